From an optimization exercise on the open Yosys and OpenROAD flow, aimed at small area; shortcuts taken in it are not production practice. RTL that was checked went through simulation tests only; none was proved equivalent to the original. Runs are listed by start time; runs that overlapped did not see each other's results, and the first one shown may already differ from the original design. Not every run is shown, and edits may drop behaviour that the tests do not exercise. For runs 1, 8 and 9, only the layout was checked, not whether the RTL still works. Power and IR drop assume default switching activity.

### flow/design.v
module FIFO_sync
(
    input wire       clk,
    input wire       rst,
    input wire       wr_en,      
    input wire [7:0] din,        
    input wire       rd_en,      
    output reg       valid,      
    output reg [7:0] dout,       
    output reg       empty,      
    output reg       full        
    );
reg [7:0] FIFO[15:0] ;   
reg [3:0] wr_ptr;        
reg [3:0] rd_ptr;        
reg [4:0] count;         
reg [7:0] dout_reg;
reg       valid_reg;
wire wr_fire = wr_en && !full;     
wire rd_fire = rd_en && !empty;    
wire [4:0] count_next = count + {4'd0, wr_fire} - {4'd0, rd_fire};
always @(posedge clk or posedge rst)
begin
    if (rst)
    begin
        wr_ptr<=0;
    end
    else if (wr_fire)
    begin
        wr_ptr<=wr_ptr+1;
    end
end
always @(posedge clk or posedge rst)
begin
    if (rst)
    begin
        rd_ptr<=0;
    end
    else if (rd_fire)
    begin
        rd_ptr<=rd_ptr+1;
    end
end
always @(posedge clk or posedge rst)
begin
    if (rst)
    begin
        count<=0;
    end
    else
        count<=count_next;
end
always @(posedge clk or posedge rst)
begin
    if (rst)
    begin
        empty<=1;
    end
    else
        empty<=(count_next==5'd0);
end
always @(posedge clk or posedge rst)
begin
    if (rst)
    begin
        full<=0;
    end
    else
        full<=(count_next==5'd16);
end
integer i;
always @(posedge clk or posedge rst)
begin
    if (rst)
    begin
        for (i=0;i<=15;i=i+1)
        begin
            FIFO[i]<=0;
        end
    end
    else if (wr_fire)
    begin
        FIFO[wr_ptr]<=din;
    end
end
always @(posedge clk or posedge rst)
begin
    if (rst)
    begin
        dout_reg<=0;
    end
    else if (rd_fire)
    begin
        dout_reg<=FIFO[rd_ptr];
    end
end
always @(posedge clk or posedge rst)
begin
    if (rst)
    begin
        valid_reg<=0;
        valid<=0;
    end
    else
    begin
        valid_reg<=rd_fire;
        valid<=valid_reg;
    end
end
always @(posedge clk or posedge rst)
begin
    if (rst)
    begin
        dout<=0;
    end
    else
        dout<=dout_reg;
end
endmodule
### flow/config.mk
export PLATFORM = sky130hd
export DESIGN_NAME = FIFO_sync
export DESIGN_NICKNAME = FIFO_sync
export VERILOG_FILES = /design/flow/design.v
export SDC_FILE = /design/flow/constraint.sdc
export NUM_CORES = 4
export LEC_CHECK = 0
export CAP_MARGIN = 20
export CORE_MARGIN = 2
export CORE_UTILIZATION = 40
export SLEW_MARGIN = 20
### flow/run.sh
#!/bin/bash
# synth_recipe.tcl (not shown) runs the flow's synth.tcl, then flattens the netlist and writes it again
# the make line also repeats each setting of config.mk as NAME=value (left out here)
make -C /OpenROAD-flow-scripts/flow DESIGN_CONFIG=/design/flow/config.mk WORK_HOME=/design/flow/orfs CLKGATE_MAP_FILE= SYNTH_SCRIPT=/design/flow/synth_recipe.tcl finish
### flow/constraint.sdc
create_clock -name core_clock -period 4.0 [get_ports {clk}]
set_input_delay 0.8000 -clock core_clock [delete_from_list [all_inputs] [get_ports {clk}]]
set_output_delay 0.8000 -clock core_clock [all_outputs]
set_load 0.01 [all_outputs]
==> metrics.yaml, run 1 <==
cts:
  clock_sinks: 161
  insertion_delay_ns: 0.43
  postCtsSetupRepairBufs: 0
  hold_buffers: 0
  cts_resized: 0
  cts_buffer_depth: 2
  htree_levels: 4
  root_buffer: "clkbuf_16"
  clkSlewWorstSetupHoldPaths_ns: 0.06
  cts_tree: "yes"
  cts_buffers: 17
synthesis:
  async_reset_ff_share_pct: 100
  yosys.area.top_type: "dfrtp_1"
  ys_ff_latch: 161
  synth_top_cell_area_share_pct: 54.9
  synth_edf_count: 0
  synth_ff_type: "dfrtp_1"
  seq_area_frac_synth_pct: 55.2
  syn_avg_cell_area_um2: 13.2
  synthTopCellsByCount: "dfrtp_1 (160), mux2_2 (108), a22oi_1 (20), clkbuf_1 (20), nand2_1 (20)"
  synth_most_common_cell: "dfrtp_1"
  syn-cell-area_um2: 7300
  synthTopCellsByArea: "dfrtp_1 (55%), mux2_2 (17%), mux2_4 (3.3%)"
  synth-warning-count: 2
  postSynthCellCount: 555
  syn_nets: 581
  ys_types: 50
place:
  io_buffers: 22
  finalWeightedCongestion: 0.777
  hpwl_um: 10800
  place_area_um2: 7760
  dp_cells: 784
timing:
  timing.fmax_mhz: 331
  hold_viol_final: 0
  drv_slew: 0
  fin_tns_setup_ns: 0
  hold_slack_ns: 0.347
  maxSlewHeadroom_pct: 25.7
  setup_viol: 0
  skew_ns: 0.00675
  period_minus_slack_ns: 3.02
  worst_pin_slew_ns: 1.11
  rsz0062_at_grt: "false"
  period_share_pct: 75.5
global_routing:
  grt_overflow: 0
  antenna_found_initial: 0
  first_global_vias: 4635
  grt_use_total_pct: 18.1
  grt_max_degree: 68
  grt_pass1_wl_um: 26900
route:
  routedWlPerCell_um: 20.4
  dr.pass1.iters: 6
  antenna_left: 0
  wirelength_um: 16700
  viasPerCell: 5.61
  drc_errors: 0
  drt_iter0_drc: 376
  vias: 4574
final_layout:
  area_growth_pct: 13.9
  drive_gt1_share_pct: 32.0
  multiInputGateArea_um2: 3070
  fin_cells: 816
  fillers: 1595
  final-seq-area_um2: 4030
  stdcell_area_um2: 8310
  utilization_pct: 46.4
  largest_reg_flops: 128
  antennaDiodeCount: 0
  nNetsFinal: 600
run_status:
  outcome: "no timing/DRC/antenna violations"
pwr:
  power_density_nw_per_um2: 845
  ir_drop_v: 0.000428
  leakagePower_nw: 3.63
die:
  die_width_um: 139
  start_util_pct: 40.8
  die_h_um: 139
  die_area_um2: 19300
  core_area_um2: 17900
  rows: 49
  ioPinCount: 23
setup_path:
  crit_fanout: 7
  crit_type: "input port to register"
  crit_path_end_kind: "register"
  required_ns: 4.34
  cp-start-kind: "input port"
  crit_arrival_ns: 3.36
min_path:
  min-delay-path-class: "register to register"
run:
  maxCapViolCount: 0
-- report_power, final --
| group | total (mW) | switching (mW) | internal, mW |
|---|---|---|---|
| logic | 2.60 | 1.31 | 1.29 |
| clock network | 1.51 | 0.662 | 0.851 |
| registers | 2.91 | 0.488 | 2.42 |
| total | 7.02 | 2.45 | 4.56 |
-- area by class of cell --
type / instances / area share (%)
clock buffer: 18 / 5.16
multi-input combinational: 347 / 36.9
clock inverter: 14 / 1.42
sequential: 161 / 48.5
inverter: 13 / 0.663
tap: 229 / 3.45
timing repair buffer: 34 / 3.88
-- final timing paths --
path                                       start                       to  slack (ns)  cells past startpoint
min                          valid_reg$_DFF_PP0_          valid$_DFF_PP0_        0.35                      0
max                                        wr_en           full$_DFF_PP0_        0.98                     11
max reg2reg                rd_ptr[3]$_DFFE_PP0P_  dout_reg[7]$_DFFE_PP0P_        1.30                      5
max in group asynchronous                    rst  FIFO[12][4]$_DFFE_PP0P_        2.38                      3
min in group asynchronous                    rst   FIFO[3][5]$_DFFE_PP0P_        0.76                      2
min reg2reg                  valid_reg$_DFF_PP0_          valid$_DFF_PP0_        0.35                      0
-- metal layers --
metal,track usage (%),vias to the layer above,wire length (um)
met4,5.69,0,234
met5,0,-,0
li1,-,2078,-
met3,4.28,19,528
met2,27.8,78,7760
met1,25.4,2399,8150
-- placed cells by master, fill, tap and decap left out, types with 5 or more instances in the layout --
cell             netlist  layout
dfrtp_1              160     160
xnor2_1                9       9
nand3b_1               5       5
mux2_4                16      16
ha_1                  13      13
a222oi_1               5       5
a21oi_1               17      17
nor2_1                 8       8
mux2i_1                7       7
clkbuf_16              0      17
nand4b_1               7       7
buf_4                  1      11
mux2_1                 6       6
nor4_1                 5       5
nor3_1                 8       8
a22oi_1               20      20
clkinv_2               0       6
inv_1                 11      10
a221oi_1               7       7
mux2_2               108     108
o21ai_0               16      16
nand3_1               15      15
nand2_1               20      20
nand2_2                8       8
o22ai_1                6       6
a211oi_1              11      11
clkdlybuf4s50_1        0      22
-- metrics by stage --
stage	power (mW)	setup slack, ns
after CTS	7.05	1.00
after detailed placement	5.53	0.535
after global placement	5.40	0.608
after floorplan	4.75	0.908
after global routing	7.46	0.798
final	7.02	0.981
-- worst max-delay path, stage by stage --
cell,delay (ns)
clkdlybuf4s50_1,0.45
nor2b_2,0.32
inv_4,0.09
ha_1,0.29
inv_1,0.04
ha_1,0.20
fa_1,0.43
a21o_1,0.18
a21oi_1,0.18
xnor2_1,0.17
nor3b_1,0.22
-- kinds of logic (layout without fill, tap and decap cells) --
group	count (synthesis)	after routing	synth area share, %
flops	161	161	55.2
buf+inv	47	79	2.74
fa+ha+maj	14	14	2.50
simple gates	95	95	7.85
compound gates	90	90	8.33
xor+xnor	10	10	1.20
mux	138	138	22.1
==> inputs of run 2 (changes only) <==
==> flow/design.v (replaced) <==
module FIFO_sync
(
    input wire       clk,
    input wire       rst,
    input wire       wr_en,      
    input wire [7:0] din,        
    input wire       rd_en,      
    output reg       valid,      
    output reg [7:0] dout,       
    output wire      empty,      
    output wire      full        
    );
reg [7:0] mem[15:0];
reg [4:0] count;         
reg       valid_reg;
assign empty = (count == 5'd0);
assign full  = count[4];
wire wr_fire = wr_en && !full;     
wire rd_fire = rd_en && !empty;    
always @(posedge clk or posedge rst)
begin
    if (rst)
        count <= 5'd0;
    else
        count <= count + {4'd0, wr_fire} - {4'd0, rd_fire};
end
integer i;
always @(posedge clk)
begin
    if (wr_fire)
    begin
        mem[0] <= din;
        for (i = 1; i <= 15; i = i + 1)
            mem[i] <= mem[i-1];
    end
end
always @(posedge clk or posedge rst)
begin
    if (rst)
    begin
        valid_reg <= 1'b0;
        valid     <= 1'b0;
    end
    else
    begin
        valid_reg <= rd_fire;
        valid     <= valid_reg;
    end
end
always @(posedge clk)
    dout <= mem[count[3:0]];
endmodule
==> run 2 against run 1 <==
Maximum frequency increased by 5.1%. Flip-flop and latch count down 18. Global-route usage decreased by 2.7 points. First-iteration DRC count is 43% lower. Register-to-register slack better by 0.09 ns. Via count is 35% lower. Final cell count decreased by 33%. Combinational power is 38% lower. Clock power down 4%. Design area down 23%. Critical path depth fell by 7. Area after synthesis shrank 25%. Critical path type is now register to primary output. Critical endpoint is now empty. Largest power group unchanged.
==> metrics.yaml, run 2 <==
setup_path:
  crit_fanout: 3
  critical_path.top_delay_family: "buffers and inverters"
  cpPeakStageDelay_ns: 0.63
  crit_arrival_ns: 2.07
  cp-start-kind: "register"
  path_buf_inv: 2
  crit_path_end_kind: "primary output"
  reg2reg_slack_ns: 1.39
  required_ns: 3.20
  cpMaxStageDelayCell: "clkdlybuf4s50_1"
  worstPathCellList: "inv_1, ha_1, nor4b_1, clkdlybuf4s50_1"
  crit_type: "register to primary output"
route:
  viasPerCell: 5.43
  routedWlPerCell_um: 19.0
  drc_errors: 0
  wirelength_um: 10300
  vias: 2960
  dr.pass1.iters: 5
  drt_iter0_drc: 213
  antenna_left: 0
pwr:
  p_clk_share_pct: 27.0
  leakagePower_nw: 2.14
  p_sw_mw: 1.71
  internal_power_mw: 3.64
  sequentialPowerShare_pct: 42.8
  ir_drop_v: 0.000371
  power_frac_comb_pct: 30.1
  swShare_pct: 32.0
  power_density_nw_per_um2: 835
cts:
  cts_resized: 0
  clock_sinks: 143
  root_buffer: "clkbuf_16"
  cts_tree: "yes"
  cts_buffers: 17
  hold_buffers: 0
  cts_buffer_depth: 2
  htree_levels: 4
  postCtsSetupRepairBufs: 0
  clkSlewWorstSetupHoldPaths_ns: 0.06
  insertion_delay_ns: 0.42
timing:
  drv_slew: 0
  rsz0062_at_grt: "false"
  period_minus_slack_ns: 2.87
  timing.fmax_mhz: 348
  worst_pin_slew_ns: 0.910
  skew_ns: 0.0112
  maxSlewHeadroom_pct: 39.3
  setup_viol: 0
  period_share_pct: 71.8
  fin_tns_setup_ns: 0
  hold_viol_final: 0
  hold_slack_ns: 0.363
run:
  maxCapViolCount: 0
run_status:
  outcome: "no timing/DRC/antenna violations"
global_routing:
  first_global_vias: 3015
  grt_overflow: 0
  grt_use_total_pct: 15.4
  grt_max_degree: 62
  antenna_found_initial: 0
  grt_pass1_wl_um: 16500
final_layout:
  regMostFlops: "mem"
  drive_gt1_share_pct: 10.3
  nNetsFinal: 377
  final_cell_mix: "edfxtp_1 (128), a22oi_1 (34), clkdlybuf4s50_1 (22)"
  layout_commonest_cell: "edfxtp_1"
  fillers: 1174
  final-seq-area_um2: 4180
  multiInputGateArea_um2: 1130
  antennaDiodeCount: 0
  largest_reg_flops: 128
  largest_registers: "mem (128), dout (8), count (5)"
  area_growth_pct: 16.6
synthesis:
  synth_most_common_cell: "edfxtp_1"
  syn_avg_cell_area_um2: 16.7
  ys_types: 44
  postSynthCellCount: 330
  synth_top_cell_area_share_pct: 69.9
  synth_ff_type: "edfxtp_1"
  synthTopCellsByCount: "edfxtp_1 (128), a22oi_1 (34), a21oi_1 (17)"
  seq_area_frac_synth_pct: 76.0
  async_reset_ff_share_pct: 4.90
  synth_edf_count: 128
  syn-cell-area_um2: 5500
  syn_nets: 351
  synthTopCellsByArea: "edfxtp_1 (70%), a22oi_1 (4.6%), dfrtp_1 (3.2%)"
  ys_ff_latch: 143
  synth-warning-count: 2
  yosys.area.top_type: "edfxtp_1"
die:
  rows: 42
  die_h_um: 121
  die_area_um2: 14700
  ioPinCount: 23
  core_area_um2: 13300
  die_width_um: 121
  start_util_pct: 41.2
min_path:
  min-delay-path-class: "register to register"
place:
  hpwl_um: 5990
  finalWeightedCongestion: 0.769
  io_buffers: 22
run 2: cell types whose count changed after synthesis, sizes merged, moves of 7 or more:
cell	before	now
dfxtp	0	8
xnor2	9	2
nor3	9	1
buf	14	21
mux2	130	0
nand2	32	15
a32o	0	7
a22oi	20	34
nand3	15	0
nand4b	7	0
o21ai	16	3
edfxtp	0	128
dfrtp	160	7
clkbuf	20	2
run 2: routing by layer:
| metal | routed length (um) | global-route usage (%) |
|---|---|---|
| met5 | 0 | 0 |
| met4 | 107 | 6.03 |
| met3 | 631 | 5.40 |
| met2 | 4950 | 22.6 |
| met1 | 4650 | 20.9 |
run 2: cell type report:
type                    count  area share (%)
clock buffers              25            7.58
well taps                 176            3.44
clock inverters             7           0.957
repair buffers             30            4.57
inverters                  10           0.625
multi-input cells         154            17.6
flip-flops and latches    143            65.2
run 2: power groups by stage:
| stage | registers [mW] | clock network [mW] | logic [mW] |
|---|---|---|---|
| final | 2.29 | 1.45 | 1.61 |
| after floorplan | 2.32 | 0 | 1.16 |
| after global routing | 2.34 | 1.54 | 1.79 |
| after detailed placement | 2.32 | 0 | 1.63 |
| after global placement | 2.31 | 0 | 1.60 |
| after CTS | 2.29 | 1.48 | 1.64 |
run 2: worst paths after layout:
kind | startpoint | end | cells after the start
worst max register to register | count[2]$_DFF_PP0_ | count[4]$_DFF_PP0_ | 13
min in group asynchronous | rst | valid_reg$_DFF_PP0_ | 2
worst min-delay path | valid_reg$_DFF_PP0_ | valid$_DFF_PP0_ | 0
max in group asynchronous | rst | count[0]$_DFF_PP0_ | 2
worst min register to register | valid_reg$_DFF_PP0_ | valid$_DFF_PP0_ | 0
worst max-delay path | count[2]$_DFF_PP0_ | empty | 4
run 2: cell families after synthesis:
logic type / count (synthesis) / synth area share [%]
multiplexers: 1 / 0.182
AO/OA/AOI/OAI: 100 / 14.1
buffers and inverters: 33 / 3.42
flip-flops: 143 / 76.0
AND/OR/NAND/NOR: 40 / 3.39
adder cells (fa/ha/maj): 9 / 2.19
XOR/XNOR: 4 / 0.638
run 2: worst register-to-register path, delay by kind of cell, from the launching register on:
kind | cells | cell delay, ns
adder cells (fa/ha/maj) | 4 | 1.03
buffers and inverters | 4 | 0.29
AO/OA/AOI/OAI | 2 | 0.20
AND/OR/NAND/NOR | 2 | 0.47
flip-flops | 1 | 0.40
XOR/XNOR | 1 | 0.13
run 2: stage by stage:
| stage | utilization (%) | instance area (um2) | power, mW | worst slack [ns] | cells |
|---|---|---|---|---|---|
| after floorplan | - | 5500 | 3.48 | 0.163 | 330 |
| final | 48.0 | 6410 | 5.35 | 1.13 | 545 |
| after global routing | 48.0 | 6410 | 5.67 | 0.942 | 545 |
| after CTS | 48.0 | 6410 | 5.42 | 1.09 | 545 |
| after global placement | 43.9 | 5860 | 3.91 | 1.18 | 513 |
| after detailed placement | 43.9 | 5860 | 3.95 | 1.12 | 513 |
==> inputs of run 3 (changes only) <==
--- a/flow/design.v
+++ b/flow/design.v
@@ -13,7 +13,23 @@
 reg [7:0] mem[15:0];
 reg [4:0] count;         
 reg       valid_reg;
-assign empty = (count == 5'd0);
+wire [3:0] lo_n, hi_n;
+wire [15:0] rsel;
+fifo_or2    u_l0 (.a(count[0]), .b(count[1]), .y(lo_n[0]));
+fifo_nand2b u_l1 (.a_n(count[1]), .b(count[0]), .y(lo_n[1]));
+fifo_nand2b u_l2 (.a_n(count[0]), .b(count[1]), .y(lo_n[2]));
+fifo_nand2  u_l3 (.a(count[0]), .b(count[1]), .y(lo_n[3]));
+fifo_or2    u_h0 (.a(count[2]), .b(count[3]), .y(hi_n[0]));
+fifo_nand2b u_h1 (.a_n(count[3]), .b(count[2]), .y(hi_n[1]));
+fifo_nand2b u_h2 (.a_n(count[2]), .b(count[3]), .y(hi_n[2]));
+fifo_nand2  u_h3 (.a(count[2]), .b(count[3]), .y(hi_n[3]));
+genvar k, b;
+generate
+    for (k = 0; k < 16; k = k + 1) begin : g_sel
+        fifo_nor2 u_sel (.a(lo_n[k % 4]), .b(hi_n[k / 4]), .y(rsel[k]));
+    end
+endgenerate
+assign empty = ~(lo_n[0] | hi_n[0] | count[4]);
 assign full  = count[4];
 wire wr_fire = wr_en && !full;     
 wire rd_fire = rd_en && !empty;    
@@ -47,6 +63,44 @@
         valid     <= valid_reg;
     end
 end
+wire [7:0] rdata;
+generate
+    for (b = 0; b < 8; b = b + 1) begin : g_rd
+        wire [4:0] y;
+        wire       y5, t;
+        for (k = 0; k < 5; k = k + 1) begin : g_ao
+            fifo_a222oi u_ao (
+                .a1(mem[3*k][b]),   .b1(rsel[3*k]),
+                .a2(mem[3*k+1][b]), .b2(rsel[3*k+1]),
+                .a3(mem[3*k+2][b]), .b3(rsel[3*k+2]),
+                .y(y[k]));
+        end
+        fifo_nand2 u_n15 (.a(mem[15][b]), .b(rsel[15]), .y(y5));
+        fifo_and3  u_a3  (.a(y[3]), .b(y[4]), .c(y5), .y(t));
+        fifo_nand4 u_n4  (.a(y[0]), .b(y[1]), .c(y[2]), .d(t), .y(rdata[b]));
+    end
+endgenerate
 always @(posedge clk)
-    dout <= mem[count[3:0]];
+    dout <= rdata;
 endmodule
+module fifo_a222oi (input wire a1, b1, a2, b2, a3, b3, output wire y);
+    assign y = ~((a1 & b1) | (a2 & b2) | (a3 & b3));
+endmodule
+module fifo_nand2 (input wire a, b, output wire y);
+    assign y = ~(a & b);
+endmodule
+module fifo_nand2b (input wire a_n, b, output wire y);
+    assign y = ~(~a_n & b);
+endmodule
+module fifo_or2 (input wire a, b, output wire y);
+    assign y = a | b;
+endmodule
+module fifo_nor2 (input wire a, b, output wire y);
+    assign y = ~(a | b);
+endmodule
+module fifo_and3 (input wire a, b, c, output wire y);
+    assign y = a & b & c;
+endmodule
+module fifo_nand4 (input wire a, b, c, d, output wire y);
+    assign y = ~(a & b & c & d);
+endmodule
--- a/flow/config.mk
+++ b/flow/config.mk
@@ -9,3 +9,5 @@
 export CORE_MARGIN = 2
 export CORE_UTILIZATION = 40
 export SLEW_MARGIN = 20
+export SYNTH_HIERARCHICAL = 1
+export SYNTH_MINIMUM_KEEP_SIZE = 0
==> run 3 against run 2 <==
Still clean on timing, DRC and antenna. Critical path type unchanged. Hold slack improved by 0.012 ns. Maximum frequency rose by 2.3%. Critical endpoint unchanged. Total power down 7.2%. Wire length down 19%.
==> metrics.yaml, run 3 <==
die:
  ioPinCount: 23
  die_width_um: 116
  die_area_um2: 13500
  rows: 40
  core_area_um2: 12100
  start_util_pct: 41.5
  die_h_um: 116
synthesis:
  ys_ff_latch: 143
  syn-cell-area_um2: 5020
  seq_area_frac_synth_pct: 83.2
  syn_avg_cell_area_um2: 19.4
  syn_nets: 277
  synthTopCellsByArea: "edfxtp_1 (77%), a222oi_1 (8.0%), dfrtp_1 (3.5%)"
  async_reset_ff_share_pct: 4.90
  synth_ff_type: "edfxtp_1"
  yosys.area.top_type: "edfxtp_1"
  synthTopCellsByCount: "edfxtp_1 (128), a222oi_1 (40), nor2_1 (18)"
  postSynthCellCount: 259
  ys_types: 19
  synth_most_common_cell: "edfxtp_1"
  synth_top_cell_area_share_pct: 76.5
  synth_edf_count: 128
  synth-warning-count: 9
timing:
  period_minus_slack_ns: 2.81
  worst_pin_slew_ns: 0.660
  maxSlewHeadroom_pct: 56.0
  period_share_pct: 70.2
  rsz0062_at_grt: "false"
  skew_ns: 0.00676
  setup_viol: 0
  drv_slew: 0
  hold_viol_final: 0
  timing.fmax_mhz: 356
  worst_slack_ns: 1.19
place:
  dp_slack_ns: 1.14
  finalWeightedCongestion: 0.750
  io_buffers: 22
  hpwl_um: 5210
final_layout:
  nNetsFinal: 319
  largest_registers: "mem (128), dout (8), count (5)"
  regMostFlops: "mem"
  drive_gt1_share_pct: 11.5
  largest_reg_flops: 128
  layout_commonest_cell: "edfxtp_1"
  final_cell_mix: "edfxtp_1 (128), a222oi_1 (40), clkdlybuf4s50_1 (22)"
  antennaDiodeCount: 0
  area_growth_pct: 22.0
pwr:
  power_density_nw_per_um2: 811
  p_total_mw: 4.97
  leakagePower_nw: 2.05
  ir_drop_v: 0.000358
global_routing:
  grt_use_total_pct: 13.5
  first_global_vias: 2482
  grt_max_degree: 129
  grt_overflow: 0
  antenna_found_initial: 0
  grt_pass1_wl_um: 13300
run_status:
  outcome: "no timing/DRC/antenna violations"
setup_path:
  crit_fanout: 7
  crit_arrival_ns: 2.01
  crit_type: "register to primary output"
  cp-start-kind: "register"
  required_ns: 3.20
  crit_path_end_kind: "primary output"
route:
  vias: 2623
  drt_iter0_drc: 386
  drc_errors: 0
  dr.pass1.iters: 5
  antenna_left: 0
  routedWlPerCell_um: 17.4
  wirelength_um: 8380
  viasPerCell: 5.44
cts:
  cts_buffer_depth: 2
  root_buffer: "clkbuf_16"
  clock_sinks: 143
  cts_buffers: 17
  postCtsSetupRepairBufs: 0
  hold_buffers: 0
  clkSlewWorstSetupHoldPaths_ns: 0.05
  insertion_delay_ns: 0.41
  cts_tree: "yes"
  htree_levels: 4
  cts_resized: 0
run:
  maxCapViolCount: 0
min_path:
  min-delay-path-class: "register to register"
[run 3: layer usage]
metal / up-vias / global-route usage [%] / wire length [um] / part of all wire (%)
li1: 1193 / - / - / -
met3: 10 / 4.65 / 502 / 6.0
met5: - / 0 / 0 / 0
met2: 91 / 20.0 / 3950 / 47
met4: 0 / 5.79 / 116 / 1.4
met1: 1329 / 18.1 / 3810 / 45
[run 3: kinds of logic (layout without fill, tap and decap cells)]
kind of cell / Yosys count / count (layout) / synth area share (%)
xor gates and xnor gates: 4 / 4 / 0.698
buffers and inverters: 9 / 64 / 0.673
DFF: 143 / 143 / 83.2
and+or+nand+nor: 54 / 54 / 5.31
AOI/OAI and AO/OA: 43 / 43 / 8.47
adders and majority gates: 6 / 6 / 1.64
[run 3: report_power, final]
part	switching, mW	internal, mW
sequential	0.184	2.12
clock	0.557	1.12
combinational	0.587	0.408
[run 3: modules after synthesis (local to each module, per instance)]
module / cells inside / flip-flops and latches / times used / area, um2
fifo_or2: 1 / 0 / 2 / 6.26
fifo_nand2b: 1 / 0 / 4 / 6.26
fifo_a222oi: 1 / 0 / 40 / 10.0
fifo_nand4: 1 / 0 / 8 / 6.26
fifo_nor2: 1 / 0 / 16 / 3.75
fifo_nand2: 1 / 0 / 10 / 3.75
fifo_and3: 1 / 0 / 8 / 6.26
FIFO_sync: 171 / 143 / 1 / 4390
[run 3: worst paths after layout]
path                                           from                  end  slack, ns  cells after the start
worst max-delay path             count[1]$_DFF_PP0_                empty       1.19                      3
worst min-delay path            valid_reg$_DFF_PP0_      valid$_DFF_PP0_       0.38                      0
min in group asynchronous                       rst  valid_reg$_DFF_PP0_       0.63                      2
worst min register to register  valid_reg$_DFF_PP0_      valid$_DFF_PP0_       0.38                      0
worst max register to register   count[1]$_DFF_PP0_   count[4]$_DFF_PP0_       1.52                     11
max in group asynchronous                       rst   count[3]$_DFF_PP0_       3.14                      2
[run 3: through the flow]
step	hold slack, ns	area [um2]	cells	setup TNS (ns)	utilization, %
2_1_floorplan	0.331	5040	259	-0.367	-
3_3_place_gp	0.346	5490	450	0	45.3
3_5_place_dp	0.347	5490	450	0	45.3
4_1_cts	0.373	6130	482	0	50.6
5_1_grt	0.398	6130	482	0	50.6
6_report	0.375	6130	482	0	50.6
[run 3: worst max-delay path, stage by stage (launching register included)]
cell             delay, ns
dfrtp_1               0.47
or2_1                 0.34
nor3_1                0.21
clkdlybuf4s50_1       0.58
[run 3: layout make-up]
cell class	instances	area [um2]
timing repair buffer	23	240
multi-input combinational	107	827
clock inverter	12	190
inverter	9	33.8
sequential	143	4180
tap	168	210
clock buffer	20	447
fill	986	5980
==> inputs of run 4 (changes only) <==
--- a/flow/config.mk
+++ b/flow/config.mk
@@ -8,6 +8,9 @@
 export CAP_MARGIN = 20
 export CORE_MARGIN = 2
 export CORE_UTILIZATION = 40
+export CTS_BUF_LIST = sky130_fd_sc_hd__clkbuf_8
+export CTS_CLUSTER_DIAMETER = 200
+export CTS_CLUSTER_SIZE = 40
 export SLEW_MARGIN = 20
 export SYNTH_HIERARCHICAL = 1
 export SYNTH_MINIMUM_KEEP_SIZE = 0
==> run 4 against run 3 <==
Synthesized cell count unchanged. Via count decreased by 0.69%. Design area decreased by 3.1%. Wire length decreased by 0.45%. Flip-flop and latch count unchanged. Area after synthesis unchanged. Maximum frequency decreased by 1.0%. Combinational power about the same. Still clean. Critical path depth unchanged. Largest cell class unchanged. Core utilization decreased by 1.6 points. Critical endpoint unchanged.
==> metrics.yaml, run 4 <==
run_status:
  outcome: "no timing/DRC/antenna violations"
setup_path:
  crit_fanout: 6
  required_ns: 3.20
  crit_path_end_kind: "primary output"
  crit_type: "register to primary output"
  cp-start-kind: "register"
  crit_arrival_ns: 2.03
synthesis:
  syn-cell-area_um2: 5020
  synthTopCellsByCount: "edfxtp_1 (128), a222oi_1 (40), nor2_1 (18)"
  synthTopCellsByArea: "edfxtp_1 (77%), a222oi_1 (8.0%), dfrtp_1 (3.5%)"
  async_reset_ff_share_pct: 4.90
  ys_types: 19
  synth_most_common_cell: "edfxtp_1"
  synth_ff_type: "edfxtp_1"
  synth-warning-count: 9
  postSynthCellCount: 259
  synth_edf_count: 128
  synth_top_cell_area_share_pct: 76.5
  syn_avg_cell_area_um2: 19.4
  seq_area_frac_synth_pct: 83.2
  ys_ff_latch: 143
  yosys.area.top_type: "edfxtp_1"
  syn_nets: 277
cts:
  root_buffer: "clkbuf_8"
  htree_levels: 4
  clock_sinks: 143
  cts_buffers: 17
  cts_tree: "yes"
  postCtsSetupRepairBufs: 0
  cts_buffer_depth: 2
  hold_buffers: 0
  insertion_delay_ns: 0.42
  clkSlewWorstSetupHoldPaths_ns: 0.07
  cts_resized: 0
global_routing:
  antenna_found_initial: 0
  grt_overflow: 0
  globalRouteMet3Util_pct: 4.81
  top_usage_layer: "met2"
  grt_max_degree: 129
  grt_pass1_wl_um: 13200
  first_global_vias: 2507
  use_met1_pct: 17.9
  grt_use_total_pct: 13.3
  met2_usage_pct: 19.9
final_layout:
  nNetsFinal: 319
  largest_registers: "mem (128), dout (8), count (5)"
  area_growth_pct: 18.2
  layout_commonest_cell: "edfxtp_1"
  final_cell_mix: "edfxtp_1 (128), a222oi_1 (40), clkdlybuf4s50_1 (22)"
  fillers: 1002
  regMostFlops: "mem"
  antennaDiodeCount: 0
  largest_reg_flops: 128
  drive_gt1_share_pct: 11.5
  stdcell_area_um2: 5940
route:
  dr.pass1.iters: 8
  vias: 2605
  antenna_left: 0
  routedWlPerCell_um: 17.3
  drc_errors: 0
  viasPerCell: 5.40
  wirelength_um: 8340
  drt_iter0_drc: 355
die:
  die_width_um: 116
  die_h_um: 116
  rows: 40
  die_area_um2: 13500
  ioPinCount: 23
  start_util_pct: 41.5
  core_area_um2: 12100
timing:
  worst_pin_slew_ns: 0.693
  timing.fmax_mhz: 353
  period_share_pct: 70.9
  rsz0062_at_grt: "false"
  period_minus_slack_ns: 2.83
  hold_slack_ns: 0.379
  skew_ns: 0.00750
  maxSlewHeadroom_pct: 53.7
  hold_viol_final: 0
  setup_viol: 0
  drv_slew: 0
pwr:
  p_total_mw: 4.55
  leakagePower_nw: 1.97
  power_density_nw_per_um2: 766
  ir_drop_v: 0.000332
place:
  place_area_um2: 5490
  io_buffers: 22
  hpwl_um: 5210
  finalWeightedCongestion: 0.750
min_path:
  min-delay-path-class: "register to register"
run:
  maxCapViolCount: 0
run 4: cell counts after synthesis:
Identical to the previous run, type by type.
run 4: where the power goes:
group	switching (mW)	internal, mW	total [mW]
sequential	0.184	2.11	2.30
clock	0.504	0.749	1.25
combinational	0.587	0.408	0.995
total	1.28	3.27	4.55
run 4: modules after synthesis (local to each module, per instance), excerpt:
module       area, um2  cells  copies in the design
fifo_nand4        6.26      1                     8
fifo_nor2         3.75      1                    16
fifo_a222oi       10.0      1                    40
fifo_nand2b       6.26      1                     4
fifo_nand2        3.75      1                    10
FIFO_sync         4390    171                     1
run 4: critical path: stages (launching register included):
cell,delay [ns]
dfrtp_1,0.46
or2_1,0.33
nor3_1,0.25
clkdlybuf4s50_1,0.58
run 4: kinds of logic after synthesis:
| family | count (synthesis) | share of synthesized area (%) |
|---|---|---|
| AO/OA/AOI/OAI | 43 | 8.47 |
| XOR/XNOR | 4 | 0.698 |
| adder cells (fa/ha/maj) | 6 | 1.64 |
| buffers and inverters | 9 | 0.673 |
| flip-flops | 143 | 83.2 |
| AND/OR/NAND/NOR | 54 | 5.31 |
run 4: layout make-up:
| type | instances | area (um2) | share of cell area (%) |
|---|---|---|---|
| timing repair buffer | 23 | 240 | 4.05 |
| clock buffer | 18 | 248 | 4.17 |
| tap | 168 | 210 | 3.54 |
| inverter | 9 | 33.8 | 0.569 |
| multi-input combinational | 107 | 827 | 13.9 |
| clock inverter | 14 | 198 | 3.33 |
| sequential | 143 | 4180 | 70.4 |
run 4: routing by layer:
metal,vias up,wire length (um),share of wire (%)
met4,0,92,1.1
met1,1321,3840,46
met5,-,0,0
li1,1190,-,-
met2,84,3910,47
met3,10,503,6.0
run 4: final timing paths:
path                                     startpoint            endpoint  slack [ns]  cells after the start
worst max-delay path             count[3]$_DFF_PP0_               empty        1.17                      3
min in group asynchronous                       rst     valid$_DFF_PP0_        0.62                      2
worst min register to register  valid_reg$_DFF_PP0_     valid$_DFF_PP0_        0.38                      0
worst min-delay path            valid_reg$_DFF_PP0_     valid$_DFF_PP0_        0.38                      0
worst max register to register   count[3]$_DFF_PP0_  count[4]$_DFF_PP0_        1.51                     11
max in group asynchronous                       rst  count[3]$_DFF_PP0_        3.15                      2
run 4: through the flow:
stage	util (%)	cells	TNS [ns]	setup WS, ns
2_1_floorplan	-	259	-0.367	-0.238
3_3_place_gp	45.3	450	0	1.19
3_5_place_dp	45.3	450	0	1.14
4_1_cts	49.0	482	0	1.11
5_1_grt	49.0	482	0	1.01
6_report	49.0	482	0	1.17
==> inputs of run 5 (changes only) <==
--- a/flow/design.v
+++ b/flow/design.v
@@ -33,12 +33,24 @@
 assign full  = count[4];
 wire wr_fire = wr_en && !full;     
 wire rd_fire = rd_en && !empty;    
+wire       chg = wr_fire ^ rd_fire;
+wire [3:0] same;       
+wire [4:0] tgl;
+fifo_xnor2 u_s0 (.a(wr_fire), .b(count[0]), .y(same[0]));
+fifo_xnor2 u_s1 (.a(wr_fire), .b(count[1]), .y(same[1]));
+fifo_xnor2 u_s2 (.a(wr_fire), .b(count[2]), .y(same[2]));
+fifo_xnor2 u_s3 (.a(wr_fire), .b(count[3]), .y(same[3]));
+assign tgl[0] = chg;
+fifo_and2 u_t1 (.a(tgl[0]), .b(same[0]), .y(tgl[1]));
+fifo_and2 u_t2 (.a(tgl[1]), .b(same[1]), .y(tgl[2]));
+fifo_and2 u_t3 (.a(tgl[2]), .b(same[2]), .y(tgl[3]));
+fifo_and2 u_t4 (.a(tgl[3]), .b(same[3]), .y(tgl[4]));
 always @(posedge clk or posedge rst)
 begin
     if (rst)
         count <= 5'd0;
     else
-        count <= count + {4'd0, wr_fire} - {4'd0, rd_fire};
+        count <= count ^ tgl;
 end
 integer i;
 always @(posedge clk)
@@ -104,3 +116,9 @@
 module fifo_nand4 (input wire a, b, c, d, output wire y);
     assign y = ~(a & b & c & d);
 endmodule
+module fifo_xnor2 (input wire a, b, output wire y);
+    assign y = ~(a ^ b);
+endmodule
+module fifo_and2 (input wire a, b, output wire y);
+    assign y = a & b;
+endmodule
==> flow/flow/run.sh (new file) <==
#!/bin/bash
# Standard ORFS layout (standard.sh), with two changes:
#  - CTS inserts no dummy loads and builds the tree from clkbuf_4 cells
#  - port buffering uses buf_1 cells (every port still gets its own buffer)
set -euo pipefail
bash standard.sh finish \
  "CTS_ARGS=-sink_clustering_enable -repair_clock_nets -dont_use_dummy_load -buf_list sky130_fd_sc_hd__clkbuf_4" \
  "BUFFER_PORTS_ARGS=-buffer_cell sky130_fd_sc_hd__buf_1" \
  > orfs_make.log 2>&1
==> flow/standard.sh (new file) <==
#!/bin/bash
# synth_recipe.tcl (not shown) runs the flow's synth.tcl, then flattens the netlist and writes it again
# the make line also repeats each setting of config.mk as NAME=value (left out here)
make -C /OpenROAD-flow-scripts/flow DESIGN_CONFIG=/design/flow/config.mk WORK_HOME=/design/flow/orfs CLKGATE_MAP_FILE= SYNTH_SCRIPT=/design/flow/synth_recipe.tcl "${@:-finish}"
--- a/flow/config.mk
+++ b/flow/config.mk
@@ -8,9 +8,6 @@
 export CAP_MARGIN = 20
 export CORE_MARGIN = 2
 export CORE_UTILIZATION = 40
-export CTS_BUF_LIST = sky130_fd_sc_hd__clkbuf_8
-export CTS_CLUSTER_DIAMETER = 200
-export CTS_CLUSTER_SIZE = 40
 export SLEW_MARGIN = 20
 export SYNTH_HIERARCHICAL = 1
 export SYNTH_MINIMUM_KEEP_SIZE = 0
removed: flow/run.sh
==> run 5 against run 4 <==
Worst setup slack better by 0.37 ns. Hold slack worse by 0.18 ns. Still clean. Sequential power hardly changed. Synthesized cell count is 3.1% lower. Clock power is 53% lower. Maximum frequency is 15% higher. Largest power group unchanged.
==> metrics.yaml, run 5 <==
pwr:
  power_frac_comb_pct: 22.3
  internal_power_mw: 2.61
  sequentialPowerShare_pct: 61.9
  p_sw_mw: 1.12
  power_density_nw_per_um2: 687
  ir_drop_v: 0.000348
  swShare_pct: 30.1
  p_clk_share_pct: 15.8
  leakagePower_nw: 1.72
setup_path:
  crit_type: "register to primary output"
  worstPathCellList: "or2_1, nor3_4, buf_1"
  cpMaxStageDelayCell: "dfrtp_1"
  cpPeakStageDelay_ns: 0.46
  crit_fanout: 6
  crit_path_end_kind: "primary output"
  ff2ff_path_depth: 8
  reg2reg_slack_ns: 1.70
  r2r-end: "count[4]$_DFF_PP0_"
  crit_arrival_ns: 1.66
  path_buf_inv: 1
  r2r-start: "count[4]$_DFF_PP0_"
  cp-start-kind: "register"
  critical_path.top_delay_family: "simple AND/OR/NAND/NOR gates"
  required_ns: 3.20
synthesis:
  synth_edf_count: 128
  synthTopCellsByArea: "edfxtp_1 (77%), a222oi_1 (8.1%), dfrtp_1 (3.5%)"
  syn_avg_cell_area_um2: 19.8
  ys_ff_latch: 143
  synth-warning-count: 9
  synth_ff_type: "edfxtp_1"
  synth_top_cell_area_share_pct: 77.3
  postSynthCellCount: 251
  async_reset_ff_share_pct: 4.90
  synth_most_common_cell: "edfxtp_1"
  ys_types: 18
  yosys.area.top_type: "edfxtp_1"
  seq_area_frac_synth_pct: 84.0
  synthTopCellsByCount: "edfxtp_1 (128), a222oi_1 (40), nor2_1 (16)"
  syn-cell-area_um2: 4970
  syn_nets: 263
timing:
  worst_slack_ns: 1.54
  hold_viol_final: 0
  setup_viol: 0
  period_share_pct: 61.6
  maxSlewHeadroom_pct: 53.1
  timing.fmax_mhz: 406
  skew_ns: 0.0310
  period_minus_slack_ns: 2.46
  rsz0062_at_grt: "false"
  drv_slew: 0
  worst_pin_slew_ns: 0.701
  fin_tns_setup_ns: 0
route:
  routed.top_layer: "met4"
  routedWlPerCell_um: 17.6
  met3_length_um: 519
  wl_met1_um: 3700
  met2WireLength_um: 3780
  antenna_left: 0
  dr.pass1.iters: 8
  drt_iter0_drc: 403
  drc_errors: 0
  viasPerCell: 5.51
  wirelength_um: 8070
  vias: 2536
final_layout:
  layout_commonest_cell: "edfxtp_1"
  fillers: 1047
  final_cell_mix: "edfxtp_1 (128), a222oi_1 (40), buf_1 (22)"
  drive_gt1_share_pct: 8.59
  area_growth_pct: 9.26
  utilization_pct: 45.1
  largest_reg_flops: 128
  largest_registers: "mem (128), dout (8), count (5)"
  nNetsFinal: 305
  regMostFlops: "mem"
  fin_cells: 460
global_routing:
  antenna_found_initial: 1
  grt_overflow: 0
  grt_use_total_pct: 13.1
  first_global_vias: 2429
  grt_pass1_wl_um: 13000
  grt_max_degree: 111
cts:
  cts_tree: "yes"
  htree_levels: 4
  root_buffer: "clkbuf_4"
  cts_resized: 0
  postCtsSetupRepairBufs: 0
  cts_buffers: 17
  cts_buffer_depth: 2
  insertion_delay_ns: 0.49
  clkSlewWorstSetupHoldPaths_ns: 0.09
  hold_buffers: 0
  clock_sinks: 143
min_path:
  min-delay-path-class: "input port to asynchronous set/reset pin"
place:
  io_buffers: 22
  dp_cells: 442
  finalWeightedCongestion: 0.767
  dp_slack_ns: 1.21
  hpwl_um: 5180
run:
  maxCapViolCount: 0
die:
  rows: 40
  die_width_um: 116
  start_util_pct: 41.2
  die_h_um: 116
  die_area_um2: 13300
  ioPinCount: 23
  core_area_um2: 12100
run_status:
  outcome: "no timing/DRC/antenna violations"
==> run 5: cell count changes in the layout (fill, tap and decap cells not counted), sizes merged, moves of 2 or more <==
cell,previous run,this run
ha,5,0
nor2,18,16
inv,11,2
clkdlybuf4s50,22,0
buf,1,23
clkinvlp,2,0
xor2,1,5
a21oi,2,0
bufinv,5,0
and2,0,4
clkinv,5,0
==> run 5: per-layer routing <==
| metal | vias to the layer above | GRT usage (%) |
|---|---|---|
| met2 | 99 | 19.0 |
| met5 | - | 0 |
| li1 | 1160 | - |
| met3 | 4 | 4.39 |
| met1 | 1273 | 18.2 |
| met4 | 0 | 5.38 |
==> run 5: worst reg2reg max path, stage by stage (launching register included) <==
cell,delay [ns]
dfrtp_1,0.47
nor2b_4,0.60
o211ai_1,0.18
o221a_2,0.18
and2_4,0.16
and2_4,0.15
and2_4,0.16
and2_4,0.15
xor2_1,0.13
==> run 5: modules after synthesis, one instance, submodules excluded, a selection <==
module | copies in the design | cells inside | flip-flops and latches
fifo_a222oi | 40 | 1 | 0
FIFO_sync | 1 | 155 | 143
fifo_and3 | 8 | 1 | 0
fifo_nor2 | 16 | 1 | 0
fifo_nand2b | 4 | 1 | 0
fifo_nand2 | 10 | 1 | 0
fifo_nand4 | 8 | 1 | 0
fifo_xnor2 | 4 | 1 | 0
fifo_and2 | 4 | 1 | 0
==> run 5: power groups by stage <==
stage | sequential, mW | clock (mW) | combinational [mW]
2_1_floorplan | 2.32 | 0 | 0.550
3_3_place_gp | 2.32 | 0 | 0.832
3_5_place_dp | 2.34 | 0 | 0.841
4_1_cts | 2.31 | 0.623 | 0.843
5_1_grt | 2.35 | 0.677 | 0.917
6_report | 2.31 | 0.589 | 0.833
==> run 5: cells by family after synthesis <==
group	after synthesis	synth area share [%]
DFF	143	84.0
and+or+nand+nor	55	5.81
AOI/OAI and AO/OA	42	8.43
xor gates and xnor gates	9	1.58
buffers and inverters	2	0.151
==> run 5: through the flow <==
stage	power [mW]	hold WS, ns	area, um2
after CTS	3.77	0.149	5430
after global routing	3.94	0.206	5430
final	3.73	0.195	5430
after floorplan	2.87	0.331	4990
after detailed placement	3.18	0.340	5300
after global placement	3.15	0.333	5300
==> run 5: layout make-up <==
class	instances	area, um2	share of cell area, %
Timing Repair Buffer	23	103	1.89
Multi-Input combinational cell	106	805	14.8
Sequential cell	143	4180	76.9
Tap cell	168	210	3.87
Clock buffer	17	128	2.35
Inverter	2	7.51	0.138
Antenna cell	1	2.50	0.0461
==> run 5: worst max path at each step <==
stage | start | end | slack, ns | cells past startpoint
6_report | count[3]$_DFF_PP0_ | empty | 1.54 | 3
5_1_grt | count[2]$_DFF_PP0_ | empty | 1.43 | 3
4_1_cts | count[3]$_DFF_PP0_ | empty | 1.49 | 3
3_5_place_dp | wr_en | count[4]$_DFF_PP0_ | 1.21 | 9
3_3_place_gp | wr_en | count[4]$_DFF_PP0_ | 1.27 | 9
2_1_floorplan | wr_en | count[4]$_DFF_PP0_ | -0.14 | 8
==> inputs of run 6 (changes only) <==
==> flow/run.sh (new file) <==
#!/bin/bash
# synth_recipe.tcl (not shown) runs the flow's synth.tcl, then flattens the netlist and writes it again
# the make line also repeats each setting of config.mk as NAME=value (left out here)
make -C /OpenROAD-flow-scripts/flow DESIGN_CONFIG=/design/flow/config.mk WORK_HOME=/design/flow/orfs CLKGATE_MAP_FILE= SYNTH_SCRIPT=/design/flow/synth_recipe.tcl finish
--- a/flow/config.mk
+++ b/flow/config.mk
@@ -8,6 +8,7 @@
 export CAP_MARGIN = 20
 export CORE_MARGIN = 2
 export CORE_UTILIZATION = 40
+export CTS_BUF_LIST = sky130_fd_sc_hd__clkbuf_4
 export SLEW_MARGIN = 20
 export SYNTH_HIERARCHICAL = 1
 export SYNTH_MINIMUM_KEEP_SIZE = 0
removed: flow/flow/run.sh
removed: flow/standard.sh
==> run 6 against run 5 <==
Die area stayed put. Combinational power rose by 8.5%. Design area rose by 4.9%. Hold slack better by 0.17 ns. Critical path depth stayed put. Register-to-register slack improved by 0.04 ns. Critical endpoint unchanged. Maximum frequency decreased by 15%. First-iteration DRC count grew 7.7%. Critical path type unchanged. Final cell count up 3.5%. Clock-buffer cell count increased by 1.
==> metrics.yaml, run 6 <==
run_status:
  outcome: "no timing/DRC/antenna violations"
setup_path:
  crit_path_end_kind: "primary output"
  reg2reg_slack_ns: 1.74
  crit_arrival_ns: 2.11
  cpMaxStageDelayCell: "clkdlybuf4s50_1"
  worstPathCellList: "or2_1, nor3_4, clkdlybuf4s50_1"
  startpoint: "count[3]$_DFF_PP0_"
  r2r-end: "count[4]$_DFF_PP0_"
  ff2ff_path_depth: 9
  cpPeakStageDelay_ns: 0.56
  cp-start-kind: "register"
  crit_type: "register to primary output"
  required_ns: 3.20
  crit_fanout: 6
  r2r-start: "count[3]$_DFF_PP0_"
route:
  drc_errors: 0
  vias: 2603
  antenna_left: 0
  viasPerCell: 5.47
  routedWlPerCell_um: 17.6
  drt_iter0_drc: 434
  wirelength_um: 8380
  dr.pass1.iters: 8
synthesis:
  yosys.area.top_type: "edfxtp_1"
  seq_area_frac_synth_pct: 84.0
  ys_types: 18
  synth-warning-count: 9
  async_reset_ff_share_pct: 4.90
  postSynthCellCount: 251
  synth_ff_type: "edfxtp_1"
  syn-cell-area_um2: 4970
  synth_edf_count: 128
  syn_nets: 263
  synth_top_cell_area_share_pct: 77.3
  syn_avg_cell_area_um2: 19.8
  synthTopCellsByCount: "edfxtp_1 (128), a222oi_1 (40), nor2_1 (16)"
  ys_ff_latch: 143
  synth_most_common_cell: "edfxtp_1"
  synthTopCellsByArea: "edfxtp_1 (77%), a222oi_1 (8.1%), dfrtp_1 (3.5%)"
pwr:
  leakagePower_nw: 1.83
  p_total_mw: 4.06
  swShare_pct: 30.1
  ir_drop_v: 0.000262
  internal_power_mw: 2.84
  sequentialPowerShare_pct: 57.0
  p_clk_share_pct: 20.7
  p_sw_mw: 1.22
  power_density_nw_per_um2: 713
  power_frac_comb_pct: 22.3
final_layout:
  regMostFlops: "mem"
  fillers: 1041
  final_cell_mix: "edfxtp_1 (128), a222oi_1 (40), clkdlybuf4s50_1 (22)"
  stdcell_area_um2: 5700
  utilization_pct: 47.3
  largest_registers: "mem (128), dout (8), count (5)"
  final-seq-area_um2: 4180
  area_growth_pct: 14.6
  layout_commonest_cell: "edfxtp_1"
  nNetsFinal: 306
  drive_gt1_share_pct: 11.7
  largest_reg_flops: 128
  multiInputGateArea_um2: 805
global_routing:
  grt_pass1_wl_um: 13400
  first_global_vias: 2459
  grt_max_degree: 62
  antenna_found_initial: 1
  grt_use_total_pct: 13.5
  grt_overflow: 0
timing:
  fin_tns_setup_ns: 0
  hold_slack_ns: 0.362
  timing.fmax_mhz: 343
  setup_viol: 0
  rsz0062_at_grt: "false"
  period_share_pct: 72.8
  skew_ns: 0.0153
  worst_pin_slew_ns: 0.742
  maxSlewHeadroom_pct: 50.5
  hold_viol_final: 0
  drv_slew: 0
  period_minus_slack_ns: 2.91
cts:
  hold_buffers: 0
  root_buffer: "clkbuf_4"
  insertion_delay_ns: 0.51
  clock_sinks: 143
  cts_resized: 0
  htree_levels: 4
  cts_tree: "yes"
  postCtsSetupRepairBufs: 0
  clkSlewWorstSetupHoldPaths_ns: 0.11
  cts_buffers: 17
  cts_buffer_depth: 2
run:
  maxCapViolCount: 0
place:
  place_area_um2: 5440
  hpwl_um: 5350
  io_buffers: 22
  finalWeightedCongestion: 0.725
die:
  die_width_um: 116
  start_util_pct: 41.2
  die_area_um2: 13300
  core_area_um2: 12100
  die_h_um: 116
  ioPinCount: 23
  rows: 40
min_path:
  min-delay-path-class: "register to register"
  min-delay-start: "valid_reg$_DFF_PP0_"
  min_path_cells: 0
  worstHoldEndpoint: "valid$_DFF_PP0_"
-- run 6: cell types whose count changed in the layout (fill, tap and decap cells not counted) --
cell             before  now
clkinvlp_4            0    3
clkinv_1              0    5
clkinv_4              0    1
buf_1                22    0
buf_4                 0    2
clkbuf_4             17   18
buf_12                1    0
clkdlybuf4s50_1       0   22
clkinv_2              0    3
bufinv_16             0    2
-- run 6: how the worst max path moves through the flow --
| stage | endpoint | slack [ns] | cells past startpoint |
|---|---|---|---|
| 4_1_cts | empty | 1.05 | 3 |
| 5_1_grt | empty | 0.96 | 3 |
| 3_5_place_dp | count[4]$_DFF_PP0_ | 0.94 | 9 |
| 3_3_place_gp | count[4]$_DFF_PP0_ | 1.02 | 9 |
| 2_1_floorplan | count[4]$_DFF_PP0_ | -0.14 | 8 |
| 6_report | empty | 1.09 | 3 |
-- run 6: layer usage --
| layer | GRT usage, % | vias to the layer above | wire, um |
|---|---|---|---|
| met5 | 0 | - | 0 |
| met4 | 6.67 | 0 | 125 |
| met3 | 4.29 | 9 | 465 |
| met2 | 19.1 | 97 | 3910 |
| met1 | 18.9 | 1320 | 3880 |
| li1 | - | 1177 | - |
-- run 6: power groups by stage --
stage / clock network, mW / logic [mW] / registers [mW]
2_1_floorplan: 0 / 0.550 / 2.32
3_3_place_gp: 0 / 0.895 / 2.32
3_5_place_dp: 0 / 0.904 / 2.35
4_1_cts: 0.867 / 0.907 / 2.32
5_1_grt: 0.938 / 0.984 / 2.36
6_report: 0.843 / 0.904 / 2.32
-- run 6: logic make-up (layout without fill, tap and decap cells) --
kind of cell,after synthesis,in the layout,synth area share [%]
flip-flops,143,143,84.0
other,0,1,0
AND/OR/NAND/NOR,55,55,5.81
AO/OA/AOI/OAI,42,42,8.43
XOR/XNOR,9,9,1.58
buffers and inverters,2,58,0.151
-- run 6: layout make-up --
type / count / share of cell area (%)
sequential: 143 / 73.3
clock inverter: 14 / 2.20
clock buffer: 18 / 2.37
inverter: 2 / 0.132
multi-input combinational: 106 / 14.1
timing repair buffer: 24 / 4.13
tap: 168 / 3.69
antenna: 1 / 0.0439
-- run 6: per-stage QoR --
step                setup slack, ns  std cells
finish                         1.09        476
detailed placement            0.936        443
global route                  0.964        476
global placement               1.02        443
floorplan                    -0.137        251
CTS                            1.05        475
-- run 6: per-module statistics from Yosys (local to each module, per instance) --
module / cells inside / copies in the design
fifo_nand2: 1 / 10
fifo_and2: 1 / 4
fifo_or2: 1 / 2
fifo_nand4: 1 / 8
fifo_nor2: 1 / 16
fifo_and3: 1 / 8
fifo_xnor2: 1 / 4
fifo_a222oi: 1 / 40
fifo_nand2b: 1 / 4
FIFO_sync: 155 / 1
-- run 6: worst max-delay path: cells and delay by family, from the launching register on --
family	cells	cell delay, ns
buf+inv	1	0.56
flops	1	0.49
simple gates	2	0.56
==> inputs of run 7 (changes only) <==
==> flow/flow/run.sh (new file) <==
#!/bin/bash
# Standard ORFS layout (standard.sh), with two changes:
#  - CTS inserts no dummy loads and builds the tree from clkbuf_4 cells
#  - port buffering uses buf_1 cells (every port still gets its own buffer)
set -euo pipefail
bash standard.sh finish \
  "CTS_ARGS=-sink_clustering_enable -repair_clock_nets -dont_use_dummy_load -buf_list sky130_fd_sc_hd__clkbuf_4" \
  "BUFFER_PORTS_ARGS=-buffer_cell sky130_fd_sc_hd__buf_1" \
  > orfs_make.log 2>&1
==> flow/standard.sh (new file) <==
#!/bin/bash
# synth_recipe.tcl (not shown) runs the flow's synth.tcl, then flattens the netlist and writes it again
# the make line also repeats each setting of config.mk as NAME=value (left out here)
make -C /OpenROAD-flow-scripts/flow DESIGN_CONFIG=/design/flow/config.mk WORK_HOME=/design/flow/orfs CLKGATE_MAP_FILE= SYNTH_SCRIPT=/design/flow/synth_recipe.tcl "${@:-finish}"
--- a/flow/config.mk
+++ b/flow/config.mk
@@ -7,8 +7,8 @@
 export LEC_CHECK = 0
 export CAP_MARGIN = 20
 export CORE_MARGIN = 2
-export CORE_UTILIZATION = 40
-export CTS_BUF_LIST = sky130_fd_sc_hd__clkbuf_4
+export CORE_UTILIZATION = 70
+export PLACE_DENSITY = 0.8
 export SLEW_MARGIN = 20
 export SYNTH_HIERARCHICAL = 1
 export SYNTH_MINIMUM_KEEP_SIZE = 0
removed: flow/run.sh
==> run 7 against run 6 <==
Worst setup slack gained 0.44 ns. Global-route usage rose by 8.8 points. Clock-buffer cell count down 1. Final cell count fell by 19%. Flip-flop and latch count is the same. Sequential share of layout area rose by 4.9 points. Non-clock buffer count down 1. Combinational power down 7.6%. Clock skew is 0.014 ns higher. Maximum frequency is 18% higher. Wire length fell by 5.7%. Critical endpoint unchanged.
==> metrics.yaml, run 7 <==
final_layout:
  antennaDiodeCount: 0
  layout_commonest_cell: "edfxtp_1"
  largest_reg_flops: 128
  area_growth_pct: 7.40
  largest_registers: "mem (128), dout (8), count (5)"
  final-seq-area_um2: 4180
  utilization_pct: 78.2
  regMostFlops: "mem"
  drive_gt1_share_pct: 8.59
  final_cell_mix: "edfxtp_1 (128), a222oi_1 (40), buf_1 (22)"
  stdcell_area_um2: 5340
  nNetsFinal: 305
  fillers: 399
  multiInputGateArea_um2: 805
setup_path:
  cpPeakStageDelay_ns: 0.45
  required_ns: 3.20
  cp.depth: 3
  critical_path.top_delay_family: "simple AND/OR/NAND/NOR gates"
  r2r-end: "count[4]$_DFF_PP0_"
  r2r-start: "count[3]$_DFF_PP0_"
  startpoint: "count[3]$_DFF_PP0_"
  crit_fanout: 6
  crit_type: "register to primary output"
  critPathCapture: "empty"
  cpMaxStageDelayCell: "dfrtp_1"
  path_buf_inv: 1
  reg2reg_slack_ns: 1.73
  worstPathCellList: "or2_1, nor3_4, buf_1"
  cp-start-kind: "register"
  crit_path_end_kind: "primary output"
  crit_arrival_ns: 1.68
  ff2ff_path_depth: 9
synthesis:
  seq_area_frac_synth_pct: 84.0
  postSynthCellCount: 251
  synthTopCellsByArea: "edfxtp_1 (77%), a222oi_1 (8.1%), dfrtp_1 (3.5%)"
  synth_xor_area_share_pct: 1.58
  ys_ff_latch: 143
  synth_fa_ha_area_share_pct: 0
  syn_nets: 263
  async_reset_ff_share_pct: 4.90
  synth-compound-area-share_pct: 8.43
  muxShareOfSynthArea_pct: 0
  synth-warning-count: 9
  yosys.area.top_type: "edfxtp_1"
  synth_most_common_cell: "edfxtp_1"
  synthTopCellsByCount: "edfxtp_1 (128), a222oi_1 (40), nor2_1 (16)"
  synth_ff_type: "edfxtp_1"
  synth_top_cell_area_share_pct: 77.3
  synth_edf_count: 128
  ys_types: 18
  synth-simple-area-share_pct: 5.81
  syn-cell-area_um2: 4970
  syn_avg_cell_area_um2: 19.8
  synth_top_family_by_area: "compound AO/OA/AOI/OAI gates"
global_routing:
  grt_use_total_pct: 22.3
  grt_pass1_wl_um: 12400
  antenna_found_initial: 0
  grt_overflow: 0
  first_global_vias: 2426
  grt_max_degree: 119
timing:
  drv_slew: 0
  timing.fmax_mhz: 404
  period_minus_slack_ns: 2.48
  setup_viol: 0
  worst_pin_slew_ns: 0.632
  maxSlewHeadroom_pct: 57.7
  skew_ns: 0.0297
  period_share_pct: 61.9
  rsz0062_at_grt: "false"
  hold_viol_final: 0
  fin_tns_setup_ns: 0
route:
  routedWlPerCell_um: 20.4
  antenna_left: 0
  drc_errors: 0
  viasPerCell: 6.63
  wirelength_um: 7900
  dr.pass1.iters: 9
  vias: 2564
  drt_iter0_drc: 360
place:
  io_buffers: 22
  hpwl_um: 5260
  place_area_um2: 5210
  finalWeightedCongestion: 0.820
cts:
  cts_tree: "yes"
  cts_buffers: 17
  insertion_delay_ns: 0.47
  clkSlewWorstSetupHoldPaths_ns: 0.11
  postCtsSetupRepairBufs: 0
  hold_buffers: 0
  cts_resized: 0
  htree_levels: 4
  root_buffer: "clkbuf_4"
  clock_sinks: 143
  cts_buffer_depth: 2
pwr:
  power_frac_comb_pct: 22.4
  p_total_mw: 3.72
  p_clk_share_pct: 15.4
  sequentialPowerShare_pct: 62.2
  leakagePower_nw: 1.72
  ir_drop_v: 0.000402
  swShare_pct: 29.9
  p_sw_mw: 1.12
  power_density_nw_per_um2: 697
  internal_power_mw: 2.61
die:
  start_util_pct: 72.8
  core_area_um2: 6830
  rows: 30
  die_area_um2: 7800
  die_h_um: 88.3
  ioPinCount: 23
  die_width_um: 88.3
min_path:
  min-delay-path-class: "input port to asynchronous set/reset pin"
run_status:
  outcome: "no timing/DRC/antenna violations"
run:
  maxCapViolCount: 0
==> run 7: worst min path at each step <==
stage | to
final | valid_reg$_DFF_PP0_
after global routing | count[0]$_DFF_PP0_
after CTS | valid_reg$_DFF_PP0_
after detailed placement | valid$_DFF_PP0_
after global placement | valid$_DFF_PP0_
after floorplan | valid$_DFF_PP0_
==> run 7: cell type report <==
type | instances | area share (%)
inverter | 2 | 0.141
multi-input combinational | 106 | 15.1
tap | 96 | 2.25
timing repair buffer | 23 | 1.92
clock buffer | 17 | 2.39
sequential | 143 | 78.2
==> run 7: cell families (layout without fill, tap and decap cells) <==
group	after synthesis	in the layout
AND/OR/NAND/NOR	55	55
flip-flops	143	143
XOR/XNOR	9	9
AO/OA/AOI/OAI	42	42
buffers and inverters	2	42
==> run 7: through the flow <==
| stage | hold WS, ns | std cells | setup WS [ns] |
|---|---|---|---|
| after floorplan | 0.331 | 251 | -0.137 |
| after global placement | 0.332 | 370 | 1.46 |
| after detailed placement | 0.336 | 370 | 1.39 |
| after CTS | 0.174 | 387 | 1.48 |
| after global routing | 0.199 | 387 | 1.41 |
| final | 0.208 | 387 | 1.52 |
==> run 7: power by group through the flow <==
stage	Sequential, mW	Combinational [mW]	Clock, mW
floorplan	2.32	0.550	0
global placement	2.31	0.807	0
detailed placement	2.34	0.836	0
CTS	2.31	0.839	0.593
global route	2.36	0.916	0.643
finish	2.32	0.835	0.572
==> run 7: per-module statistics from Yosys (local to each module, per instance), a selection <==
module | cells | cell area (um2) | copies in the design | flops+latches
FIFO_sync | 155 | 4280 | 1 | 143
fifo_nor2 | 1 | 3.75 | 16 | 0
fifo_nand2 | 1 | 3.75 | 10 | 0
fifo_or2 | 1 | 6.26 | 2 | 0
fifo_and2 | 1 | 6.26 | 4 | 0
fifo_a222oi | 1 | 10.0 | 40 | 0
==> run 7: per-layer routing <==
layer / part of all wire (%) / GRT usage (%) / vias to the layer above / routed length, um
met5: 0 / 0 / - / 0
met1: 44 / 32.1 / 1295 / 3510
met3: 6.6 / 6.53 / 6 / 521
met4: 0.67 / 7.58 / 0 / 53
li1: - / - / 1161 / -
met2: 48 / 33.7 / 102 / 3810
==> inputs of run 8 (changes only) <==
--- a/flow/design.v
+++ b/flow/design.v
@@ -29,11 +29,14 @@
         fifo_nor2 u_sel (.a(lo_n[k % 4]), .b(hi_n[k / 4]), .y(rsel[k]));
     end
 endgenerate
-assign empty = ~(lo_n[0] | hi_n[0] | count[4]);
 assign full  = count[4];
-wire wr_fire = wr_en && !full;     
-wire rd_fire = rd_en && !empty;    
-wire       chg = wr_fire ^ rd_fire;
+fifo_nor3 u_empty (.a(lo_n[0]), .b(hi_n[0]), .c(count[4]), .y(empty));
+wire wr_fire;    
+wire rd_fire;    
+fifo_nor2b u_wf (.a(count[4]), .b_n(wr_en), .y(wr_fire));
+fifo_nor2b u_rf (.a(empty), .b_n(rd_en), .y(rd_fire));
+wire       chg;
+fifo_xor2 u_chg (.a(wr_fire), .b(rd_fire), .y(chg));
 wire [3:0] same;       
 wire [4:0] tgl;
 fifo_xnor2 u_s0 (.a(wr_fire), .b(count[0]), .y(same[0]));
@@ -45,12 +48,19 @@
 fifo_and2 u_t2 (.a(tgl[1]), .b(same[1]), .y(tgl[2]));
 fifo_and2 u_t3 (.a(tgl[2]), .b(same[2]), .y(tgl[3]));
 fifo_and2 u_t4 (.a(tgl[3]), .b(same[3]), .y(tgl[4]));
+wire [4:0] count_nx;
+genvar n;
+generate
+    for (n = 0; n < 5; n = n + 1) begin : g_cnt
+        fifo_xor2 u_nx (.a(count[n]), .b(tgl[n]), .y(count_nx[n]));
+    end
+endgenerate
 always @(posedge clk or posedge rst)
 begin
     if (rst)
         count <= 5'd0;
     else
-        count <= count ^ tgl;
+        count <= count_nx;
 end
 integer i;
 always @(posedge clk)
@@ -122,3 +132,12 @@
 module fifo_and2 (input wire a, b, output wire y);
     assign y = a & b;
 endmodule
+module fifo_xor2 (input wire a, b, output wire y);
+    assign y = a ^ b;
+endmodule
+module fifo_nor3 (input wire a, b, c, output wire y);
+    assign y = ~(a | b | c);
+endmodule
+module fifo_nor2b (input wire a, b_n, output wire y);
+    assign y = ~(a | ~b_n);
+endmodule
--- a/flow/config.mk
+++ b/flow/config.mk
@@ -7,8 +7,7 @@
 export LEC_CHECK = 0
 export CAP_MARGIN = 20
 export CORE_MARGIN = 2
-export CORE_UTILIZATION = 70
-export PLACE_DENSITY = 0.8
+export CORE_UTILIZATION = 40
 export SLEW_MARGIN = 20
 export SYNTH_HIERARCHICAL = 1
 export SYNTH_MINIMUM_KEEP_SIZE = 0
==> run 8 against run 7 <==
Still clean. Area after synthesis shrank 0.10%. Design area rose by 1.5%. Maximum frequency shrank 2.6%. Clock skew fell by 0.0067 ns. Non-clock buffer count unchanged. Critical endpoint unchanged. Highest routed layer unchanged.
==> metrics.yaml, run 8 <==
synthesis:
  synth_edf_count: 128
  seq_area_frac_synth_pct: 84.1
  synthTopCellsByArea: "edfxtp_1 (77%), a222oi_1 (8.1%), dfrtp_1 (3.5%)"
  synth_ff_type: "edfxtp_1"
  postSynthCellCount: 249
  syn-cell-area_um2: 4970
  ys_ff_latch: 143
  ys_types: 16
  syn_avg_cell_area_um2: 20.0
  yosys.area.top_type: "edfxtp_1"
  syn_nets: 261
  synth_most_common_cell: "edfxtp_1"
  synth_top_cell_area_share_pct: 77.4
  async_reset_ff_share_pct: 4.90
  synth-warning-count: 9
  synthTopCellsByCount: "edfxtp_1 (128), a222oi_1 (40), nor2_1 (16)"
global_routing:
  grt_max_degree: 110
  grt_use_total_pct: 13.0
  grt_overflow: 0
  grt_pass1_wl_um: 12800
  first_global_vias: 2361
  antenna_found_initial: 1
die:
  rows: 40
  die_area_um2: 13300
  die_width_um: 115
  core_area_um2: 12100
  ioPinCount: 23
  die_h_um: 115
  start_util_pct: 41.2
setup_path:
  crit_fanout: 6
  cpMaxStageDelayCell: "dfrtp_1"
  crit_arrival_ns: 1.74
  required_ns: 3.20
  worstPathCellList: "or2_1, nor3_2, buf_1"
  crit_type: "register to primary output"
  critical_path.top_delay_family: "simple AND/OR/NAND/NOR gates"
  crit_path_end_kind: "primary output"
  path_buf_inv: 1
  cp-start-kind: "register"
  cpPeakStageDelay_ns: 0.45
route:
  routed.top_layer: "met4"
  vias: 2519
  wl_met1_um: 3750
  met3_length_um: 455
  dr.pass1.iters: 9
  met2WireLength_um: 3760
  viasPerCell: 5.50
  wirelength_um: 8090
  drc_errors: 0
  antenna_left: 0
  routedWlPerCell_um: 17.7
  drt_iter0_drc: 391
cts:
  clkSlewWorstSetupHoldPaths_ns: 0.08
  clock_sinks: 143
  cts_resized: 0
  postCtsSetupRepairBufs: 0
  insertion_delay_ns: 0.50
  cts_tree: "yes"
  root_buffer: "clkbuf_4"
  cts_buffer_depth: 2
  cts_buffers: 17
  hold_buffers: 0
  htree_levels: 4
pwr:
  power_density_nw_per_um2: 687
  leakagePower_nw: 1.71
  ir_drop_v: 0.000550
place:
  dp_slack_ns: 1.34
  io_buffers: 22
  hpwl_um: 5120
  dp_cells: 440
  finalWeightedCongestion: 0.766
timing:
  skew_ns: 0.0230
  hold_slack_ns: 0.210
  timing.fmax_mhz: 394
  period_minus_slack_ns: 2.54
  hold_viol_final: 0
  drv_slew: 0
  worst_pin_slew_ns: 0.771
  rsz0062_at_grt: "false"
  period_share_pct: 63.5
  maxSlewHeadroom_pct: 48.5
  setup_viol: 0
  worst_slack_ns: 1.46
  fin_tns_setup_ns: 0
final_layout:
  layout_commonest_cell: "edfxtp_1"
  regMostFlops: "mem"
  drive_gt1_share_pct: 8.30
  fin_cells: 458
  area_growth_pct: 9.07
  largest_reg_flops: 128
  nNetsFinal: 303
  largest_registers: "mem (128), dout (8), count (5)"
  utilization_pct: 44.9
  final_cell_mix: "edfxtp_1 (128), a222oi_1 (40), buf_1 (22)"
run:
  maxCapViolCount: 0
run_status:
  outcome: "no timing/DRC/antenna violations"
min_path:
  min-delay-path-class: "input port to asynchronous set/reset pin"
[run 8: report_power, final]
| part | switching, mW | total (mW) | internal, mW |
|---|---|---|---|
| clock network | 0.400 | 0.595 | 0.195 |
| registers | 0.186 | 2.30 | 2.12 |
| logic | 0.535 | 0.821 | 0.287 |
| total | 1.12 | 3.72 | 2.60 |
[run 8: area by class of cell]
| cell class | count | area (um2) |
|---|---|---|
| Sequential cell | 143 | 4180 |
| Timing Repair Buffer | 23 | 103 |
| Inverter | 1 | 3.75 |
| Clock buffer | 17 | 128 |
| Fill cell | 1036 | 6640 |
| Antenna cell | 1 | 2.50 |
| Tap cell | 168 | 210 |
| Multi-Input combinational cell | 105 | 793 |
[run 8: cells by family (layout without fill, tap and decap cells)]
| logic type | count (synthesis) | in the layout | synth area share (%) |
|---|---|---|---|
| other cells | 0 | 1 | 0 |
| compound gates | 40 | 40 | 8.06 |
| flops | 143 | 143 | 84.1 |
| xor+xnor | 10 | 10 | 1.76 |
| simple gates | 55 | 55 | 5.99 |
| buf+inv | 1 | 41 | 0.0755 |
[run 8: final timing paths]
path / startpoint / endpoint / slack [ns] / cells after the start
max: count[1]$_DFF_PP0_ / empty / 1.46 / 3
min: rst / valid$_DFF_PP0_ / 0.21 / 2
min in group core_clock: valid_reg$_DFF_PP0_ / valid$_DFF_PP0_ / 0.35 / 0
max reg2reg: count[1]$_DFF_PP0_ / count[4]$_DFF_PP0_ / 1.78 / 9
max in group asynchronous: rst / count[3]$_DFF_PP0_ / 3.57 / 2
min reg2reg: valid_reg$_DFF_PP0_ / valid$_DFF_PP0_ / 0.35 / 0
[run 8: modules after synthesis (local to each module, per instance)]
| module | flops+latches | times used | cells inside | cell area, um2 |
|---|---|---|---|---|
| fifo_nor3 | 0 | 1 | 1 | 10.0 |
| fifo_nand2b | 0 | 4 | 1 | 6.26 |
| fifo_and2 | 0 | 4 | 1 | 6.26 |
| fifo_nor2b | 0 | 2 | 1 | 13.8 |
| fifo_xor2 | 0 | 6 | 1 | 8.76 |
| fifo_or2 | 0 | 2 | 1 | 6.26 |
| fifo_nand4 | 0 | 8 | 1 | 6.26 |
| fifo_a222oi | 0 | 40 | 1 | 10.0 |
| fifo_xnor2 | 0 | 4 | 1 | 8.76 |
| fifo_nand2 | 0 | 10 | 1 | 3.75 |
| fifo_nor2 | 0 | 16 | 1 | 3.75 |
| fifo_and3 | 0 | 8 | 1 | 6.26 |
| FIFO_sync | 143 | 1 | 144 | 4180 |
[run 8: metal layers]
layer | up-vias | global-route usage (%)
met5 | - | 0
met4 | 0 | 6.27
met3 | 9 | 3.92
met2 | 93 | 17.8
met1 | 1264 | 19.0
li1 | 1153 | -
[run 8: per-stage QoR]
step                      area (um2)  power (mW)
after global placement          5290        3.13
after floorplan                 4980        2.85
final                           5420        3.72
after detailed placement        5290        3.16
after global routing            5420        3.93
after CTS                       5420        3.76
==> inputs of run 9 (changes only) <==
--- a/flow/config.mk
+++ b/flow/config.mk
@@ -5,9 +5,9 @@
 export SDC_FILE = /design/flow/constraint.sdc
 export NUM_CORES = 4
 export LEC_CHECK = 0
-export CAP_MARGIN = 20
+export CAP_MARGIN = 0
 export CORE_MARGIN = 2
 export CORE_UTILIZATION = 40
-export SLEW_MARGIN = 20
+export SLEW_MARGIN = 0
 export SYNTH_HIERARCHICAL = 1
 export SYNTH_MINIMUM_KEEP_SIZE = 0
==> run 9 against run 8 <==
Combinational power hardly changed. Non-clock buffer count is the same. Wire length did not move. Clock skew unchanged. First-iteration DRC count stayed put. Hold slack is the same. Critical path depth did not move. Sequential share of layout area did not move. Flip-flop and latch count did not move. Area after synthesis unchanged. Synthesized cell count unchanged. Critical endpoint unchanged.
==> metrics.yaml, run 9 <==
setup_path:
  critical_path.top_delay_family: "simple AND/OR/NAND/NOR gates"
  crit_fanout: 6
  cpMaxStageDelayCell: "dfrtp_1"
  reg2reg_slack_ns: 1.78
  worstPathCellList: "or2_1, nor3_2, buf_1"
  required_ns: 3.20
  crit_type: "register to primary output"
  crit_arrival_ns: 1.74
  crit_path_end_kind: "primary output"
  path_buf_inv: 1
  cpPeakStageDelay_ns: 0.45
  cp-start-kind: "register"
die:
  die_area_um2: 13300
  start_util_pct: 41.2
  rows: 40
  die_h_um: 115
  die_width_um: 115
  ioPinCount: 23
  core_area_um2: 12100
timing:
  rsz0062_at_grt: "false"
  hold_viol_final: 0
  fin_tns_setup_ns: 0
  period_share_pct: 63.5
  worst_slack_ns: 1.46
  drv_slew: 0
  setup_viol: 0
  period_minus_slack_ns: 2.54
  maxSlewHeadroom_pct: 48.5
  worst_pin_slew_ns: 0.771
  skew_ns: 0.0230
  timing.fmax_mhz: 394
route:
  dr.pass1.iters: 9
  vias: 2519
  viasPerCell: 5.50
  wirelength_um: 8090
  antenna_left: 0
  drt_iter0_drc: 391
  routedWlPerCell_um: 17.7
  drc_errors: 0
final_layout:
  largest_registers: "mem (128), dout (8), count (5)"
  fillers: 1036
  layout_commonest_cell: "edfxtp_1"
  nNetsFinal: 303
  multiInputGateArea_um2: 793
  drive_gt1_share_pct: 8.30
  fin_cells: 458
  largest_reg_flops: 128
  area_growth_pct: 9.07
  final_cell_mix: "edfxtp_1 (128), a222oi_1 (40), buf_1 (22)"
  utilization_pct: 44.9
  final-seq-area_um2: 4180
  regMostFlops: "mem"
synthesis:
  async_reset_ff_share_pct: 4.90
  postSynthCellCount: 249
  synth_ff_type: "edfxtp_1"
  synth-warning-count: 9
  synthTopCellsByArea: "edfxtp_1 (77%), a222oi_1 (8.1%), dfrtp_1 (3.5%)"
  ys_types: 16
  synth_most_common_cell: "edfxtp_1"
  ys_ff_latch: 143
  synth_edf_count: 128
  syn-cell-area_um2: 4970
  synthTopCellsByCount: "edfxtp_1 (128), a222oi_1 (40), nor2_1 (16)"
  syn_nets: 261
  syn_avg_cell_area_um2: 20.0
  yosys.area.top_type: "edfxtp_1"
  synth_top_cell_area_share_pct: 77.4
  seq_area_frac_synth_pct: 84.1
cts:
  htree_levels: 4
  cts_buffer_depth: 2
  hold_buffers: 0
  cts_buffers: 17
  postCtsSetupRepairBufs: 0
  insertion_delay_ns: 0.50
  clock_sinks: 143
  cts_resized: 0
  root_buffer: "clkbuf_4"
  cts_tree: "yes"
  clkSlewWorstSetupHoldPaths_ns: 0.08
global_routing:
  first_global_vias: 2361
  grt_overflow: 0
  grt_pass1_wl_um: 12800
  grt_max_degree: 110
  grt_use_total_pct: 13.0
  antenna_found_initial: 1
pwr:
  leakagePower_nw: 1.71
  ir_drop_v: 0.000550
  power_density_nw_per_um2: 687
min_path:
  min-delay-path-class: "input port to asynchronous set/reset pin"
run:
  maxCapViolCount: 0
place:
  dp_cells: 440
  finalWeightedCongestion: 0.766
  io_buffers: 22
  hpwl_um: 5120
  dp_slack_ns: 1.34
run_status:
  outcome: "no timing/DRC/antenna violations"
==> run 9: cell counts in the layout (fill, tap and decap cells not counted) <==
Identical to the previous run, type by type.
==> run 9: through the flow <==
step                      area (um2)  hold slack (ns)  total power, mW
after global routing            5420            0.175             3.93
final                           5420            0.210             3.72
after floorplan                 4980            0.331             2.85
after global placement          5290            0.331             3.13
after CTS                       5420            0.164             3.76
after detailed placement        5290            0.336             3.16
==> run 9: final timing paths <==
check,from,to,cells past startpoint
worst max-delay path,count[1]$_DFF_PP0_,empty,3
worst min-delay path,rst,valid$_DFF_PP0_,2
worst max register to register,count[1]$_DFF_PP0_,count[4]$_DFF_PP0_,9
worst min register to register,valid_reg$_DFF_PP0_,valid$_DFF_PP0_,0
max in group asynchronous,rst,count[3]$_DFF_PP0_,2
min in group core_clock,valid_reg$_DFF_PP0_,valid$_DFF_PP0_,0
==> run 9: cell type report <==
| cell class | count | area share, % |
|---|---|---|
| flip-flops and latches | 143 | 77.1 |
| well taps | 168 | 3.88 |
| diodes | 1 | 0.0462 |
| repair buffers | 23 | 1.89 |
| multi-input cells | 105 | 14.6 |
| inverters | 1 | 0.0693 |
| clock buffers | 17 | 2.36 |
==> run 9: cells by family after synthesis <==
family | after synthesis | synth area share [%]
compound gates | 40 | 8.06
xor+xnor | 10 | 1.76
buf+inv | 1 | 0.0755
flops | 143 | 84.1
simple gates | 55 | 5.99
==> run 9: modules after synthesis, one instance, submodules excluded, a selection <==
module       times used  cells  cell area, um2
fifo_xnor2            4      1            8.76
fifo_or2              2      1            6.26
fifo_nand2           10      1            3.75
fifo_nand4            8      1            6.26
fifo_xor2             6      1            8.76
fifo_nor2b            2      1            13.8
FIFO_sync             1    144            4180
fifo_and2             4      1            6.26
fifo_a222oi          40      1            10.0
fifo_nor3             1      1            10.0
fifo_and3             8      1            6.26
fifo_nor2            16      1            3.75
==> run 9: per-layer routing <==
metal  vias to the layer above  wire [um]  track usage, %
li1                       1153          -               -
met1                      1264       3750            19.0
met2                        93       3760            17.8
met3                         9        455            3.92
met4                         0        122            6.27
met5                         -          0               0
==> run 9: where the power goes <==
part           leakage [nW]  switching (mW)  total, mW  internal (mW)
Sequential             1.36           0.186       2.30           2.12
Clock                0.0782           0.400      0.595          0.195
Combinational         0.276           0.535      0.821          0.287
Total                  1.71            1.12       3.72           2.60
==> inputs of run 10 (changes only) <==
--- a/flow/design.v
+++ b/flow/design.v
@@ -30,31 +30,29 @@
     end
 endgenerate
 assign full  = count[4];
-fifo_nor3 u_empty (.a(lo_n[0]), .b(hi_n[0]), .c(count[4]), .y(empty));
+wire nz_lo;
+fifo_inv  u_nz    (.a(rsel[0]), .y(nz_lo));
+fifo_nor2 u_empty (.a(nz_lo), .b(count[4]), .y(empty));
 wire wr_fire;    
 wire rd_fire;    
-fifo_nor2b u_wf (.a(count[4]), .b_n(wr_en), .y(wr_fire));
-fifo_nor2b u_rf (.a(empty), .b_n(rd_en), .y(rd_fire));
-wire       chg;
-fifo_xor2 u_chg (.a(wr_fire), .b(rd_fire), .y(chg));
-wire [3:0] same;       
-wire [4:0] tgl;
-fifo_xnor2 u_s0 (.a(wr_fire), .b(count[0]), .y(same[0]));
-fifo_xnor2 u_s1 (.a(wr_fire), .b(count[1]), .y(same[1]));
-fifo_xnor2 u_s2 (.a(wr_fire), .b(count[2]), .y(same[2]));
-fifo_xnor2 u_s3 (.a(wr_fire), .b(count[3]), .y(same[3]));
-assign tgl[0] = chg;
-fifo_and2 u_t1 (.a(tgl[0]), .b(same[0]), .y(tgl[1]));
-fifo_and2 u_t2 (.a(tgl[1]), .b(same[1]), .y(tgl[2]));
-fifo_and2 u_t3 (.a(tgl[2]), .b(same[2]), .y(tgl[3]));
-fifo_and2 u_t4 (.a(tgl[3]), .b(same[3]), .y(tgl[4]));
+wire wr_en_n, rd_en_n;
+fifo_inv  u_wn (.a(wr_en), .y(wr_en_n));
+fifo_inv  u_rn (.a(rd_en), .y(rd_en_n));
+fifo_nor2 u_wf (.a(count[4]), .b(wr_en_n), .y(wr_fire));
+fifo_nor2 u_rf (.a(empty), .b(rd_en_n), .y(rd_fire));
+wire       chg;        
+wire       dn;         
+wire [3:0] cy;
 wire [4:0] count_nx;
-genvar n;
-generate
-    for (n = 0; n < 5; n = n + 1) begin : g_cnt
-        fifo_xor2 u_nx (.a(count[n]), .b(tgl[n]), .y(count_nx[n]));
-    end
-endgenerate
+fifo_xor2  u_chg (.a(wr_fire), .b(rd_fire), .y(chg));
+wire       rd_fire_n;
+fifo_inv   u_rfn (.a(rd_fire), .y(rd_fire_n));
+fifo_nor2  u_dn  (.a(wr_fire), .b(rd_fire_n), .y(dn));
+fifo_ha    u_c0  (.a(count[0]), .b(chg), .s(count_nx[0]), .co(cy[0]));
+fifo_fa    u_c1  (.a(count[1]), .b(dn), .ci(cy[0]), .s(count_nx[1]), .co(cy[1]));
+fifo_fa    u_c2  (.a(count[2]), .b(dn), .ci(cy[1]), .s(count_nx[2]), .co(cy[2]));
+fifo_fa    u_c3  (.a(count[3]), .b(dn), .ci(cy[2]), .s(count_nx[3]), .co(cy[3]));
+fifo_o21ba u_c4  (.a1(count[4]), .a2(cy[3]), .b1_n(dn), .x(count_nx[4]));
 always @(posedge clk or posedge rst)
 begin
     if (rst)
@@ -126,18 +124,18 @@
 module fifo_nand4 (input wire a, b, c, d, output wire y);
     assign y = ~(a & b & c & d);
 endmodule
-module fifo_xnor2 (input wire a, b, output wire y);
-    assign y = ~(a ^ b);
-endmodule
-module fifo_and2 (input wire a, b, output wire y);
-    assign y = a & b;
-endmodule
 module fifo_xor2 (input wire a, b, output wire y);
     assign y = a ^ b;
 endmodule
-module fifo_nor3 (input wire a, b, c, output wire y);
-    assign y = ~(a | b | c);
+module fifo_ha (input wire a, b, output wire s, co);
+    assign {co, s} = a + b;
 endmodule
-module fifo_nor2b (input wire a, b_n, output wire y);
-    assign y = ~(a | ~b_n);
+module fifo_fa (input wire a, b, ci, output wire s, co);
+    assign {co, s} = a + b + ci;
 endmodule
+module fifo_o21ba (input wire a1, a2, b1_n, output wire x);
+    assign x = (a1 | a2) & ~b1_n;
+endmodule
+module fifo_inv (input wire a, output wire y);
+    assign y = ~a;
+endmodule
==> flow/flow/run.sh (replaced) <==
#!/bin/bash
# Standard ORFS layout (standard.sh), with these changes:
#  - CTS inserts no dummy loads and builds the tree from clkbuf_4 cells
#  - port buffering uses buf_1 cells (every port still gets its own buffer)
#  - no pre-placement timing repair at floorplan (it sizes up gates against
#    wire-load estimates; placement-based repair still runs later)
set -euo pipefail
bash standard.sh finish \
  "CTS_ARGS=-sink_clustering_enable -repair_clock_nets -dont_use_dummy_load -buf_list sky130_fd_sc_hd__clkbuf_4" \
  "BUFFER_PORTS_ARGS=-buffer_cell sky130_fd_sc_hd__buf_1" \
  "REMOVE_ABC_BUFFERS=1" \
  > orfs_make.log 2>&1
--- a/flow/config.mk
+++ b/flow/config.mk
@@ -5,9 +5,9 @@
 export SDC_FILE = /design/flow/constraint.sdc
 export NUM_CORES = 4
 export LEC_CHECK = 0
-export CAP_MARGIN = 0
+export CAP_MARGIN = 20
 export CORE_MARGIN = 2
 export CORE_UTILIZATION = 40
-export SLEW_MARGIN = 0
+export SLEW_MARGIN = 20
 export SYNTH_HIERARCHICAL = 1
 export SYNTH_MINIMUM_KEEP_SIZE = 0
==> run 10 against run 9 <==
Still clean. Clock skew increased by 0.0021 ns. First-iteration DRC count increased by 10%. Total power down 0.90%. Combinational power is 4.3% lower.
==> metrics.yaml, run 10 <==
route:
  vias: 2535
  viasPerCell: 5.83
  drt_iter0_drc: 430
  antenna_left: 0
  drc_errors: 0
  routedWlPerCell_um: 18.9
  dr.pass1.iters: 8
  wirelength_um: 8220
cts:
  cts_tree: "yes"
  hold_buffers: 0
  postCtsSetupRepairBufs: 0
  cts_buffers: 17
  htree_levels: 4
  cts_buffer_depth: 2
  clock_sinks: 143
  root_buffer: "clkbuf_4"
  clkSlewWorstSetupHoldPaths_ns: 0.10
  insertion_delay_ns: 0.51
  cts_resized: 0
setup_path:
  critical_path.top_delay_family: "adder cells"
  ff2ff_path_depth: 12
  cp-start-kind: "register"
  path_buf_inv: 2
  worstPathCellList: "or2_1, nor2_1, buf_4, inv_1, nor2_1, nor2_1, xor2_1, ha_1, fa_1, fa_1, fa_1, o21ba_1"
  cp.depth: 12
  crit_fanout: 9
  crit_arrival_ns: 3.47
  crit_type: "register to register"
  cpPeakStageDelay_ns: 0.44
  cpMaxStageDelayCell: "dfrtp_1"
  required_ns: 4.40
  crit_path_end_kind: "register"
timing:
  drv_slew: 0
  rsz0062_at_grt: "false"
  maxSlewHeadroom_pct: 36.3
  period_share_pct: 76.9
  hold_slack_ns: 0.193
  setup_viol: 0
  worst_pin_slew_ns: 0.956
  hold_viol_final: 0
  timing.fmax_mhz: 325
  period_minus_slack_ns: 3.07
  skew_ns: 0.0251
global_routing:
  grt_use_total_pct: 13.6
  antenna_found_initial: 0
  grt_pass1_wl_um: 13000
  grt_max_degree: 80
  first_global_vias: 2394
  grt_overflow: 0
synthesis:
  syn_avg_cell_area_um2: 20.1
  seq_area_frac_synth_pct: 84.6
  ys_ff_latch: 143
  ys_types: 15
  postSynthCellCount: 246
  synthTopCellsByArea: "edfxtp_1 (78%), a222oi_1 (8.1%), dfrtp_1 (3.5%)"
  synth_edf_count: 128
  synth_top_family_by_area: "compound AO/OA/AOI/OAI gates"
  synth_ff_type: "edfxtp_1"
  muxShareOfSynthArea_pct: 0
  synth-compound-area-share_pct: 8.31
  synth-simple-area-share_pct: 5.07
  yosys.area.top_type: "edfxtp_1"
  async_reset_ff_share_pct: 4.90
  synthTopCellsByCount: "edfxtp_1 (128), a222oi_1 (40), nor2_1 (20)"
  synth-warning-count: 9
  synth_top_cell_area_share_pct: 77.8
  synth_xor_area_share_pct: 0.177
  synth_most_common_cell: "edfxtp_1"
  syn-cell-area_um2: 4940
  synth_fa_ha_area_share_pct: 1.47
die:
  die_area_um2: 13300
  core_area_um2: 12000
  die_h_um: 115
  rows: 40
  ioPinCount: 23
  start_util_pct: 41.1
  die_width_um: 115
final_layout:
  final-seq-area_um2: 4180
  nNetsFinal: 306
  layout_commonest_cell: "edfxtp_1"
  fillers: 1071
  drive_gt1_share_pct: 7.29
  antennaDiodeCount: 0
  largest_reg_flops: 128
  regMostFlops: "mem"
  largest_registers: "mem (128), dout (8), count (5)"
  final_cell_mix: "edfxtp_1 (128), a222oi_1 (40), buf_1 (22)"
  fin_cells: 435
  area_growth_pct: 8.59
  multiInputGateArea_um2: 749
run:
  maxCapViolCount: 0
pwr:
  ir_drop_v: 0.000280
  p_total_mw: 3.69
  leakagePower_nw: 1.72
  power_density_nw_per_um2: 687
place:
  io_buffers: 22
  finalWeightedCongestion: 0.786
  dp_cells: 418
  hpwl_um: 5260
run_status:
  outcome: "no timing/DRC/antenna violations"
min_path:
  min-delay-path-class: "input port to asynchronous set/reset pin"
-- run 10: layout make-up --
type                       instances  share of cell area (%)
sequential                       143                    77.9
multi-input combinational         98                    14.0
tap                              147                    3.43
clock buffer                      17                    2.38
timing repair buffer              25                    1.96
inverter                           5                   0.350
-- run 10: path summary, 6_finish.rpt --
kind | end | from | slack [ns]
min in group core_clock | valid$_DFF_PP0_ | valid_reg$_DFF_PP0_ | 0.36
min | count[1]$_DFF_PP0_ | rst | 0.19
max reg2reg | count[4]$_DFF_PP0_ | count[1]$_DFF_PP0_ | 0.93
max in group asynchronous | valid$_DFF_PP0_ | rst | 3.56
min reg2reg | valid$_DFF_PP0_ | valid_reg$_DFF_PP0_ | 0.36
max | count[4]$_DFF_PP0_ | count[1]$_DFF_PP0_ | 0.93
-- run 10: stage by stage --
step / TNS, ns / cell area, um2 / utilization (%) / setup WS [ns]
floorplan: -382.00 / 4940 / - / -4.97
global placement: 0 / 5240 / 43.6 / 1.01
finish: 0 / 5360 / 44.7 / 0.925
global route: 0 / 5360 / 44.7 / 0.718
CTS: 0 / 5360 / 44.7 / 0.925
detailed placement: 0 / 5240 / 43.6 / 0.935
-- run 10: cells by family (layout without fill, tap and decap cells) --
family | count (synthesis) | after routing
flops | 143 | 143
simple gates | 52 | 52
compound gates | 41 | 41
buf+inv | 5 | 47
fa+ha+maj | 4 | 4
xor+xnor | 1 | 1
-- run 10: metal layers --
layer	wire (um)	GRT usage, %
met2	3810	19.4
met5	0	0
met4	91	6.27
met3	530	4.74
met1	3790	18.8
-- run 10: power breakdown --
part           total, mW  switching, mW  internal, mW
clock              0.595          0.401         0.194
sequential          2.31          0.182          2.12
combinational      0.786          0.524         0.262
total               3.69           1.11          2.58
-- run 10: modules after synthesis (local to each module, per instance), a selection --
module       flops+latches  area, um2  cells  times used
fifo_a222oi              0       10.0      1          40
fifo_fa                  0       20.0      1           3
fifo_ha                  0       12.5      1           1
fifo_inv                 0       3.75      1           4
fifo_nand4               0       6.26      1           8
fifo_or2                 0       6.26      1           2
fifo_xor2                0       8.76      1           1
==> inputs of run 11 (changes only) <==
--- a/flow/design.v
+++ b/flow/design.v
@@ -60,16 +60,21 @@
     else
         count <= count_nx;
 end
-integer i;
-always @(posedge clk)
-begin
-    if (wr_fire)
-    begin
-        mem[0] <= din;
-        for (i = 1; i <= 15; i = i + 1)
-            mem[i] <= mem[i-1];
+wire wr_hold;
+fifo_inv u_wh (.a(wr_fire), .y(wr_hold));
+wire [7:0] mem_nx [15:0];
+genvar r;
+generate
+    for (r = 0; r < 16; r = r + 1) begin : g_row
+        wire [7:0] src = (r == 0) ? din : mem[(r == 0) ? 0 : r - 1];
+        for (b = 0; b < 8; b = b + 1) begin : g_bit
+            fifo_a22o u_hold (.a1(mem[r][b]), .a2(wr_hold), .b1(src[b]), .b2(wr_fire),
+                              .x(mem_nx[r][b]));
+        end
+        always @(posedge clk)
+            mem[r] <= mem_nx[r];
     end
-end
+endgenerate
 always @(posedge clk or posedge rst)
 begin
     if (rst)
@@ -139,3 +144,6 @@
 module fifo_inv (input wire a, output wire y);
     assign y = ~a;
 endmodule
+module fifo_a22o (input wire a1, a2, b1, b2, output wire x);
+    assign x = (a1 & a2) | (b1 & b2);
+endmodule
==> run 11 against run 10 <==
Design area fell by 2.7%. Synthesized cell count grew 52%. Clock-buffer cell count did not move. Wire length rose by 20%. Non-clock buffer count is 2 higher. Hold slack worse by 0.016 ns. Clock power is 1% higher. Critical path type unchanged. Critical endpoint unchanged. Largest power group unchanged.
==> metrics.yaml, run 11 <==
pwr:
  sequentialPowerShare_pct: 57.6
  p_clk_share_pct: 13.4
  power_frac_comb_pct: 29.0
  ir_drop_v: 0.000336
  internal_power_mw: 2.95
  leakagePower_nw: 1.98
  swShare_pct: 34.3
  p_total_mw: 4.49
  p_sw_mw: 1.54
  power_density_nw_per_um2: 861
synthesis:
  synth_ff_type: "dfxtp_1"
  ys_types: 15
  yosys.area.top_type: "dfxtp_1"
  synthTopCellsByArea: "dfxtp_1 (57%), a22o_1 (23%), a222oi_1 (8.4%)"
  syn_avg_cell_area_um2: 12.8
  synth-warning-count: 9
  ys_ff_latch: 143
  postSynthCellCount: 375
  synth_most_common_cell: "dfxtp_1"
  async_reset_ff_share_pct: 4.90
  seq_area_frac_synth_pct: 60.6
  synthTopCellsByCount: "dfxtp_1 (136), a22o_1 (128), a222oi_1 (40)"
  synth_edf_count: 0
  syn-cell-area_um2: 4780
  synth_top_cell_area_share_pct: 56.9
die:
  rows: 39
  die_width_um: 113
  die_h_um: 113
  core_area_um2: 11600
  ioPinCount: 23
  die_area_um2: 12800
  start_util_pct: 41.4
route:
  wirelength_um: 9890
  viasPerCell: 6.14
  routedWlPerCell_um: 17.6
  drc_errors: 0
  dr.pass1.iters: 9
  antenna_left: 0
  vias: 3456
  drt_iter0_drc: 364
final_layout:
  layout_commonest_cell: "dfxtp_1"
  drive_gt1_share_pct: 5.73
  regMostFlops: "mem"
  stdcell_area_um2: 5220
  utilization_pct: 45.1
  largest_registers: "mem (128), dout (8), count (5)"
  final_cell_mix: "dfxtp_1 (136), a22o_1 (128), a222oi_1 (40)"
  area_growth_pct: 9.16
  largest_reg_flops: 128
  nNetsFinal: 437
run_status:
  outcome: "no timing/DRC/antenna violations"
global_routing:
  first_global_vias: 3078
  grt_use_total_pct: 15.8
  grt_overflow: 0
  antenna_found_initial: 1
  grt_pass1_wl_um: 16100
  grt_max_degree: 69
timing:
  hold_slack_ns: 0.177
  skew_ns: 0.0308
  setup_viol: 0
  period_share_pct: 78.2
  worst_pin_slew_ns: 0.710
  timing.fmax_mhz: 320
  worst_slack_ns: 0.872
  rsz0062_at_grt: "false"
  period_minus_slack_ns: 3.13
  drv_slew: 0
  hold_viol_final: 0
  maxSlewHeadroom_pct: 52.5
place:
  finalWeightedCongestion: 0.727
  dp_slack_ns: 0.861
  io_buffers: 22
  hpwl_um: 6160
  place_area_um2: 5090
setup_path:
  required_ns: 4.40
  startpoint: "count[3]$_DFF_PP0_"
  cp-start-kind: "register"
  r2r-start: "count[3]$_DFF_PP0_"
  crit_path_end_kind: "register"
  crit_fanout: 9
  crit_arrival_ns: 3.53
  crit_type: "register to register"
cts:
  htree_levels: 4
  postCtsSetupRepairBufs: 0
  hold_buffers: 0
  cts_resized: 0
  root_buffer: "clkbuf_4"
  cts_buffer_depth: 2
  insertion_delay_ns: 0.51
  clock_sinks: 143
  cts_buffers: 17
  clkSlewWorstSetupHoldPaths_ns: 0.10
  cts_tree: "yes"
run:
  maxCapViolCount: 0
min_path:
  min-delay-path-class: "input port to asynchronous set/reset pin"
-- run 11: layer usage --
layer  vias to the layer above  routed length, um  track usage, %
met5                         -                  0               0
met4                         0                 92            6.10
met3                         8                348            4.34
met2                        83               4440            21.8
met1                      1698               5000            23.5
li1                       1667                  -               -
-- run 11: path summary, 6_finish.rpt --
kind,depth (start not counted),slack (ns),end
setup / recovery,12,0.87,count[4]$_DFF_PP0_
hold / removal,2,0.18,count[3]$_DFF_PP0_
setup reg to reg,12,0.87,count[4]$_DFF_PP0_
hold reg to reg,0,0.35,valid$_DFF_PP0_
max in group asynchronous,2,3.59,valid_reg$_DFF_PP0_
min in group core_clock,0,0.35,valid$_DFF_PP0_
-- run 11: power groups by stage --
stage	clock network, mW	registers (mW)	logic, mW
finish	0.601	2.59	1.30
global route	0.692	2.68	1.43
CTS	0.630	2.58	1.31
detailed placement	0	2.61	1.31
global placement	0	2.57	1.26
floorplan	0	2.49	1.02
-- run 11: area by class of cell --
class,instances,area [um2]
Fill cell,1039,6340
Clock buffer,17,128
Tap cell,143,179
Sequential cell,143,2900
Inverter,6,23.8
Multi-Input combinational cell,226,1870
Timing Repair Buffer,27,120
Antenna cell,1,2.50
-- run 11: worst max-delay path, cell delays in order (launching register included) --
cell and delay [ns]:
dfrtp_1 0.45, or2_1 0.30, nor2_1 0.14, buf_4 0.19, inv_1 0.05, nor2_1 0.12
nor2_1 0.09, xor2_1 0.16, ha_1 0.20, fa_1 0.38, fa_1 0.40, fa_1 0.37
o21ba_1 0.19
-- run 11: per-stage QoR --
stage | cells | TNS (ns)
3_5_place_dp | 545 | 0
3_3_place_gp | 545 | 0
4_1_cts | 562 | 0
2_1_floorplan | 375 | -686.64
5_1_grt | 563 | 0
6_report | 563 | 0
-- run 11: per-module statistics from Yosys, one instance, submodules excluded --
module | flops+latches | cell area, um2
fifo_nand2b | 0 | 6.26
fifo_nor2 | 0 | 3.75
fifo_nand2 | 0 | 3.75
fifo_and3 | 0 | 6.26
fifo_or2 | 0 | 6.26
fifo_fa | 0 | 20.0
fifo_nand4 | 0 | 6.26
fifo_a22o | 0 | 8.76
fifo_inv | 0 | 3.75
fifo_a222oi | 0 | 10.0
FIFO_sync | 143 | 2900
fifo_xor2 | 0 | 8.76
fifo_ha | 0 | 12.5
fifo_o21ba | 0 | 10.0
-- run 11: logic make-up (layout without fill, tap and decap cells) --
kind of cell	count (synthesis)	in the layout	synth area share, %
AO/OA/AOI/OAI	169	169	32.0
flip-flops	143	143	60.6
AND/OR/NAND/NOR	52	52	5.23
buffers and inverters	6	50	0.471
adder cells (fa/ha/maj)	4	4	1.52
XOR/XNOR	1	1	0.183
other	0	1	0
==> inputs of run 12 (changes only) <==
==> flow/run.sh (new file) <==
#!/bin/bash
# synth_recipe.tcl (not shown) runs the flow's synth.tcl, then flattens the netlist and writes it again
# the make line also repeats each setting of config.mk as NAME=value (left out here)
make -C /OpenROAD-flow-scripts/flow DESIGN_CONFIG=/design/flow/config.mk WORK_HOME=/design/flow/orfs CLKGATE_MAP_FILE= SYNTH_SCRIPT=/design/flow/synth_recipe.tcl finish
--- a/flow/config.mk
+++ b/flow/config.mk
@@ -8,6 +8,7 @@
 export CAP_MARGIN = 20
 export CORE_MARGIN = 2
 export CORE_UTILIZATION = 40
+export CTS_BUF_LIST = sky130_fd_sc_hd__clkbuf_4
 export SLEW_MARGIN = 20
 export SYNTH_HIERARCHICAL = 1
 export SYNTH_MINIMUM_KEEP_SIZE = 0
removed: flow/flow/run.sh
removed: flow/standard.sh
==> run 12 against run 11 <==
Register-to-register slack about the same. Final cell count increased by 2.7%. Highest routed layer unchanged. Still clean on timing, DRC and antenna. Critical endpoint unchanged. Area after synthesis unchanged. Clock skew decreased by 0.018 ns. Sequential power about the same. Clock-buffer cell count increased by 1. Synthesized cell count unchanged. Wire length decreased by 0.74%. Largest power group unchanged. Non-clock buffer count unchanged.
==> metrics.yaml, run 12 <==
run_status:
  outcome: "no timing/DRC/antenna violations"
timing:
  maxSlewHeadroom_pct: 40.8
  worst_slack_ns: 0.886
  drv_slew: 0
  hold_viol_final: 0
  period_share_pct: 77.8
  period_minus_slack_ns: 3.11
  worst_pin_slew_ns: 0.888
  skew_ns: 0.0125
  setup_viol: 0
  rsz0062_at_grt: "false"
  timing.fmax_mhz: 321
  fin_tns_setup_ns: 0
final_layout:
  largest_reg_flops: 128
  utilization_pct: 47.6
  drive_gt1_share_pct: 9.45
  fin_cells: 578
  nNetsFinal: 437
  largest_registers: "mem (128), dout (8), count (5)"
  layout_commonest_cell: "dfxtp_1"
  regMostFlops: "mem"
  final_cell_mix: "dfxtp_1 (136), a22o_1 (128), a222oi_1 (40)"
  area_growth_pct: 15.2
synthesis:
  seq_area_frac_synth_pct: 60.6
  postSynthCellCount: 375
  synth-compound-area-share_pct: 32.0
  ys_types: 15
  synth_most_common_cell: "dfxtp_1"
  syn_nets: 391
  synth_top_family_by_area: "compound AO/OA/AOI/OAI gates"
  yosys.area.top_type: "dfxtp_1"
  synth_fa_ha_area_share_pct: 1.52
  syn_avg_cell_area_um2: 12.8
  synth_ff_type: "dfxtp_1"
  synth-simple-area-share_pct: 5.23
  synth-warning-count: 9
  synth_xor_area_share_pct: 0.183
  syn-cell-area_um2: 4780
  muxShareOfSynthArea_pct: 0
  synth_top_cell_area_share_pct: 56.9
  synthTopCellsByCount: "dfxtp_1 (136), a22o_1 (128), a222oi_1 (40)"
  synth_edf_count: 0
  synthTopCellsByArea: "dfxtp_1 (57%), a22o_1 (23%), a222oi_1 (8.4%)"
  ys_ff_latch: 143
  async_reset_ff_share_pct: 4.90
setup_path:
  crit_fanout: 9
  worstPathCellList: "or2_1, nor2_1, buf_4, inv_1, nor2_1, nor2_1, xor2_1, ha_1, fa_2, fa_2, fa_2, o21ba_1"
  startpoint: "count[3]$_DFF_PP0_"
  path_buf_inv: 2
  crit_arrival_ns: 3.51
  cpPeakStageDelay_ns: 0.45
  crit_type: "register to register"
  cp-start-kind: "register"
  critical_path.top_delay_family: "adder cells"
  crit_path_end_kind: "register"
  r2r-start: "count[3]$_DFF_PP0_"
  cpMaxStageDelayCell: "dfrtp_1"
  required_ns: 4.39
route:
  dr.pass1.iters: 6
  vias: 3483
  drt_iter0_drc: 350
  drc_errors: 0
  wirelength_um: 9810
  routedWlPerCell_um: 17.0
  antenna_left: 0
  viasPerCell: 6.03
cts:
  cts_buffers: 17
  cts_tree: "yes"
  postCtsSetupRepairBufs: 0
  cts_resized: 0
  cts_buffer_depth: 2
  insertion_delay_ns: 0.49
  root_buffer: "clkbuf_4"
  clock_sinks: 143
  htree_levels: 4
  clkSlewWorstSetupHoldPaths_ns: 0.11
  hold_buffers: 0
global_routing:
  grt_pass1_wl_um: 16400
  first_global_vias: 3191
  grt_max_degree: 89
  grt_overflow: 0
  antenna_found_initial: 1
  grt_use_total_pct: 16.0
run:
  maxCapViolCount: 0
place:
  dp_slack_ns: 0.710
  hpwl_um: 6160
  dp_cells: 545
  finalWeightedCongestion: 0.732
  io_buffers: 22
pwr:
  power_density_nw_per_um2: 867
  power_frac_comb_pct: 28.2
  ir_drop_v: 0.000409
  leakagePower_nw: 2.11
  p_clk_share_pct: 17.6
  p_sw_mw: 1.61
  swShare_pct: 33.7
  sequentialPowerShare_pct: 54.2
  p_total_mw: 4.78
  internal_power_mw: 3.17
die:
  die_width_um: 113
  rows: 39
  die_h_um: 113
  ioPinCount: 23
  start_util_pct: 41.4
  core_area_um2: 11600
  die_area_um2: 12800
min_path:
  min-delay-path-class: "register to register"
  min-delay-start: "valid_reg$_DFF_PP0_"
-- run 12: cell counts after synthesis --
No cell type changed its count.
-- run 12: cell type report --
cell class,instances,area (um2)
Clock buffer,18,135
Sequential cell,143,2900
Multi-Input combinational cell,226,1880
Clock inverter,14,124
Inverter,6,36.3
Fill cell,1054,6050
Antenna cell,1,2.50
Tap cell,143,179
Timing Repair Buffer,27,258
-- run 12: logic make-up (layout without fill, tap and decap cells) --
family / Yosys count / in the layout
AOI/OAI and AO/OA: 169 / 169
DFF: 143 / 143
and+or+nand+nor: 52 / 52
buffers and inverters: 6 / 65
adders and majority gates: 4 / 4
xor gates and xnor gates: 1 / 1
other: 0 / 1
-- run 12: worst paths after layout --
check                      cells after the start                  to  slack [ns]
max                                           12  count[4]$_DFF_PP0_        0.89
min                                            0     valid$_DFF_PP0_        0.36
max reg2reg                                   12  count[4]$_DFF_PP0_        0.89
min reg2reg                                    0     valid$_DFF_PP0_        0.36
max in group asynchronous                      2  count[2]$_DFF_PP0_        3.26
min in group asynchronous                      2  count[4]$_DFF_PP0_        0.53
-- run 12: per-layer routing --
metal	wire length [um]	share of wire, %	track usage [%]
met1	5010	51	23.6
met2	4310	44	22.6
met3	386	3.9	3.75
met4	107	1.1	6.26
met5	0	0	0
-- run 12: per-stage QoR --
step                      instance area, um2  hold WS (ns)
after floorplan                         4810         0.331
after global placement                  5250         0.338
after detailed placement                5250         0.342
after CTS                               5510         0.367
after global routing                    5510         0.369
final                                   5510         0.364
-- run 12: Yosys stat by module, one instance, submodules excluded --
module       cells  area [um2]
FIFO_sync      144        2900
fifo_fa          1        20.0
fifo_ha          1        12.5
fifo_a222oi      1        10.0
fifo_o21ba       1        10.0
fifo_a22o        1        8.76
fifo_xor2        1        8.76
fifo_and3        1        6.26
fifo_nand2b      1        6.26
fifo_nand4       1        6.26
fifo_or2         1        6.26
fifo_inv         1        3.75
fifo_nand2       1        3.75
fifo_nor2        1        3.75
-- run 12: power groups by stage --
stage               logic (mW)  registers, mW  clock network, mW
finish                    1.35           2.59              0.839
global route              1.48           2.68              0.940
global placement          1.30           2.57                  0
CTS                       1.35           2.58              0.872
floorplan                 1.01           2.50                  0
detailed placement        1.35           2.61                  0
-- run 12: worst reg2reg max path, cell delays in order, from the launching register on --
cell and delay, ns:
dfrtp_1 0.45, or2_1 0.30, nor2_1 0.13, buf_4 0.18, inv_1 0.05, nor2_1 0.12, nor2_1 0.09, xor2_1 0.16
ha_1 0.20, fa_2 0.37, fa_2 0.41, fa_2 0.38, o21ba_1 0.17

afterwards: timing with drivers on the ports:
The flow's constraints put no driver on any port. The routed layouts listed below were extracted and timed again, unchanged, in two steps. Step 1: set_driving_cell puts a clkbuf_16 on clk and a buf_2 on each other input, an assumption about the parent block. Step 2 moves the port delays by t, midway between the first and last clock arrival at a register: inputs arrive t later, outputs are due t later. That takes back most of the time a late clock gives input paths. Slacks: no drivers / after step 1 / after step 2; pairs: no drivers / after step 1.
run | t, ns | setup WS [ns] | hold slack, ns | worst setup path at the end
run 1 | 0.472 | 0.981 / 0.996 / 0.524 | 0.347 / 0.347 / 0.347 | input to register
run 2 | 0.452 | 1.128 / 1.090 / 1.129 | 0.363 / 0.363 / 0.363 | input to register
run 3 | 0.440 | 1.194 / 1.157 / 1.140 | 0.375 / 0.375 / 0.375 | input to register
run 4 | 0.446 | 1.165 / 1.134 / 1.149 | 0.379 / 0.379 / 0.379 | input to register
run 5 | 0.510 | 1.538 / 1.507 / 1.244 | 0.195 / 0.185 / 0.346 | input to register
run 6 | 0.536 | 1.086 / 1.055 / 0.976 | 0.362 / 0.362 / 0.362 | input to register
run 7 | 0.489 | 1.525 / 1.496 / 1.405 | 0.208 / 0.199 / 0.382 | input to register
run 8 | 0.514 | 1.460 / 1.430 / 1.346 | 0.210 / 0.200 / 0.346 | input to register
run 9 | 0.514 | 1.460 / 1.430 / 1.346 | 0.210 / 0.200 / 0.346 | input to register
run 10 | 0.530 | 0.925 / 0.925 / 0.925 | 0.193 / 0.184 / 0.355 | register to register
run 11 | 0.530 | 0.872 / 0.872 / 0.872 | 0.177 / 0.166 / 0.355 | register to register
run 12 | 0.518 | 0.886 / 0.886 / 0.725 | 0.364 / 0.364 / 0.364 | input to register
After both steps every run listed still meets setup and hold. The setup slack of run 1, which loses most, moves by +0.015 ns with the drivers and by -0.457 ns with both steps.
